This is an optimization exercise on Yosys and OpenROAD, whose aim is small area, not a production implementation.
In this exercise RTL edits were held to simulation tests only and were not proved equivalent to the original.
The runs stand in the order in which they began. Some may have run side by side, so a run need not build on the results above it, and the first need not be the original design.
Some runs may be left out. An edit can pass the tests and still lose a function that they never use.
Power figures rest on the tool's default switching activity, not on a simulated workload.

$ cat config.mk
export PLATFORM = sky130hd
export DESIGN_NAME = ym2149_audio
export DESIGN_NICKNAME = ym2149_audio
export VERILOG_FILES = /design/flow/design.v
export SDC_FILE = /design/flow/constraint.sdc
export NUM_CORES = 8
export LEC_CHECK = 0
export CAP_MARGIN = 20
export CORE_MARGIN = 2
export CORE_UTILIZATION = 40
export SLEW_MARGIN = 20
$ cat constraint.sdc
create_clock -name core_clock -period 10.0 [get_ports {clk_i}]
set_input_delay 2.0000 -clock core_clock [delete_from_list [all_inputs] [get_ports {clk_i}]]
set_output_delay 2.0000 -clock core_clock [all_outputs]
set_load 0.01 [all_outputs]
$ cat design.v
module ym2149_audio
  (input  clk_i,
   input  en_clk_psg_i,
   input  sel_n_i,
   input  reset_n_i,
   input  bc_i,
   input  bdir_i,
   input  [7:0] data_i,
   output [7:0] data_r_o,
   output [11:0] ch_a_o,
   output [11:0] ch_b_o,
   output [11:0] ch_c_o,
   output [13:0] mix_audio_o,
   output [13:0] pcm14s_o);
  reg [3:0] reg_addr_r;
  wire [3:0] reg_addr_x;
  reg [7:0] data_i_r;
  reg [7:0] data_o_r;
  reg [1:0] busctl_r;
  reg sel_n_r;
  reg sel_ff_r;
  wire sel_ff_x;
  wire en_int_clk_psg_s;
  reg [127:0] reg_file_ar;
  wire en_data_rd_s;
  wire en_data_wr_s;
  reg [11:0] ch_a_level_r;
  wire [11:0] ch_a_level_x;
  reg [11:0] ch_b_level_r;
  wire [11:0] ch_b_level_x;
  reg [11:0] ch_c_level_r;
  wire [11:0] ch_c_level_x;
  reg [11:0] ch_a_period_s;
  wire ch_a_tone_en_n_s;
  wire ch_a_noise_en_n_s;
  wire ch_a_mode_s;
  reg [11:0] ch_b_period_s;
  wire ch_b_tone_en_n_s;
  wire ch_b_noise_en_n_s;
  wire ch_b_mode_s;
  reg [11:0] ch_c_period_s;
  wire ch_c_tone_en_n_s;
  wire ch_c_noise_en_n_s;
  wire ch_c_mode_s;
  reg [4:0] noise_period_s;
  wire [15:0] env_period_s;
  wire env_continue_s;
  wire env_attack_s;
  wire env_alternate_s;
  wire env_hold_s;
  reg [2:0] clk_div8_r;
  wire [2:0] clk_div8_x;
  reg en_cnt_r;
  wire en_cnt_x;
  reg [11:0] ch_a_cnt_r;
  wire [11:0] ch_a_cnt_x;
  wire flatline_a_s;
  reg tone_a_r;
  wire tone_a_x;
  reg [11:0] ch_b_cnt_r;
  wire [11:0] ch_b_cnt_x;
  wire flatline_b_s;
  reg tone_b_r;
  wire tone_b_x;
  reg [11:0] ch_c_cnt_r;
  wire [11:0] ch_c_cnt_x;
  wire flatline_c_s;
  reg tone_c_r;
  wire tone_c_x;
  reg [4:0] noise_cnt_r;
  wire [4:0] noise_cnt_x;
  wire flatline_n_s;
  reg noise_ff_r;
  wire noise_ff_x;
  reg [16:0] noise_lfsr_r;
  wire [16:0] noise_lfsr_x;
  wire noise_fb_s;
  wire noise_s;
  wire mix_a_s;
  wire mix_b_s;
  wire mix_c_s;
  reg env_shape_wr_r;
  wire env_shape_wr_x;
  wire env_rst_s;
  reg [15:0] env_cnt_r;
  wire [15:0] env_cnt_x;
  reg env_ff_r;
  wire env_ff_x;
  reg [4:0] shape_cnt_r;
  wire [4:0] shape_cnt_x;
  reg continue_ff_r;
  wire continue_ff_x;
  reg attack_ff_r;
  wire attack_ff_x;
  reg hold_ff_r;
  wire hold_ff_x;
  wire env_sel_s;
  reg [4:0] env_out_s;
  wire [11:0] level_a_s;
  wire [11:0] level_b_s;
  wire [11:0] level_c_s;
  reg [11:0] dac_a_r;
  reg [11:0] dac_b_r;
  reg [11:0] dac_c_r;
  reg [13:0] sum_audio_r;
  reg dac_reg_bit0_s;
  wire [11:0] dac_reg_level_s;
  wire [11:0] dac_env_level_s;
  reg [11:0] sign_a_r;
  wire [11:0] sign_a_x;
  wire [11:0] level_a_env_s;
  reg [11:0] sign_b_r;
  wire [11:0] sign_b_x;
  wire [11:0] level_b_env_s;
  reg [11:0] sign_c_r;
  wire [11:0] sign_c_x;
  wire [11:0] level_c_env_s;
  reg [13:0] pcm14s_r;
  wire [1:0] n52_o;
  wire n60_o;
  wire n62_o;
  wire n64_o;
  wire [3:0] n65_o;
  wire n67_o;
  wire [3:0] n68_o;
  wire [3:0] n69_o;
  wire [2:0] n70_o;
  reg [3:0] n71_o;
  reg n74_o;
  reg n78_o;
  wire n82_o;
  wire n83_o;
  wire [3:0] n86_o;
  wire n88_o;
  wire n89_o;
  wire [3:0] n91_o;
  wire [4:0] n92_o;
  wire [4:0] n95_o;
  wire n99_o;
  wire [11:0] n100_o;
  wire n102_o;
  wire [11:0] n103_o;
  wire n105_o;
  wire [11:0] n106_o;
  wire n110_o;
  wire [3:0] n129_o;
  wire [3:0] n134_o;
  wire [127:0] n137_o;
  wire [11:0] n138_o;
  wire [11:0] n139_o;
  wire [11:0] n140_o;
  wire [7:0] n141_o;
  wire [127:0] n142_o;
  wire [11:0] n143_o;
  wire [11:0] n144_o;
  wire [11:0] n145_o;
  wire [3:0] n146_o;
  wire n147_o;
  wire [127:0] n148_o;
  wire [11:0] n149_o;
  wire [11:0] n150_o;
  wire [11:0] n151_o;
  wire n152_o;
  wire [3:0] n154_o;
  wire [7:0] n156_o;
  wire [127:0] n157_o;
  wire [127:0] n158_o;
  wire [11:0] n160_o;
  wire [11:0] n162_o;
  wire [11:0] n164_o;
  wire n166_o;
  wire [3:0] n175_o;
  wire [7:0] n176_o;
  wire [11:0] n177_o;
  wire n178_o;
  wire n179_o;
  wire n180_o;
  wire [3:0] n181_o;
  wire [7:0] n182_o;
  wire [11:0] n183_o;
  wire n184_o;
  wire n185_o;
  wire n186_o;
  wire [3:0] n187_o;
  wire [7:0] n188_o;
  wire [11:0] n189_o;
  wire n190_o;
  wire n191_o;
  wire n192_o;
  wire [4:0] n193_o;
  wire [7:0] n194_o;
  wire [7:0] n195_o;
  wire [15:0] n196_o;
  wire n197_o;
  wire n198_o;
  wire n199_o;
  wire n200_o;
  wire n201_o;
  wire n202_o;
  wire n203_o;
  wire n204_o;
  wire [2:0] n212_o;
  wire n215_o;
  wire n216_o;
  wire n221_o;
  wire [2:0] n222_o;
  wire n223_o;
  wire [2:0] n225_o;
  wire n227_o;
  wire n232_o;
  wire n233_o;
  wire [11:0] n234_o;
  wire [11:0] n236_o;
  wire [11:0] n237_o;
  wire n240_o;
  wire n241_o;
  wire n244_o;
  wire n245_o;
  wire n246_o;
  wire n247_o;
  wire n248_o;
  wire n250_o;
  wire n251_o;
  wire [11:0] n252_o;
  wire [11:0] n254_o;
  wire [11:0] n255_o;
  wire n258_o;
  wire n259_o;
  wire n262_o;
  wire n263_o;
  wire n264_o;
  wire n265_o;
  wire n266_o;
  wire n268_o;
  wire n269_o;
  wire [11:0] n270_o;
  wire [11:0] n272_o;
  wire [11:0] n273_o;
  wire n276_o;
  wire n277_o;
  wire n280_o;
  wire n281_o;
  wire n282_o;
  wire n283_o;
  wire n284_o;
  wire n288_o;
  wire [11:0] n289_o;
  wire n290_o;
  wire [11:0] n291_o;
  wire n292_o;
  wire [11:0] n293_o;
  wire n294_o;
  wire [11:0] n296_o;
  wire n298_o;
  wire [11:0] n300_o;
  wire n302_o;
  wire [11:0] n304_o;
  wire n306_o;
  wire n315_o;
  wire n316_o;
  wire [4:0] n317_o;
  wire [4:0] n319_o;
  wire [4:0] n320_o;
  wire n323_o;
  wire n324_o;
  wire n327_o;
  wire n328_o;
  wire n329_o;
  wire n330_o;
  wire n331_o;
  wire n332_o;
  wire n333_o;
  wire n334_o;
  wire [15:0] n335_o;
  wire [16:0] n336_o;
  wire n337_o;
  wire n341_o;
  wire n342_o;
  wire n343_o;
  wire [16:0] n344_o;
  wire [4:0] n345_o;
  wire n346_o;
  wire n347_o;
  wire [4:0] n349_o;
  wire n351_o;
  wire [16:0] n353_o;
  wire n358_o;
  wire n359_o;
  wire n360_o;
  wire n361_o;
  wire n362_o;
  wire n363_o;
  wire n364_o;
  wire n365_o;
  wire n366_o;
  wire n368_o;
  wire n369_o;
  wire [15:0] n370_o;
  wire [15:0] n372_o;
  wire [15:0] n373_o;
  wire n374_o;
  wire n375_o;
  wire n376_o;
  wire n377_o;
  wire n378_o;
  wire n379_o;
  wire [4:0] n381_o;
  wire [4:0] n383_o;
  wire n387_o;
  wire n388_o;
  wire n389_o;
  wire [4:0] n390_o;
  wire [15:0] n391_o;
  wire n392_o;
  wire n393_o;
  wire [15:0] n395_o;
  wire n397_o;
  wire [4:0] n399_o;
  wire n405_o;
  wire n406_o;
  wire n407_o;
  wire n408_o;
  wire n409_o;
  wire n411_o;
  wire n412_o;
  wire n413_o;
  wire n415_o;
  wire n416_o;
  wire n418_o;
  wire [4:0] n419_o;
  wire [4:0] n420_o;
  wire n421_o;
  wire [4:0] n422_o;
  wire [4:0] n425_o;
  wire n431_o;
  wire n432_o;
  wire n433_o;
  wire n434_o;
  wire n435_o;
  wire n436_o;
  wire n437_o;
  wire n438_o;
  wire n439_o;
  wire n441_o;
  wire n443_o;
  wire n445_o;
  wire n451_o;
  wire [11:0] n452_o;
  wire n453_o;
  wire [11:0] n454_o;
  wire n456_o;
  wire [11:0] n457_o;
  wire n458_o;
  wire [11:0] n459_o;
  wire n461_o;
  wire [11:0] n462_o;
  wire n463_o;
  wire [11:0] n464_o;
  wire [13:0] n469_o;
  wire [13:0] n471_o;
  wire [13:0] n472_o;
  wire [13:0] n474_o;
  wire [13:0] n475_o;
  wire n485_o;
  wire [11:0] n486_o;
  wire n487_o;
  wire [11:0] n488_o;
  wire n489_o;
  wire [11:0] n490_o;
  wire [11:0] n492_o;
  wire n493_o;
  wire n494_o;
  wire n495_o;
  wire n496_o;
  wire n497_o;
  wire [11:0] n498_o;
  wire [10:0] n499_o;
  wire [10:0] n500_o;
  wire [11:0] n502_o;
  wire [11:0] n504_o;
  wire n505_o;
  wire [11:0] n506_o;
  wire [10:0] n507_o;
  wire [11:0] n509_o;
  wire [11:0] n511_o;
  wire n512_o;
  wire n513_o;
  wire n514_o;
  wire n515_o;
  wire n516_o;
  wire [11:0] n517_o;
  wire [10:0] n518_o;
  wire [10:0] n519_o;
  wire [11:0] n521_o;
  wire [11:0] n523_o;
  wire n524_o;
  wire [11:0] n525_o;
  wire [10:0] n526_o;
  wire [11:0] n528_o;
  wire [11:0] n530_o;
  wire n531_o;
  wire n532_o;
  wire n533_o;
  wire n534_o;
  wire n535_o;
  wire [11:0] n536_o;
  wire [10:0] n537_o;
  wire [10:0] n538_o;
  wire [11:0] n540_o;
  wire [11:0] n542_o;
  wire n543_o;
  wire [11:0] n544_o;
  wire [10:0] n545_o;
  wire [11:0] n547_o;
  wire n551_o;
  wire n552_o;
  wire [1:0] n553_o;
  wire [13:0] n554_o;
  wire n555_o;
  wire n556_o;
  wire [1:0] n557_o;
  wire [13:0] n558_o;
  wire [13:0] n559_o;
  wire n560_o;
  wire n561_o;
  wire [1:0] n562_o;
  wire [13:0] n563_o;
  wire [13:0] n564_o;
  reg [3:0] n574_q;
  reg [7:0] n575_q;
  reg [7:0] n576_q;
  reg [1:0] n577_q;
  reg n578_q;
  wire n579_o;
  reg n580_q;
  reg [127:0] n581_q;
  reg [11:0] n582_q;
  reg [11:0] n583_q;
  reg [11:0] n584_q;
  reg [2:0] n585_q;
  reg n586_q;
  reg [11:0] n587_q;
  reg n588_q;
  reg [11:0] n589_q;
  reg n590_q;
  reg [11:0] n591_q;
  reg n592_q;
  reg [4:0] n593_q;
  reg n594_q;
  reg [16:0] n595_q;
  reg n596_q;
  reg [15:0] n597_q;
  reg n598_q;
  reg [4:0] n599_q;
  reg n600_q;
  reg n601_q;
  reg n602_q;
  wire [11:0] n603_o;
  reg [11:0] n604_q;
  wire [11:0] n605_o;
  reg [11:0] n606_q;
  wire [11:0] n607_o;
  reg [11:0] n608_q;
  wire [13:0] n609_o;
  reg [13:0] n610_q;
  wire [11:0] n611_o;
  reg [11:0] n612_q;
  wire [11:0] n613_o;
  reg [11:0] n614_q;
  wire [11:0] n615_o;
  reg [11:0] n616_q;
  wire [13:0] n617_o;
  reg [13:0] n618_q;
  wire [11:0] n620_data;  
  wire [11:0] n621_data;  
  wire [7:0] n622_o;
  wire [7:0] n623_o;
  wire [7:0] n624_o;
  wire [7:0] n625_o;
  wire [7:0] n626_o;
  wire [7:0] n627_o;
  wire [7:0] n628_o;
  wire [7:0] n629_o;
  wire [7:0] n630_o;
  wire [7:0] n631_o;
  wire [7:0] n632_o;
  wire [7:0] n633_o;
  wire [7:0] n634_o;
  wire [7:0] n635_o;
  wire [7:0] n636_o;
  wire [7:0] n637_o;
  wire [1:0] n638_o;
  reg [7:0] n639_o;
  wire [1:0] n640_o;
  reg [7:0] n641_o;
  wire [1:0] n642_o;
  reg [7:0] n643_o;
  wire [1:0] n644_o;
  reg [7:0] n645_o;
  wire [1:0] n646_o;
  reg [7:0] n647_o;
  wire n648_o;
  wire n649_o;
  wire n650_o;
  wire n651_o;
  wire n652_o;
  wire n653_o;
  wire n654_o;
  wire n655_o;
  wire n656_o;
  wire n657_o;
  wire n658_o;
  wire n659_o;
  wire n660_o;
  wire n661_o;
  wire n662_o;
  wire n663_o;
  wire n664_o;
  wire n665_o;
  wire n666_o;
  wire n667_o;
  wire n668_o;
  wire n669_o;
  wire n670_o;
  wire n671_o;
  wire n672_o;
  wire n673_o;
  wire n674_o;
  wire n675_o;
  wire n676_o;
  wire n677_o;
  wire n678_o;
  wire n679_o;
  wire n680_o;
  wire n681_o;
  wire n682_o;
  wire n683_o;
  wire [7:0] n684_o;
  wire [7:0] n685_o;
  wire [7:0] n686_o;
  wire [7:0] n687_o;
  wire [7:0] n688_o;
  wire [7:0] n689_o;
  wire [7:0] n690_o;
  wire [7:0] n691_o;
  wire [7:0] n692_o;
  wire [7:0] n693_o;
  wire [7:0] n694_o;
  wire [7:0] n695_o;
  wire [7:0] n696_o;
  wire [7:0] n697_o;
  wire [7:0] n698_o;
  wire [7:0] n699_o;
  wire [7:0] n700_o;
  wire [7:0] n701_o;
  wire [7:0] n702_o;
  wire [7:0] n703_o;
  wire [7:0] n704_o;
  wire [7:0] n705_o;
  wire [7:0] n706_o;
  wire [7:0] n707_o;
  wire [7:0] n708_o;
  wire [7:0] n709_o;
  wire [7:0] n710_o;
  wire [7:0] n711_o;
  wire [7:0] n712_o;
  wire [7:0] n713_o;
  wire [7:0] n714_o;
  wire [7:0] n715_o;
  wire [127:0] n716_o;
  assign data_r_o = data_o_r;
  assign ch_a_o = dac_a_r;
  assign ch_b_o = dac_b_r;
  assign ch_c_o = dac_c_r;
  assign mix_audio_o = sum_audio_r;
  assign pcm14s_o = pcm14s_r;
  always @*
    reg_addr_r = n574_q;  
  assign reg_addr_x = n71_o;  
  always @*
    data_i_r = n575_q;  
  always @*
    data_o_r = n576_q;  
  always @*
    busctl_r = n577_q;  
  always @*
    sel_n_r = n578_q;  
  always @*
    sel_ff_r = n580_q;  
  assign sel_ff_x = n201_o;  
  assign en_int_clk_psg_s = n204_o;  
  always @*
    reg_file_ar = n581_q;  
  assign en_data_rd_s = n74_o;  
  assign en_data_wr_s = n78_o;  
  always @*
    ch_a_level_r = n582_q;  
  assign ch_a_level_x = n100_o;  
  always @*
    ch_b_level_r = n583_q;  
  assign ch_b_level_x = n103_o;  
  always @*
    ch_c_level_r = n584_q;  
  assign ch_c_level_x = n106_o;  
  always @*
    ch_a_period_s = n177_o;  
  assign ch_a_tone_en_n_s = n178_o;  
  assign ch_a_noise_en_n_s = n179_o;  
  assign ch_a_mode_s = n180_o;  
  always @*
    ch_b_period_s = n183_o;  
  assign ch_b_tone_en_n_s = n184_o;  
  assign ch_b_noise_en_n_s = n185_o;  
  assign ch_b_mode_s = n186_o;  
  always @*
    ch_c_period_s = n189_o;  
  assign ch_c_tone_en_n_s = n190_o;  
  assign ch_c_noise_en_n_s = n191_o;  
  assign ch_c_mode_s = n192_o;  
  always @*
    noise_period_s = n193_o;  
  assign env_period_s = n196_o;  
  assign env_continue_s = n197_o;  
  assign env_attack_s = n198_o;  
  assign env_alternate_s = n199_o;  
  assign env_hold_s = n200_o;  
  always @*
    clk_div8_r = n585_q;  
  assign clk_div8_x = n212_o;  
  always @*
    en_cnt_r = n586_q;  
  assign en_cnt_x = n216_o;  
  always @*
    ch_a_cnt_r = n587_q;  
  assign ch_a_cnt_x = n234_o;  
  assign flatline_a_s = n241_o;  
  always @*
    tone_a_r = n588_q;  
  assign tone_a_x = n244_o;  
  always @*
    ch_b_cnt_r = n589_q;  
  assign ch_b_cnt_x = n252_o;  
  assign flatline_b_s = n259_o;  
  always @*
    tone_b_r = n590_q;  
  assign tone_b_x = n262_o;  
  always @*
    ch_c_cnt_r = n591_q;  
  assign ch_c_cnt_x = n270_o;  
  assign flatline_c_s = n277_o;  
  always @*
    tone_c_r = n592_q;  
  assign tone_c_x = n280_o;  
  always @*
    noise_cnt_r = n593_q;  
  assign noise_cnt_x = n317_o;  
  assign flatline_n_s = n324_o;  
  always @*
    noise_ff_r = n594_q;  
  assign noise_ff_x = n327_o;  
  always @*
    noise_lfsr_r = n595_q;  
  assign noise_lfsr_x = n336_o;  
  assign noise_fb_s = n334_o;  
  assign noise_s = n337_o;  
  assign mix_a_s = n360_o;  
  assign mix_b_s = n363_o;  
  assign mix_c_s = n366_o;  
  always @*
    env_shape_wr_r = n596_q;  
  assign env_shape_wr_x = n83_o;  
  assign env_rst_s = n379_o;  
  always @*
    env_cnt_r = n597_q;  
  assign env_cnt_x = n370_o;  
  always @*
    env_ff_r = n598_q;  
  assign env_ff_x = n377_o;  
  always @*
    shape_cnt_r = n599_q;  
  assign shape_cnt_x = n381_o;  
  always @*
    continue_ff_r = n600_q;  
  assign continue_ff_x = n406_o;  
  always @*
    attack_ff_r = n601_q;  
  assign attack_ff_x = n413_o;  
  always @*
    hold_ff_r = n602_q;  
  assign hold_ff_x = n416_o;  
  assign env_sel_s = n408_o;  
  always @*
    env_out_s = n419_o;  
  assign level_a_s = n452_o;  
  assign level_b_s = n457_o;  
  assign level_c_s = n462_o;  
  always @*
    dac_a_r = n604_q;  
  always @*
    dac_b_r = n606_q;  
  always @*
    dac_c_r = n608_q;  
  always @*
    sum_audio_r = n610_q;  
  always @*
    dac_reg_bit0_s = n89_o;  
  assign dac_reg_level_s = n621_data;  
  assign dac_env_level_s = n620_data;  
  always @*
    sign_a_r = n612_q;  
  assign sign_a_x = n498_o;  
  assign level_a_env_s = n486_o;  
  always @*
    sign_b_r = n614_q;  
  assign sign_b_x = n517_o;  
  assign level_b_env_s = n488_o;  
  always @*
    sign_c_r = n616_q;  
  assign sign_c_x = n536_o;  
  assign level_c_env_s = n490_o;  
  always @*
    pcm14s_r = n618_q;  
  assign n52_o = {bdir_i, bc_i};
  assign n60_o = busctl_r == 2'b00;
  assign n62_o = busctl_r == 2'b01;
  assign n64_o = busctl_r == 2'b10;
  assign n65_o = data_i_r[7:4];
  assign n67_o = n65_o == 4'b0000;
  assign n68_o = data_i_r[3:0];
  assign n69_o = n67_o ? n68_o : reg_addr_r;
  assign n70_o = {n64_o, n62_o, n60_o};
  always @*
    case (n70_o)
      3'b100: n71_o = reg_addr_r;
      3'b010: n71_o = reg_addr_r;
      3'b001: n71_o = reg_addr_r;
      default: n71_o = n69_o;
    endcase
  always @*
    case (n70_o)
      3'b100: n74_o = 1'b0;
      3'b010: n74_o = 1'b1;
      3'b001: n74_o = 1'b0;
      default: n74_o = 1'b0;
    endcase
  always @*
    case (n70_o)
      3'b100: n78_o = 1'b1;
      3'b010: n78_o = 1'b0;
      3'b001: n78_o = 1'b0;
      default: n78_o = 1'b0;
    endcase
  assign n82_o = reg_addr_r == 4'b1101;
  assign n83_o = n82_o ? en_data_wr_s : 1'b0;
  assign n86_o = data_i_r[3:0];
  assign n88_o = n86_o == 4'b0000;
  assign n89_o = n88_o ? 1'b0 : 1'b1;
  assign n91_o = data_i_r[3:0];
  assign n92_o = {n91_o, dac_reg_bit0_s};
  assign n95_o = 5'b11111 - n92_o;
  assign n99_o = reg_addr_r == 4'b1000;
  assign n100_o = n99_o ? dac_reg_level_s : ch_a_level_r;
  assign n102_o = reg_addr_r == 4'b1001;
  assign n103_o = n102_o ? dac_reg_level_s : ch_b_level_r;
  assign n105_o = reg_addr_r == 4'b1010;
  assign n106_o = n105_o ? dac_reg_level_s : ch_c_level_r;
  assign n110_o = ~reset_n_i;
  assign n129_o = 4'b1111 - reg_addr_r;
  assign n134_o = 4'b1111 - reg_addr_r;
  assign n137_o = en_data_wr_s ? n716_o : reg_file_ar;
  assign n138_o = en_data_wr_s ? ch_a_level_x : ch_a_level_r;
  assign n139_o = en_data_wr_s ? ch_b_level_x : ch_b_level_r;
  assign n140_o = en_data_wr_s ? ch_c_level_x : ch_c_level_r;
  assign n141_o = n147_o ? n647_o : data_o_r;
  assign n142_o = en_data_rd_s ? reg_file_ar : n137_o;
  assign n143_o = en_data_rd_s ? ch_a_level_r : n138_o;
  assign n144_o = en_data_rd_s ? ch_b_level_r : n139_o;
  assign n145_o = en_data_rd_s ? ch_c_level_r : n140_o;
  assign n146_o = en_clk_psg_i ? reg_addr_x : reg_addr_r;
  assign n147_o = en_clk_psg_i & en_data_rd_s;
  assign n148_o = en_clk_psg_i ? n142_o : reg_file_ar;
  assign n149_o = en_clk_psg_i ? n143_o : ch_a_level_r;
  assign n150_o = en_clk_psg_i ? n144_o : ch_b_level_r;
  assign n151_o = en_clk_psg_i ? n145_o : ch_c_level_r;
  assign n152_o = en_clk_psg_i ? env_shape_wr_x : env_shape_wr_r;
  assign n154_o = n110_o ? 4'b0000 : n146_o;
  assign n156_o = n110_o ? 8'b00000000 : n141_o;
  assign n157_o = {8'b00000000, 8'b00000000, 8'b00000000, 8'b00000000, 8'b00000000, 8'b00000000, 8'b00000000, 8'b00000000, 8'b00000000, 8'b00000000, 8'b00000000, 8'b00000000, 8'b00000000, 8'b00000000, 8'b00000000, 8'b00000000};
  assign n158_o = n110_o ? n157_o : n148_o;
  assign n160_o = n110_o ? 12'b100000000000 : n149_o;
  assign n162_o = n110_o ? 12'b100000000000 : n150_o;
  assign n164_o = n110_o ? 12'b100000000000 : n151_o;
  assign n166_o = n110_o ? 1'b0 : n152_o;
  assign n175_o = reg_file_ar[115:112];
  assign n176_o = reg_file_ar[127:120];
  assign n177_o = {n175_o, n176_o};
  assign n178_o = reg_file_ar[64];
  assign n179_o = reg_file_ar[67];
  assign n180_o = reg_file_ar[60];
  assign n181_o = reg_file_ar[99:96];
  assign n182_o = reg_file_ar[111:104];
  assign n183_o = {n181_o, n182_o};
  assign n184_o = reg_file_ar[65];
  assign n185_o = reg_file_ar[68];
  assign n186_o = reg_file_ar[52];
  assign n187_o = reg_file_ar[83:80];
  assign n188_o = reg_file_ar[95:88];
  assign n189_o = {n187_o, n188_o};
  assign n190_o = reg_file_ar[66];
  assign n191_o = reg_file_ar[69];
  assign n192_o = reg_file_ar[44];
  assign n193_o = reg_file_ar[76:72];
  assign n194_o = reg_file_ar[31:24];
  assign n195_o = reg_file_ar[39:32];
  assign n196_o = {n194_o, n195_o};
  assign n197_o = reg_file_ar[19];
  assign n198_o = reg_file_ar[18];
  assign n199_o = reg_file_ar[17];
  assign n200_o = reg_file_ar[16];
  assign n201_o = ~sel_ff_r;
  assign n202_o = en_clk_psg_i & sel_ff_r;
  assign n203_o = ~sel_n_r;
  assign n204_o = n203_o ? n202_o : en_clk_psg_i;
  assign n212_o = clk_div8_r + 3'b001;
  assign n215_o = clk_div8_r == 3'b011;
  assign n216_o = n215_o ? 1'b1 : 1'b0;
  assign n221_o = ~reset_n_i;
  assign n222_o = en_int_clk_psg_s ? clk_div8_x : clk_div8_r;
  assign n223_o = en_int_clk_psg_s ? en_cnt_x : en_cnt_r;
  assign n225_o = n221_o ? 3'b000 : n222_o;
  assign n227_o = n221_o ? 1'b0 : n223_o;
  assign n232_o = $unsigned(ch_a_cnt_r) >= $unsigned(ch_a_period_s);
  assign n233_o = en_cnt_x & n232_o;
  assign n234_o = n233_o ? 12'b000000000000 : n237_o;
  assign n236_o = ch_a_cnt_r + 12'b000000000001;
  assign n237_o = en_cnt_r ? n236_o : ch_a_cnt_r;
  assign n240_o = $unsigned(ch_a_period_s) < $unsigned(12'b000000000110);
  assign n241_o = n240_o ? 1'b1 : 1'b0;
  assign n244_o = flatline_a_s ? 1'b1 : n248_o;
  assign n245_o = ~tone_a_r;
  assign n246_o = $unsigned(ch_a_cnt_r) >= $unsigned(ch_a_period_s);
  assign n247_o = en_cnt_x & n246_o;
  assign n248_o = n247_o ? n245_o : tone_a_r;
  assign n250_o = $unsigned(ch_b_cnt_r) >= $unsigned(ch_b_period_s);
  assign n251_o = en_cnt_x & n250_o;
  assign n252_o = n251_o ? 12'b000000000000 : n255_o;
  assign n254_o = ch_b_cnt_r + 12'b000000000001;
  assign n255_o = en_cnt_r ? n254_o : ch_b_cnt_r;
  assign n258_o = $unsigned(ch_b_period_s) < $unsigned(12'b000000000110);
  assign n259_o = n258_o ? 1'b1 : 1'b0;
  assign n262_o = flatline_b_s ? 1'b1 : n266_o;
  assign n263_o = ~tone_b_r;
  assign n264_o = $unsigned(ch_b_cnt_r) >= $unsigned(ch_b_period_s);
  assign n265_o = en_cnt_x & n264_o;
  assign n266_o = n265_o ? n263_o : tone_b_r;
  assign n268_o = $unsigned(ch_c_cnt_r) >= $unsigned(ch_c_period_s);
  assign n269_o = en_cnt_x & n268_o;
  assign n270_o = n269_o ? 12'b000000000000 : n273_o;
  assign n272_o = ch_c_cnt_r + 12'b000000000001;
  assign n273_o = en_cnt_r ? n272_o : ch_c_cnt_r;
  assign n276_o = $unsigned(ch_c_period_s) < $unsigned(12'b000000000110);
  assign n277_o = n276_o ? 1'b1 : 1'b0;
  assign n280_o = flatline_c_s ? 1'b1 : n284_o;
  assign n281_o = ~tone_c_r;
  assign n282_o = $unsigned(ch_c_cnt_r) >= $unsigned(ch_c_period_s);
  assign n283_o = en_cnt_x & n282_o;
  assign n284_o = n283_o ? n281_o : tone_c_r;
  assign n288_o = ~reset_n_i;
  assign n289_o = en_int_clk_psg_s ? ch_a_cnt_x : ch_a_cnt_r;
  assign n290_o = en_int_clk_psg_s ? tone_a_x : tone_a_r;
  assign n291_o = en_int_clk_psg_s ? ch_b_cnt_x : ch_b_cnt_r;
  assign n292_o = en_int_clk_psg_s ? tone_b_x : tone_b_r;
  assign n293_o = en_int_clk_psg_s ? ch_c_cnt_x : ch_c_cnt_r;
  assign n294_o = en_int_clk_psg_s ? tone_c_x : tone_c_r;
  assign n296_o = n288_o ? 12'b000000000000 : n289_o;
  assign n298_o = n288_o ? 1'b1 : n290_o;
  assign n300_o = n288_o ? 12'b000000000000 : n291_o;
  assign n302_o = n288_o ? 1'b1 : n292_o;
  assign n304_o = n288_o ? 12'b000000000000 : n293_o;
  assign n306_o = n288_o ? 1'b1 : n294_o;
  assign n315_o = $unsigned(noise_cnt_r) >= $unsigned(noise_period_s);
  assign n316_o = en_cnt_x & n315_o;
  assign n317_o = n316_o ? 5'b00000 : n320_o;
  assign n319_o = noise_cnt_r + 5'b00001;
  assign n320_o = en_cnt_r ? n319_o : noise_cnt_r;
  assign n323_o = $unsigned(noise_period_s) < $unsigned(5'b00101);
  assign n324_o = n323_o ? 1'b1 : 1'b0;
  assign n327_o = flatline_n_s ? 1'b1 : n331_o;
  assign n328_o = ~noise_ff_r;
  assign n329_o = $unsigned(noise_cnt_r) >= $unsigned(noise_period_s);
  assign n330_o = en_cnt_x & n329_o;
  assign n331_o = n330_o ? n328_o : noise_ff_r;
  assign n332_o = noise_lfsr_r[3];
  assign n333_o = noise_lfsr_r[0];
  assign n334_o = n332_o ^ n333_o;
  assign n335_o = noise_lfsr_r[16:1];
  assign n336_o = {noise_fb_s, n335_o};
  assign n337_o = noise_lfsr_r[0];
  assign n341_o = ~reset_n_i;
  assign n342_o = ~noise_ff_r;
  assign n343_o = n342_o & noise_ff_x;
  assign n344_o = n347_o ? noise_lfsr_x : noise_lfsr_r;
  assign n345_o = en_int_clk_psg_s ? noise_cnt_x : noise_cnt_r;
  assign n346_o = en_int_clk_psg_s ? noise_ff_x : noise_ff_r;
  assign n347_o = en_int_clk_psg_s & n343_o;
  assign n349_o = n341_o ? 5'b00000 : n345_o;
  assign n351_o = n341_o ? 1'b1 : n346_o;
  assign n353_o = n341_o ? 17'b10000000000000000 : n344_o;
  assign n358_o = ch_a_tone_en_n_s | tone_a_r;
  assign n359_o = ch_a_noise_en_n_s | noise_s;
  assign n360_o = n358_o & n359_o;
  assign n361_o = ch_b_tone_en_n_s | tone_b_r;
  assign n362_o = ch_b_noise_en_n_s | noise_s;
  assign n363_o = n361_o & n362_o;
  assign n364_o = ch_c_tone_en_n_s | tone_c_r;
  assign n365_o = ch_c_noise_en_n_s | noise_s;
  assign n366_o = n364_o & n365_o;
  assign n368_o = $unsigned(env_cnt_r) >= $unsigned(env_period_s);
  assign n369_o = en_cnt_x & n368_o;
  assign n370_o = n369_o ? 16'b0000000000000000 : n373_o;
  assign n372_o = env_cnt_r + 16'b0000000000000001;
  assign n373_o = en_cnt_r ? n372_o : env_cnt_r;
  assign n374_o = ~env_ff_r;
  assign n375_o = $unsigned(env_cnt_r) >= $unsigned(env_period_s);
  assign n376_o = en_cnt_x & n375_o;
  assign n377_o = n376_o ? n374_o : env_ff_r;
  assign n378_o = ~reset_n_i;
  assign n379_o = n378_o | env_shape_wr_r;
  assign n381_o = hold_ff_x ? 5'b11111 : n383_o;
  assign n383_o = shape_cnt_r + 5'b00001;
  assign n387_o = ~hold_ff_r;
  assign n388_o = env_ff_r != env_ff_x;
  assign n389_o = n387_o & n388_o;
  assign n390_o = n393_o ? shape_cnt_x : shape_cnt_r;
  assign n391_o = en_int_clk_psg_s ? env_cnt_x : env_cnt_r;
  assign n392_o = en_int_clk_psg_s ? env_ff_x : env_ff_r;
  assign n393_o = en_int_clk_psg_s & n389_o;
  assign n395_o = env_rst_s ? 16'b0000000000000000 : n391_o;
  assign n397_o = env_rst_s ? 1'b1 : n392_o;
  assign n399_o = env_rst_s ? 5'b00000 : n390_o;
  assign n405_o = shape_cnt_r == 5'b11111;
  assign n406_o = n405_o ? env_continue_s : continue_ff_r;
  assign n407_o = ~attack_ff_r;
  assign n408_o = env_attack_s ? n407_o : attack_ff_r;
  assign n409_o = ~attack_ff_r;
  assign n411_o = shape_cnt_r == 5'b11111;
  assign n412_o = n411_o & env_alternate_s;
  assign n413_o = n412_o ? n409_o : attack_ff_r;
  assign n415_o = shape_cnt_r == 5'b11111;
  assign n416_o = n415_o ? env_hold_s : hold_ff_r;
  assign n418_o = ~continue_ff_r;
  assign n419_o = n418_o ? 5'b00000 : n422_o;
  assign n420_o = ~shape_cnt_r;
  assign n421_o = ~env_sel_s;
  assign n422_o = n421_o ? n420_o : shape_cnt_r;
  assign n425_o = 5'b11111 - env_out_s;
  assign n431_o = ~hold_ff_r;
  assign n432_o = env_ff_r != env_ff_x;
  assign n433_o = n431_o & n432_o;
  assign n434_o = n437_o ? continue_ff_x : continue_ff_r;
  assign n435_o = n438_o ? attack_ff_x : attack_ff_r;
  assign n436_o = n439_o ? hold_ff_x : hold_ff_r;
  assign n437_o = en_int_clk_psg_s & n433_o;
  assign n438_o = en_int_clk_psg_s & n433_o;
  assign n439_o = en_int_clk_psg_s & n433_o;
  assign n441_o = env_rst_s ? 1'b1 : n434_o;
  assign n443_o = env_rst_s ? 1'b0 : n435_o;
  assign n445_o = env_rst_s ? 1'b0 : n436_o;
  assign n451_o = ~mix_a_s;
  assign n452_o = n451_o ? 12'b000000000000 : n454_o;
  assign n453_o = ~ch_a_mode_s;
  assign n454_o = n453_o ? ch_a_level_r : dac_env_level_s;
  assign n456_o = ~mix_b_s;
  assign n457_o = n456_o ? 12'b000000000000 : n459_o;
  assign n458_o = ~ch_b_mode_s;
  assign n459_o = n458_o ? ch_b_level_r : dac_env_level_s;
  assign n461_o = ~mix_c_s;
  assign n462_o = n461_o ? 12'b000000000000 : n464_o;
  assign n463_o = ~ch_c_mode_s;
  assign n464_o = n463_o ? ch_c_level_r : dac_env_level_s;
  assign n469_o = {2'b00, dac_a_r};
  assign n471_o = {2'b00, dac_b_r};
  assign n472_o = n469_o + n471_o;
  assign n474_o = {2'b00, dac_c_r};
  assign n475_o = n472_o + n474_o;
  assign n485_o = ~ch_a_mode_s;
  assign n486_o = n485_o ? ch_a_level_r : dac_env_level_s;
  assign n487_o = ~ch_b_mode_s;
  assign n488_o = n487_o ? ch_b_level_r : dac_env_level_s;
  assign n489_o = ~ch_c_mode_s;
  assign n490_o = n489_o ? ch_c_level_r : dac_env_level_s;
  assign n492_o = level_a_env_s - 12'b100000000000;
  assign n493_o = ch_a_tone_en_n_s & ch_a_noise_en_n_s;
  assign n494_o = n493_o | flatline_a_s;
  assign n495_o = ~ch_a_noise_en_n_s;
  assign n496_o = n495_o & flatline_n_s;
  assign n497_o = n494_o | n496_o;
  assign n498_o = n497_o ? n492_o : n506_o;
  assign n499_o = level_a_env_s[11:1];
  assign n500_o = ~n499_o;
  assign n502_o = {1'b1, n500_o};
  assign n504_o = n502_o + 12'b000000000001;
  assign n505_o = ~mix_a_s;
  assign n506_o = n505_o ? n504_o : n509_o;
  assign n507_o = level_a_env_s[11:1];
  assign n509_o = {1'b0, n507_o};
  assign n511_o = level_b_env_s - 12'b100000000000;
  assign n512_o = ch_b_tone_en_n_s & ch_b_noise_en_n_s;
  assign n513_o = n512_o | flatline_b_s;
  assign n514_o = ~ch_b_noise_en_n_s;
  assign n515_o = n514_o & flatline_n_s;
  assign n516_o = n513_o | n515_o;
  assign n517_o = n516_o ? n511_o : n525_o;
  assign n518_o = level_b_env_s[11:1];
  assign n519_o = ~n518_o;
  assign n521_o = {1'b1, n519_o};
  assign n523_o = n521_o + 12'b000000000001;
  assign n524_o = ~mix_b_s;
  assign n525_o = n524_o ? n523_o : n528_o;
  assign n526_o = level_b_env_s[11:1];
  assign n528_o = {1'b0, n526_o};
  assign n530_o = level_c_env_s - 12'b100000000000;
  assign n531_o = ch_c_tone_en_n_s & ch_c_noise_en_n_s;
  assign n532_o = n531_o | flatline_c_s;
  assign n533_o = ~ch_c_noise_en_n_s;
  assign n534_o = n533_o & flatline_n_s;
  assign n535_o = n532_o | n534_o;
  assign n536_o = n535_o ? n530_o : n544_o;
  assign n537_o = level_c_env_s[11:1];
  assign n538_o = ~n537_o;
  assign n540_o = {1'b1, n538_o};
  assign n542_o = n540_o + 12'b000000000001;
  assign n543_o = ~mix_c_s;
  assign n544_o = n543_o ? n542_o : n547_o;
  assign n545_o = level_c_env_s[11:1];
  assign n547_o = {1'b0, n545_o};
  assign n551_o = sign_a_r[11];
  assign n552_o = sign_a_r[11];
  assign n553_o = {n551_o, n552_o};
  assign n554_o = {n553_o, sign_a_r};
  assign n555_o = sign_b_r[11];
  assign n556_o = sign_b_r[11];
  assign n557_o = {n555_o, n556_o};
  assign n558_o = {n557_o, sign_b_r};
  assign n559_o = n554_o + n558_o;
  assign n560_o = sign_c_r[11];
  assign n561_o = sign_c_r[11];
  assign n562_o = {n560_o, n561_o};
  assign n563_o = {n562_o, sign_c_r};
  assign n564_o = n559_o + n563_o;
  always @(posedge clk_i)
    n574_q <= n154_o;
  always @(posedge clk_i)
    n575_q <= data_i;
  always @(posedge clk_i)
    n576_q <= n156_o;
  always @(posedge clk_i)
    n577_q <= n52_o;
  always @(posedge clk_i)
    n578_q <= sel_n_i;
  assign n579_o = en_clk_psg_i ? sel_ff_x : sel_ff_r;
  always @(posedge clk_i)
    n580_q <= reset_n_i ? n579_o : 1'b1;    
  always @(posedge clk_i)
    n581_q <= n158_o;
  always @(posedge clk_i)
    n582_q <= n160_o;
  always @(posedge clk_i)
    n583_q <= n162_o;
  always @(posedge clk_i)
    n584_q <= n164_o;
  always @(posedge clk_i)
    n585_q <= n225_o;
  always @(posedge clk_i)
    n586_q <= n227_o;
  always @(posedge clk_i)
    n587_q <= n296_o;
  always @(posedge clk_i)
    n588_q <= n298_o;
  always @(posedge clk_i)
    n589_q <= n300_o;
  always @(posedge clk_i)
    n590_q <= n302_o;
  always @(posedge clk_i)
    n591_q <= n304_o;
  always @(posedge clk_i)
    n592_q <= n306_o;
  always @(posedge clk_i)
    n593_q <= n349_o;
  always @(posedge clk_i)
    n594_q <= n351_o;
  always @(posedge clk_i)
    n595_q <= n353_o;
  always @(posedge clk_i)
    n596_q <= n166_o;
  always @(posedge clk_i)
    n597_q <= n395_o;
  always @(posedge clk_i)
    n598_q <= n397_o;
  always @(posedge clk_i)
    n599_q <= n399_o;
  always @(posedge clk_i)
    n600_q <= n441_o;
  always @(posedge clk_i)
    n601_q <= n443_o;
  always @(posedge clk_i)
    n602_q <= n445_o;
  assign n603_o = en_clk_psg_i ? level_a_s : dac_a_r;
  always @(posedge clk_i)
    n604_q <= n603_o;
  assign n605_o = en_clk_psg_i ? level_b_s : dac_b_r;
  always @(posedge clk_i)
    n606_q <= n605_o;
  assign n607_o = en_clk_psg_i ? level_c_s : dac_c_r;
  always @(posedge clk_i)
    n608_q <= n607_o;
  assign n609_o = en_clk_psg_i ? n475_o : sum_audio_r;
  always @(posedge clk_i)
    n610_q <= n609_o;
  assign n611_o = en_clk_psg_i ? sign_a_x : sign_a_r;
  always @(posedge clk_i)
    n612_q <= n611_o;
  assign n613_o = en_clk_psg_i ? sign_b_x : sign_b_r;
  always @(posedge clk_i)
    n614_q <= n613_o;
  assign n615_o = en_clk_psg_i ? sign_c_x : sign_c_r;
  always @(posedge clk_i)
    n616_q <= n615_o;
  assign n617_o = en_clk_psg_i ? n564_o : pcm14s_r;
  always @(posedge clk_i)
    n618_q <= n617_o;
  function [11:0] n619;
    input [4:0] idx;
    case (idx)
      5'd0: n619 = 12'b111111111111;
      5'd1: n619 = 12'b110101110110;
      5'd2: n619 = 12'b101101010011;
      5'd3: n619 = 12'b100110000111;
      5'd4: n619 = 12'b100000000100;
      5'd5: n619 = 12'b011010111111;
      5'd6: n619 = 12'b010110101101;
      5'd7: n619 = 12'b010011000111;
      5'd8: n619 = 12'b010000000101;
      5'd9: n619 = 12'b001101100001;
      5'd10: n619 = 12'b001011011000;
      5'd11: n619 = 12'b001001100101;
      5'd12: n619 = 12'b001000000100;
      5'd13: n619 = 12'b000110110010;
      5'd14: n619 = 12'b000101101101;
      5'd15: n619 = 12'b000100110011;
      5'd16: n619 = 12'b000100000010;
      5'd17: n619 = 12'b000011011001;
      5'd18: n619 = 12'b000010110111;
      5'd19: n619 = 12'b000010011010;
      5'd20: n619 = 12'b000010000001;
      5'd21: n619 = 12'b000001101101;
      5'd22: n619 = 12'b000001011100;
      5'd23: n619 = 12'b000001001101;
      5'd24: n619 = 12'b000001000001;
      5'd25: n619 = 12'b000000110111;
      5'd26: n619 = 12'b000000101110;
      5'd27: n619 = 12'b000000100111;
      5'd28: n619 = 12'b000000100001;
      5'd29: n619 = 12'b000000011011;
      5'd30: n619 = 12'b000000010111;
      5'd31: n619 = 12'b000000000000;
      default: n619 = 12'b000000000000;
    endcase
  endfunction
  assign n620_data = n619(n425_o);
  assign n621_data = n619(n95_o);
  assign n622_o = reg_file_ar[7:0];
  assign n623_o = reg_file_ar[15:8];
  assign n624_o = reg_file_ar[23:16];
  assign n625_o = reg_file_ar[31:24];
  assign n626_o = reg_file_ar[39:32];
  assign n627_o = reg_file_ar[47:40];
  assign n628_o = reg_file_ar[55:48];
  assign n629_o = reg_file_ar[63:56];
  assign n630_o = reg_file_ar[71:64];
  assign n631_o = reg_file_ar[79:72];
  assign n632_o = reg_file_ar[87:80];
  assign n633_o = reg_file_ar[95:88];
  assign n634_o = reg_file_ar[103:96];
  assign n635_o = reg_file_ar[111:104];
  assign n636_o = reg_file_ar[119:112];
  assign n637_o = reg_file_ar[127:120];
  assign n638_o = n129_o[1:0];
  always @*
    case (n638_o)
      2'b00: n639_o = n622_o;
      2'b01: n639_o = n623_o;
      2'b10: n639_o = n624_o;
      2'b11: n639_o = n625_o;
    endcase
  assign n640_o = n129_o[1:0];
  always @*
    case (n640_o)
      2'b00: n641_o = n626_o;
      2'b01: n641_o = n627_o;
      2'b10: n641_o = n628_o;
      2'b11: n641_o = n629_o;
    endcase
  assign n642_o = n129_o[1:0];
  always @*
    case (n642_o)
      2'b00: n643_o = n630_o;
      2'b01: n643_o = n631_o;
      2'b10: n643_o = n632_o;
      2'b11: n643_o = n633_o;
    endcase
  assign n644_o = n129_o[1:0];
  always @*
    case (n644_o)
      2'b00: n645_o = n634_o;
      2'b01: n645_o = n635_o;
      2'b10: n645_o = n636_o;
      2'b11: n645_o = n637_o;
    endcase
  assign n646_o = n129_o[3:2];
  always @*
    case (n646_o)
      2'b00: n647_o = n639_o;
      2'b01: n647_o = n641_o;
      2'b10: n647_o = n643_o;
      2'b11: n647_o = n645_o;
    endcase
  assign n648_o = n134_o[3];
  assign n649_o = ~n648_o;
  assign n650_o = n134_o[2];
  assign n651_o = ~n650_o;
  assign n652_o = n649_o & n651_o;
  assign n653_o = n649_o & n650_o;
  assign n654_o = n648_o & n651_o;
  assign n655_o = n648_o & n650_o;
  assign n656_o = n134_o[1];
  assign n657_o = ~n656_o;
  assign n658_o = n652_o & n657_o;
  assign n659_o = n652_o & n656_o;
  assign n660_o = n653_o & n657_o;
  assign n661_o = n653_o & n656_o;
  assign n662_o = n654_o & n657_o;
  assign n663_o = n654_o & n656_o;
  assign n664_o = n655_o & n657_o;
  assign n665_o = n655_o & n656_o;
  assign n666_o = n134_o[0];
  assign n667_o = ~n666_o;
  assign n668_o = n658_o & n667_o;
  assign n669_o = n658_o & n666_o;
  assign n670_o = n659_o & n667_o;
  assign n671_o = n659_o & n666_o;
  assign n672_o = n660_o & n667_o;
  assign n673_o = n660_o & n666_o;
  assign n674_o = n661_o & n667_o;
  assign n675_o = n661_o & n666_o;
  assign n676_o = n662_o & n667_o;
  assign n677_o = n662_o & n666_o;
  assign n678_o = n663_o & n667_o;
  assign n679_o = n663_o & n666_o;
  assign n680_o = n664_o & n667_o;
  assign n681_o = n664_o & n666_o;
  assign n682_o = n665_o & n667_o;
  assign n683_o = n665_o & n666_o;
  assign n684_o = reg_file_ar[7:0];
  assign n685_o = n668_o ? data_i_r : n684_o;
  assign n686_o = reg_file_ar[15:8];
  assign n687_o = n669_o ? data_i_r : n686_o;
  assign n688_o = reg_file_ar[23:16];
  assign n689_o = n670_o ? data_i_r : n688_o;
  assign n690_o = reg_file_ar[31:24];
  assign n691_o = n671_o ? data_i_r : n690_o;
  assign n692_o = reg_file_ar[39:32];
  assign n693_o = n672_o ? data_i_r : n692_o;
  assign n694_o = reg_file_ar[47:40];
  assign n695_o = n673_o ? data_i_r : n694_o;
  assign n696_o = reg_file_ar[55:48];
  assign n697_o = n674_o ? data_i_r : n696_o;
  assign n698_o = reg_file_ar[63:56];
  assign n699_o = n675_o ? data_i_r : n698_o;
  assign n700_o = reg_file_ar[71:64];
  assign n701_o = n676_o ? data_i_r : n700_o;
  assign n702_o = reg_file_ar[79:72];
  assign n703_o = n677_o ? data_i_r : n702_o;
  assign n704_o = reg_file_ar[87:80];
  assign n705_o = n678_o ? data_i_r : n704_o;
  assign n706_o = reg_file_ar[95:88];
  assign n707_o = n679_o ? data_i_r : n706_o;
  assign n708_o = reg_file_ar[103:96];
  assign n709_o = n680_o ? data_i_r : n708_o;
  assign n710_o = reg_file_ar[111:104];
  assign n711_o = n681_o ? data_i_r : n710_o;
  assign n712_o = reg_file_ar[119:112];
  assign n713_o = n682_o ? data_i_r : n712_o;
  assign n714_o = reg_file_ar[127:120];
  assign n715_o = n683_o ? data_i_r : n714_o;
  assign n716_o = {n715_o, n713_o, n711_o, n709_o, n707_o, n705_o, n703_o, n701_o, n699_o, n697_o, n695_o, n693_o, n691_o, n689_o, n687_o, n685_o};
endmodule
$ cat run.sh
#!/bin/bash
# synth_recipe.tcl (not shown) runs the flow's synth.tcl, then flattens the netlist and writes it again
# the make line also repeats each setting of config.mk as NAME=value (left out here)
make -C /OpenROAD-flow-scripts/flow DESIGN_CONFIG=/design/flow/config.mk WORK_HOME=/design/flow/orfs CLKGATE_MAP_FILE= SYNTH_SCRIPT=/design/flow/synth_recipe.tcl finish
==> results of run 1 <==
==> stage by stage <==
stage          instances  area, µm²  utilization, %  power (mW)
3_5_place_dp        2978      23000            42.9        1.91
3_3_place_gp        2978      23000            42.9        1.91
6_report            3057      24600            45.8        3.60
5_1_grt             3057      24600            45.8        3.73
4_1_cts             3057      24600            45.8        3.64
2_1_floorplan       2301      21600               -        1.81
==> routing by layer <==
metal	GRT usage, %	wire (µm)	vias to the layer above
met4	6.43	1400	0
met2	36.0	28500	462
met5	0	0	-
met3	2.63	2730	90
met1	28.1	26500	8218
li1	-	-	8210
==> power by group through the flow <==
stage                     logic, mW  registers, mW  clock network, mW
after global routing          0.274           1.63               1.82
after CTS                     0.250           1.63               1.76
after floorplan               0.138           1.67                  0
final                         0.248           1.63               1.72
after global placement        0.246           1.66                  0
after detailed placement      0.249           1.66                  0
==> cell usage after synthesis, drive strengths merged, types with 7 or more instances <==
cell and number:
a21oi 99, o211ai 20, o22ai 11, xnor2 45, o21ai 100, nand3 64
nor2 200, a21boi 60, nor2b 137, nand4 38, nand2 236, and3 18
a31oi 12, mux4 37, edfxtp 100, dfxtp 279, o211a 11, ha 112
inv 107, a211oi 29, clkbuf 109, nand3b 8, xor2 33, mux2i 130
nand2b 24, fa 26, o21a 9, or2 7, and2 31, a21o 23
buf 24, a22oi 11, o31ai 7, nor3b 7, nor4 17, or3 9
nor3 26
==> critical path, cell delays in order (launching register included) <==
cell	delay (ps)
dfxtp_1	510
xnor2_2	150
buf_4	320
nor2_1	60
o21ai_0	740
inv_1	230
ha_1	370
or2_2	300
mux4_2	470
o21ai_2	140
o22ai_1	240
mux2i_1	640
nand3_2	240
nor4_2	370
a311oi_1	160
a21o_1	200
==> final timing paths <==
check / from / to / slack, ps / cells past startpoint
min: n595_q[5] / n595_q[5] / 460 / 2
min reg2reg: n595_q[5] / n595_q[5] / 460 / 2
max: n581_q[18] / n612_q[11] / 4580 / 15
max reg2reg: n581_q[18] / n612_q[11] / 4580 / 15
==> state kept, by name, indices dropped and copies added, names as in the netlist, 8 cells and up <==
name	count
n612_q	12
n575_q	8
n584_q	12
n581_q	128
n606_q	12
n589_q	12
n616_q	12
n583_q	12
n576_q	8
n608_q	12
n604_q	12
n591_q	12
n614_q	12
n610_q	14
n587_q	12
n597_q	16
n582_q	12
n595_q	17
n618_q	14
==> final cells by class <==
cell class	instances	area, µm²
Timing Repair Buffer	114	1060
Clock inverter	21	307
Tap cell	696	871
Inverter	111	417
Clock buffer	58	1240
Multi-Input combinational cell	1678	12100
Sequential cell	379	8590
Fill cell	5105	29000
==> logic make-up (layout without fill, tap and decap cells) <==
group | Yosys count | count (layout) | share of synthesized area, %
AOI/OAI and AO/OA | 454 | 454 | 14.2
xor gates and xnor gates | 80 | 80 | 3.42
adders and majority gates | 138 | 138 | 8.91
buffers and inverters | 244 | 304 | 4.41
DFF | 379 | 379 | 39.8
muxes | 173 | 173 | 10.4
and+or+nand+nor | 833 | 833 | 18.9
==> qor.csv, run 1 <==
stage,metric,value,unit
synth,syn_nets,2453,
die,coreArea,53600,µm²
timing,max_freq,185,MHz
timing,max_slew_margin,34.4,%
synth,synth.area.top_cells,"dfxtp_1, edfxtp_1, ha_1",
global_route,grt_max_degree,93,
finish,final_common_cell,dfxtp_1,
min_path,hp-class,register to register,
timing,finalSetupViolCount,0,
die,rows,85,
pwr,pwr-share-seq,45.3,%
global_route,grt_pass1_wl,94300,µm
synth,yosysUniqueCellTypes,90,
timing,finalHoldViolCount,0,
timing,finalMaxSlewViolations,0,
detailed_routing,drt_wl_total,59100,µm
clock_tree,cts-hold-fix-buffers,0,
clock_tree,cts_setup_buffers,0,
synth,ys_async_sr_fraction,0,%
clock_tree,numCtsBuffers,44,
pwr,intPower,2.78,mW
timing,worst_pin_slew,971,ps
critical_path,crit_arrival,5740,ps
critical_path,cp_max_fo,26,
critical_path,endpoint_kind,register,
timing,hold_ws,461,ps
pwr,irDropWorstVdd,0.127,mV
synth,yosysWarnings,1,
die,die_w,236,µm
detailed_routing,num_vias,16980,
global_route,grt.overflow.total,0,
clock_tree,cts_resized,0,
global_route,grt_pass1_vias,16488,
clock_tree,insertion_delay,580,ps
finish,antenna_cells,0,
pwr,leakagePower,9.18,nW
synth,synth-seq-cells,379,
synth,synth_edf_count,100,
clock_tree,h-tree-depth,2,
pwr,comb_power_share,6.9,%
clock_tree,cts_sinks,379,
pwr,powerDensity,147,nW/µm²
die,dieArea,55800,µm²
clock_tree,cts_buffer_depth,3,
die,design.portCount,86,
timing,skew,19.9,ps
pwr,p_sw,0.826,mW
die,start_util,40.2,%
pwr,p_sw_share,22.9,%
placed_design,dpl.hpwl,42600,µm
timing,fin_setup_tns,0,ps
placed_design,portBuffers,85,
detailed_routing,drcViolationCount,0,
clock_tree,cts_tree,built,
finish,syn_to_final_growth,13.9,%
synth,avgSynthCellArea,9.38,µm²
run_status,outcome,finished clean,
detailed_routing,ant_nets,0,
synth,synth_top_area_share,25.9,%
pwr,p_clk_share,47.9,%
placed_design,gp_congestion,0.892,
clock_tree,clk_pin_slew_worst_paths,60,ps
detailed_routing,via_per_inst,5.55,
synth,synth_seq_area_share,39.8,%
flow_run,cap_violations,0,
finish,final_cell_mix,"dfxtp_1, nand2_1, nor2_1",
synth,syn-instance-count,2301,
placed_design,pre_cts_slack,4500,ps
detailed_routing,dr.pass1.iters,5,
timing,fin_ws,4580,ps
finish,drive_above_1_share,7.54,%
global_route,antenna_found_initial,0,
finish,finalNetCount,2480,
timing,period_share,54.2,%
die,die_y,236,µm
timing,grt_setup_unrepaired,false,
synth,yosysTopAreaCell,dfxtp_1,
critical_path,worstPathRequired,10320,ps
critical_path,worstSetupPathType,register to register,
synth,synth_flop_cell,dfxtp_1,
detailed_routing,wl_per_cell,19.3,µm
detailed_routing,drt_iter0_drc,1302,
clock_tree,cts-root-buf,clkbuf_16,
global_route,grt_use_total,21.2,%
critical_path,worst_setup_path_start_kind,register,
synth,syn_area,21600,µm²
timing,period_needed,5420,ps
==> run 2, diff against run 1 <==
==> design.v (replaced) <==
module ym2149_audio
  (input  clk_i,
   input  en_clk_psg_i,
   input  sel_n_i,
   input  reset_n_i,
   input  bc_i,
   input  bdir_i,
   input  [7:0] data_i,
   output [7:0] data_r_o,
   output [11:0] ch_a_o,
   output [11:0] ch_b_o,
   output [11:0] ch_c_o,
   output [13:0] mix_audio_o,
   output [13:0] pcm14s_o);
  localparam [31:0] DAC_B0  = 32'h7BB6CBED;
  localparam [31:0] DAC_B1  = 32'h6E0DA0AF;
  localparam [31:0] DAC_B2  = 32'h4EE459FB;
  localparam [31:0] DAC_B3  = 32'h24EA4461;
  localparam [31:0] DAC_B4  = 32'h624EA427;
  localparam [31:0] DAC_B5  = 32'h1E24EA63;
  localparam [31:0] DAC_B6  = 32'h01E24E87;
  localparam [31:0] DAC_B7  = 32'h001E24E9;
  localparam [31:0] DAC_B8  = 32'h0001E24F;
  localparam [31:0] DAC_B9  = 32'h00001E25;
  localparam [31:0] DAC_B10 = 32'h000001E3;
  localparam [31:0] DAC_B11 = 32'h0000001F;
  function [11:0] dac_rom;
    input [4:0] idx;
    dac_rom = {DAC_B11[idx], DAC_B10[idx], DAC_B9[idx], DAC_B8[idx],
               DAC_B7[idx],  DAC_B6[idx],  DAC_B5[idx], DAC_B4[idx],
               DAC_B3[idx],  DAC_B2[idx],  DAC_B1[idx], DAC_B0[idx]};
  endfunction
  function ge16;
    input [15:0] a, b;
    integer k;
    reg c;
    begin
      c = 1'b1;
      for (k = 0; k < 16; k = k + 1)
        c = (a[k] & ~b[k]) | (a[k] & c) | (~b[k] & c);
      ge16 = c;
    end
  endfunction
  function [15:0] cnt_next;
    input [15:0] a;
    input ci, clr;
    integer k;
    reg c;
    begin
      c = ci;
      for (k = 0; k < 16; k = k + 1) begin
        cnt_next[k] = ~clr & (a[k] ^ c);
        c = c & a[k];
      end
    end
  endfunction
  function [13:0] add3;
    input [11:0] a, b, c;
    input ci0, ci1;
    reg [12:0] s, k;
    reg cy;
    integer i;
    begin
      k[0] = ci0;
      for (i = 0; i < 12; i = i + 1) begin
        s[i] = a[i] ^ b[i] ^ c[i];
        k[i+1] = (a[i] & b[i]) | (a[i] & c[i]) | (b[i] & c[i]);
      end
      s[12] = 1'b0;
      cy = ci1;
      for (i = 0; i < 13; i = i + 1) begin
        add3[i] = s[i] ^ k[i] ^ cy;
        cy = (s[i] & k[i]) | (s[i] & cy) | (k[i] & cy);
      end
      add3[13] = cy;
    end
  endfunction
  reg [7:0] data_i_r;
  reg [1:0] busctl_r;
  reg sel_n_r;
  reg sel_ff_r;
  reg [3:0] reg_addr_r;
  reg [7:0] data_o_r;
  reg [127:0] rf;    
  reg [2:0] written_r;
  reg env_shape_wr_r;
  always @(posedge clk_i) begin
    data_i_r <= data_i;
    busctl_r <= {bdir_i, bc_i};
    sel_n_r  <= sel_n_i;
  end
  always @(posedge clk_i)
    if (!reset_n_i)
      sel_ff_r <= 1'b1;
    else if (en_clk_psg_i)
      sel_ff_r <= ~sel_ff_r;
  wire en_int = sel_n_r ? en_clk_psg_i : (en_clk_psg_i & sel_ff_r);
  wire rd_s = (busctl_r == 2'b01);
  wire wr_s = (busctl_r == 2'b10);
  wire la_s = (busctl_r == 2'b11);
  wire [7:0] wdata = data_i_r & {8{reset_n_i}};
  wire wr_e = en_clk_psg_i & wr_s;
  integer r;
  always @(posedge clk_i)
    for (r = 0; r < 16; r = r + 1)
      if (!reset_n_i || (wr_e && reg_addr_r == r))
        rf[8*r +: 8] <= wdata;
  always @(posedge clk_i)
    if (!reset_n_i) begin
      reg_addr_r <= 4'd0;
      data_o_r <= 8'd0;
      written_r <= 3'b000;
      env_shape_wr_r <= 1'b0;
    end else if (en_clk_psg_i) begin
      if (la_s && data_i_r[7:4] == 4'd0)
        reg_addr_r <= data_i_r[3:0];
      if (rd_s)
        data_o_r <= rf[8*reg_addr_r +: 8];
      if (wr_s) begin
        if (reg_addr_r == 4'd8)  written_r[0] <= 1'b1;
        if (reg_addr_r == 4'd9)  written_r[1] <= 1'b1;
        if (reg_addr_r == 4'd10) written_r[2] <= 1'b1;
      end
      env_shape_wr_r <= wr_s && (reg_addr_r == 4'd13);
    end
  assign data_r_o = data_o_r;
  wire [11:0] per_a = rf[11:0];
  wire [11:0] per_b = rf[27:16];
  wire [11:0] per_c = rf[43:32];
  wire [4:0]  per_n = rf[52:48];
  wire [2:0]  tone_en_n  = rf[58:56];
  wire [2:0]  noise_en_n = rf[61:59];
  wire [15:0] per_e = rf[103:88];
  wire env_continue = rf[107];
  wire env_attack   = rf[106];
  wire env_alt      = rf[105];
  wire env_hold     = rf[104];
  reg [2:0] div_r;
  always @(posedge clk_i)
    div_r <= cnt_next({13'd0, div_r}, en_int, !reset_n_i);
  wire cmp_e = en_int & (div_r == 3'd3);
  wire inc_e = en_int & (div_r == 3'd4);
  reg [11:0] cnt_a, cnt_b, cnt_c;
  reg [2:0]  tone_r;
  wire ge_a = ge16({4'd0, cnt_a}, {4'd0, per_a});
  wire ge_b = ge16({4'd0, cnt_b}, {4'd0, per_b});
  wire ge_c = ge16({4'd0, cnt_c}, {4'd0, per_c});
  wire flat_a = (per_a[11:3] == 9'd0) & ~(per_a[2] & per_a[1]);
  wire flat_b = (per_b[11:3] == 9'd0) & ~(per_b[2] & per_b[1]);
  wire flat_c = (per_c[11:3] == 9'd0) & ~(per_c[2] & per_c[1]);
  always @(posedge clk_i) begin
    cnt_a <= cnt_next({4'd0, cnt_a}, inc_e, !reset_n_i || (cmp_e && ge_a));
    cnt_b <= cnt_next({4'd0, cnt_b}, inc_e, !reset_n_i || (cmp_e && ge_b));
    cnt_c <= cnt_next({4'd0, cnt_c}, inc_e, !reset_n_i || (cmp_e && ge_c));
  end
  always @(posedge clk_i)
    if (!reset_n_i)
      tone_r <= 3'b111;
    else if (en_int) begin
      if (flat_a) tone_r[0] <= 1'b1; else if (cmp_e && ge_a) tone_r[0] <= ~tone_r[0];
      if (flat_b) tone_r[1] <= 1'b1; else if (cmp_e && ge_b) tone_r[1] <= ~tone_r[1];
      if (flat_c) tone_r[2] <= 1'b1; else if (cmp_e && ge_c) tone_r[2] <= ~tone_r[2];
    end
  reg [4:0]  cnt_n;
  reg        noise_ff_r;
  reg [16:0] lfsr_r;
  wire ge_n = ge16({11'd0, cnt_n}, {11'd0, per_n});
  wire flat_n = (per_n[4:3] == 2'd0) & ~(per_n[2] & (per_n[1] | per_n[0]));
  wire noise_ff_x = flat_n | (noise_ff_r ^ (cmp_e & ge_n));
  always @(posedge clk_i)
    cnt_n <= cnt_next({11'd0, cnt_n}, inc_e, !reset_n_i || (cmp_e && ge_n));
  always @(posedge clk_i)
    if (!reset_n_i) begin
      noise_ff_r <= 1'b1;
      lfsr_r <= 17'h10000;
    end else if (en_int) begin
      noise_ff_r <= noise_ff_x;
      if (!noise_ff_r && noise_ff_x)
        lfsr_r <= {lfsr_r[3] ^ lfsr_r[0], lfsr_r[16:1]};
    end
  wire noise_s = lfsr_r[0];
  wire [2:0] mix_s = (tone_en_n | tone_r) & (noise_en_n | {3{noise_s}});
  reg [15:0] cnt_e;
  reg        env_ff_r;
  reg [4:0]  shape_r;
  reg        cont_r, att_r, hold_r;
  wire ge_e = ge16(cnt_e, per_e);
  wire env_tgl = cmp_e & ge_e;
  wire shape_end = (shape_r == 5'd31);
  wire hold_x = shape_end ? env_hold : hold_r;
  wire env_step = ~hold_r & env_tgl;
  always @(posedge clk_i)
    cnt_e <= cnt_next(cnt_e, inc_e, !reset_n_i || env_shape_wr_r || env_tgl);
  always @(posedge clk_i)
    if (!reset_n_i || env_shape_wr_r) begin
      env_ff_r <= 1'b1;
      shape_r <= 5'd0;
      cont_r <= 1'b1;
      att_r <= 1'b0;
      hold_r <= 1'b0;
    end else begin
      if (env_tgl) env_ff_r <= ~env_ff_r;
      if (env_step) begin
        shape_r <= hold_x ? 5'd31 : cnt_next({11'd0, shape_r}, 1'b1, 1'b0);
        if (shape_end) begin
          cont_r <= env_continue;
          hold_r <= env_hold;
          if (env_alt) att_r <= ~att_r;
        end
      end
    end
  wire env_sel = env_attack ^ att_r;
  wire [4:0] env_idx = ~cont_r ? 5'd31 : (env_sel ? ~shape_r : shape_r);
  wire [2:0] mode_s = {rf[84], rf[76], rf[68]};
  wire [2:0] flat_s = {flat_c, flat_b, flat_a};
  wire [2:0] cond_s = (tone_en_n & noise_en_n) | flat_s | (~noise_en_n & {3{flat_n}});
  function [4:0] reg_idx;
    input [3:0] v;
    reg_idx = ~{v, |v};
  endfunction
  reg [4:0] idx_a, idx_b, idx_c;
  reg [2:0] mid_r, mix_r, cond_r;
  always @(posedge clk_i)
    if (en_clk_psg_i) begin
      idx_a <= mode_s[0] ? env_idx : reg_idx(rf[67:64]);
      idx_b <= mode_s[1] ? env_idx : reg_idx(rf[75:72]);
      idx_c <= mode_s[2] ? env_idx : reg_idx(rf[83:80]);
      mid_r <= ~mode_s & ~written_r;
      mix_r <= mix_s;
      cond_r <= cond_s;
    end
  wire [11:0] lvl_a = mid_r[0] ? 12'h800 : dac_rom(idx_a);
  wire [11:0] lvl_b = mid_r[1] ? 12'h800 : dac_rom(idx_b);
  wire [11:0] lvl_c = mid_r[2] ? 12'h800 : dac_rom(idx_c);
  wire [11:0] dac_a = lvl_a & {12{mix_r[0]}};
  wire [11:0] dac_b = lvl_b & {12{mix_r[1]}};
  wire [11:0] dac_c = lvl_c & {12{mix_r[2]}};
  assign ch_a_o = dac_a;
  assign ch_b_o = dac_b;
  assign ch_c_o = dac_c;
  function [10:0] sign_op;
    input [11:0] l;
    input cond, mix;
    sign_op = cond ? l[10:0] : (l[11:1] ^ {11{~mix}});
  endfunction
  wire [10:0] op_a = sign_op(lvl_a, cond_r[0], mix_r[0]);
  wire [10:0] op_b = sign_op(lvl_b, cond_r[1], mix_r[1]);
  wire [10:0] op_c = sign_op(lvl_c, cond_r[2], mix_r[2]);
  wire [2:0] neg_s = ~cond_r & ~mix_r;
  wire [2:0] lvl_hi = {lvl_c[11], lvl_b[11], lvl_a[11]};
  wire [2:0] t_s = (cond_r & ~lvl_hi) | neg_s;
  wire [13:0] s_lo = add3({1'b0, op_a}, {1'b0, op_b}, {1'b0, op_c}, neg_s[0], neg_s[1]);
  wire [15:0] s_lo1 = cnt_next({2'b00, s_lo}, neg_s[2], 1'b0);
  wire [1:0] n_t = {(t_s[0] & t_s[1]) | (t_s[0] & t_s[2]) | (t_s[1] & t_s[2]),
                    t_s[0] ^ t_s[1] ^ t_s[2]};
  wire [2:0] pcm_hi = {1'b0, s_lo1[12:11]} - {1'b0, n_t};
  reg [13:0] sum_r, pcm_r;
  always @(posedge clk_i)
    if (en_clk_psg_i) begin
      sum_r <= add3(dac_a, dac_b, dac_c, 1'b0, 1'b0);
      pcm_r <= {pcm_hi, s_lo1[10:0]};
    end
  assign mix_audio_o = sum_r;
  assign pcm14s_o = pcm_r;
endmodule
==> qor.csv, run 2 <==
stage,metric,value,unit
global_route,grt_max_degree,55,
finish,finish.utilization,47.1,%
finish,largest_reg_flops,128,
critical_path,endpoint_kind,register,
timing,hold_ws,446,ps
timing,finalSetupViolCount,0,
clock_tree,cts_resized,0,
finish,multi_input_area,7840,µm²
synth,syn-instance-count,1401,
clock_tree,cts-hold-fix-buffers,0,
critical_path,path_delay_family,adder cells,
pwr,leakagePower,7.65,nW
finish,largest_register,rf,
synth,yosysWarnings,1,
clock_tree,cts-root-buf,clkbuf_16,
critical_path,worst-path-buf-inv,7,
critical_path,cp_max_fo,12,
finish,finalNetCount,1660,
timing,finalHoldViolCount,0,
synth,synth_flop_cell,edfxtp_1,
detailed_routing,via_per_inst,5.39,
synth,synth_edf_count,180,
timing,max_slew_margin,27.1,%
die,design.portCount,86,
detailed_routing,wl_per_cell,19.3,µm
run_status,outcome,finished clean,
clock_tree,insertion_delay,550,ps
clock_tree,h-tree-depth,2,
synth,avgSynthCellArea,11.6,µm²
synth,synth_seq_area_share,47.6,%
critical_path,critPathMostFrequentCell,fa_1,
detailed_routing,drt_wl_total,39100,µm
finish,final_cell_mix,"edfxtp_1, ha_1, dfxtp_1",
clock_tree,cts_sinks,297,
critical_path,crit_slowest_cell,edfxtp_1,
timing,finalMaxSlewViolations,0,
detailed_routing,num_vias,10917,
detailed_routing,drt_iter0_drc,661,
global_route,grt.overflow.total,0,
global_route,grt_pass1_vias,10724,
pwr,powerDensity,172,nW/µm²
placed_design,portBuffers,85,
min_path,hp-class,register to register,
timing,skew,31.9,ps
global_route,grt_pass1_wl,61100,µm
synth,yosysTopAreaCell,edfxtp_1,
finish,final_common_cell,edfxtp_1,
synth,synth-seq-cells,297,
clock_tree,cts_tree,built,
die,die_w,206,µm
synth,ys_async_sr_fraction,0,%
placed_design,dpl.hpwl,29000,µm
timing,fin_setup_tns,0,ps
clock_tree,cts_setup_buffers,0,
clock_tree,cts_buffer_depth,3,
global_route,grt_use_total,19.0,%
synth,syn_area,16300,µm²
finish,antenna_cells,0,
flow_run,cap_violations,0,
finish,postLayoutCellArea,18800,µm²
finish,fill_cells,3619,
finish,top_regs,"rf (128), lfsr_r (17), cnt_e (16)",
clock_tree,clk_pin_slew_worst_paths,60,ps
synth,synth_top_area_share,33.2,%
timing,grt_setup_unrepaired,false,
timing,worst_pin_slew,1080,ps
die,die_y,206,µm
critical_path,worstPathRequired,10280,ps
synth,synth_most_common_cell,edfxtp_1,
finish,syn_to_final_growth,15.5,%
timing,max_freq,112,MHz
synth,yosysUniqueCellTypes,67,
die,start_util,40.8,%
synth,syn_nets,1587,
detailed_routing,ant_nets,0,
clock_tree,numCtsBuffers,34,
pwr,irDropWorstVdd,0.115,mV
die,rows,73,
placed_design,placed_area,17700,µm²
detailed_routing,drcViolationCount,0,
timing,period_share,89.3,%
critical_path,crit_arrival,9210,ps
die,dieArea,42300,µm²
critical_path,cpPeakStageDelay,600,ps
timing,period_needed,8930,ps
global_route,antenna_found_initial,0,
synth,synth.area.top_cells,"edfxtp_1, dfxtp_1, ha_1",
detailed_routing,dr.pass1.iters,5,
critical_path,worstSetupPathType,register to register,
placed_design,gp_congestion,0.901,
synth,yosys-top-cells-count,"edfxtp_1, ha_1, dfxtp_1",
critical_path,worst_setup_path_start_kind,register,
die,coreArea,39900,µm²
finish,drive_above_1_share,9.27,%
finish,seqCellArea,7750,µm²
==> run 2: changes by cell type after synthesis, sizes merged, moves of 36 or more <==
cell / before / now
a21boi: 60 / 4
clkbuf: 109 / 52
dfxtp: 279 / 117
edfxtp: 100 / 180
mux2i: 130 / 49
nand2: 236 / 77
nand3: 64 / 12
nand4: 38 / 1
nor2: 200 / 111
nor2b: 137 / 27
o21ai: 100 / 46
xnor2: 45 / 9
==> run 2: area by class of cell <==
cell class	count	area share [%]
inverter	108	2.16
clock inverter	17	0.985
timing repair buffer	105	5.30
tap	525	3.50
multi-input combinational	928	41.7
clock buffer	44	5.10
sequential	297	41.2
==> run 2: cell families after synthesis <==
group,synth area share [%]
AOI/OAI and AO/OA,10.1
DFF,47.6
buffers and inverters,4.18
xor gates and xnor gates,0.915
adders and majority gates,16.3
and+or+nand+nor,11.6
muxes,9.25
==> run 2: final timing paths <==
path                                 from         to  slack, ps  depth (start not counted)
worst max-delay path             idx_c[0]  pcm_r[12]       1070                         29
worst min-delay path            lfsr_r[6]  lfsr_r[5]        450                          2
worst max register to register   idx_c[0]  pcm_r[12]       1070                         29
worst min register to register  lfsr_r[6]  lfsr_r[5]        450                          2
==> run 2: power by group <==
part / internal [mW] / switching, mW
logic: 0.237 / 0.275
registers: 1.40 / 0.0632
clock network: 0.758 / 0.505
==> run 2: routing by layer <==
layer | vias to the layer above | global-route usage [%] | wire (µm)
met1 | 5302 | 24.0 | 16400
met5 | - | 0 | 0
li1 | 5226 | - | -
met3 | 69 | 3.67 | 2290
met2 | 320 | 32.8 | 19400
met4 | 0 | 5.60 | 950
==> run 2: per-stage QoR <==
step	setup WS, ps	total power [mW]	instances
6_report	1070	3.24	2024
5_1_grt	583	3.41	2024
4_1_cts	1060	3.29	2024
3_5_place_dp	1060	2.01	1963
3_3_place_gp	1170	2.00	1963
2_1_floorplan	1530	1.79	1401
==> run 2: worst min-delay path, delay by kind of cell, from the launching register on <==
family / cells / cell delay [ps]
and+or+nand+nor: 1 / 60
DFF: 1 / 290
muxes: 1 / 60
==> run 3, diff against run 2 <==
--- a/config.mk
+++ b/config.mk
@@ -10,2 +10,3 @@
 export CORE_UTILIZATION = 40
+export CTS_BUF_LIST = sky130_fd_sc_hd__clkbuf_1 sky130_fd_sc_hd__clkbuf_2 sky130_fd_sc_hd__clkbuf_4
 export SLEW_MARGIN = 20
==> qor.csv, run 3 <==
stage,metric,value,unit
timing,period_share,89.3,%
finish,final_cell_mix,"edfxtp_1, ha_1, dfxtp_1",
critical_path,crit_slowest_cell,edfxtp_1,
finish,finish.utilization,46.6,%
finish,syn_to_final_growth,14.3,%
clock_tree,h-tree-depth,3,
timing,max_freq,112,MHz
finish,postLayoutCellArea,18600,µm²
critical_path,critPathMostFrequentCell,fa_1,
die,coreArea,39900,µm²
synth,syn_nets,1587,
timing,skew,61.0,ps
synth,synth_flop_cell,edfxtp_1,
finish,fill_cells,3684,
finish,largest_register,rf,
timing,worst_pin_slew,1090,ps
finish,multi_input_area,7840,µm²
clock_tree,cts_setup_buffers,0,
synth,yosysTopAreaCell,edfxtp_1,
finish,top_regs,"rf (128), lfsr_r (17), cnt_e (16)",
detailed_routing,via_per_inst,5.30,
critical_path,worstSetupPathType,register to register,
timing,fin_setup_tns,0,ps
global_route,antenna_found_initial,2,
min_path,hp-class,register to register,
placed_design,placed_area,17700,µm²
critical_path,worst_setup_path_start_kind,register,
critical_path,cp_max_fo,12,
run_status,outcome,finished clean,
clock_tree,numCtsBuffers,81,
global_route,grt.overflow.total,0,
critical_path,crit_arrival,9400,ps
synth,yosysWarnings,1,
die,start_util,40.8,%
clock_tree,clk_pin_slew_worst_paths,60,ps
die,die_y,206,µm
synth,synth_most_common_cell,edfxtp_1,
pwr,power.total,3.00,mW
detailed_routing,drt_iter0_drc,708,
finish,finalNetCount,1707,
clock_tree,cts_resized,0,
timing,hold_ws,427,ps
finish,final_common_cell,edfxtp_1,
detailed_routing,ant_nets,0,
clock_tree,cts-hold-fix-buffers,0,
global_route,grt_pass1_wl,61900,µm
placed_design,portBuffers,85,
pwr,leakagePower,7.59,nW
timing,finalMaxSlewViolations,0,
die,die_w,206,µm
global_route,grt_use_total,19.2,%
synth,ys_async_sr_fraction,0,%
finish,drive_above_1_share,11.0,%
critical_path,cpPeakStageDelay,610,ps
pwr,powerDensity,161,nW/µm²
clock_tree,insertion_delay,750,ps
finish,seqCellArea,7750,µm²
synth,synth_seq_area_share,47.6,%
clock_tree,cts_buffer_depth,3,
synth,synth.area.top_cells,"edfxtp_1, dfxtp_1, ha_1",
synth,syn-instance-count,1401,
placed_design,dpl.hpwl,29000,µm
clock_tree,cts-root-buf,clkbuf_4,
global_route,grt_max_degree,55,
pwr,irDropWorstVdd,0.0889,mV
synth,yosys-top-cells-count,"edfxtp_1, ha_1, dfxtp_1",
detailed_routing,num_vias,11198,
detailed_routing,drcViolationCount,0,
critical_path,endpoint_kind,register,
placed_design,gp_congestion,0.901,
synth,yosysUniqueCellTypes,67,
synth,synth-seq-cells,297,
clock_tree,cts_sinks,297,
timing,grt_setup_unrepaired,false,
critical_path,worstPathRequired,10470,ps
finish,largest_reg_flops,128,
synth,synth_edf_count,180,
clock_tree,cts_tree,built,
timing,finalSetupViolCount,0,
timing,finalHoldViolCount,0,
global_route,grt_pass1_vias,11123,
die,dieArea,42300,µm²
die,rows,73,
flow_run,cap_violations,0,
synth,syn_area,16300,µm²
timing,max_slew_margin,26.8,%
synth,avgSynthCellArea,11.6,µm²
detailed_routing,dr.pass1.iters,5,
detailed_routing,wl_per_cell,18.8,µm
die,design.portCount,86,
detailed_routing,drt_wl_total,39600,µm
timing,period_needed,8930,ps
synth,synth_top_area_share,33.2,%
## run 3: cell counts after synthesis
No cell type changed its count.
## run 3: worst max-delay path, delay by kind of cell (launching register included)
| kind | cells | cell delay, ps |
|---|---|---|
| AND/OR/NAND/NOR | 1 | 150 |
| flip-flops | 1 | 610 |
| AO/OA/AOI/OAI | 1 | 200 |
| multiplexers | 2 | 740 |
| adder cells (fa/ha/maj) | 18 | 6380 |
| buffers and inverters | 7 | 640 |
## run 3: path summary, 6_finish.rpt
check / startpoint / to / slack (ps) / depth (start not counted)
worst max-delay path: idx_c[0] / pcm_r[12] / 1070 / 29
worst max register to register: idx_c[0] / pcm_r[12] / 1070 / 29
worst min-delay path: lfsr_r[6] / lfsr_r[5] / 430 / 2
worst min register to register: lfsr_r[6] / lfsr_r[5] / 430 / 2
## run 3: metal layers
metal,part of all wire [%],vias to the layer above,global-route usage (%)
met5,0,-,0
met4,2.6,0,7.48
met3,6.3,61,3.86
met2,49,371,32.8
met1,42,5395,23.8
li1,-,5371,-
## run 3: stage by stage
| step | worst slack, ps | instances |
|---|---|---|
| finish | 1070 | 2112 |
| global route | 578 | 2112 |
| CTS | 1080 | 2111 |
| detailed placement | 1060 | 1963 |
| global placement | 1170 | 1963 |
| floorplan | 1530 | 1401 |
## run 3: power breakdown
group	internal, mW	switching, mW
Clock	0.506	0.513
Sequential	1.40	0.0634
Combinational	0.237	0.275
Total	2.15	0.852
## run 3: final cells by class
type                       instances  area share [%]
multi-input combinational        928            42.2
clock buffer                     124            4.18
timing repair buffer             105            5.36
clock inverter                    24           0.835
antenna                            1          0.0135
sequential                       297            41.7
inverter                         108            2.18
tap                              525            3.53
## run 3: cells by family (layout without fill, tap and decap cells)
logic type / after synthesis / after routing / share of synthesized area (%)
AO/OA/AOI/OAI: 249 / 249 / 10.1
XOR/XNOR: 17 / 17 / 0.915
adder cells (fa/ha/maj): 187 / 187 / 16.3
buffers and inverters: 176 / 361 / 4.18
flip-flops: 297 / 297 / 47.6
multiplexers: 95 / 95 / 9.25
other: 0 / 1 / 0
AND/OR/NAND/NOR: 380 / 380 / 11.6
==> run 4, diff against run 3 <==
--- a/config.mk
+++ b/config.mk
@@ -10,3 +10,5 @@
 export CORE_UTILIZATION = 40
-export CTS_BUF_LIST = sky130_fd_sc_hd__clkbuf_1 sky130_fd_sc_hd__clkbuf_2 sky130_fd_sc_hd__clkbuf_4
+export CTS_BUF_LIST = sky130_fd_sc_hd__clkbuf_8
+export CTS_CLUSTER_DIAMETER = 50
+export CTS_CLUSTER_SIZE = 16
 export SLEW_MARGIN = 20
==> qor.csv, run 4 <==
stage,metric,value,unit
placed_design,placed_cells,1963,
timing,hold_ws,459,ps
critical_path,crit_arrival,9300,ps
timing,grt_setup_unrepaired,false,
die,die_w,206,µm
critical_path,crit_slowest_cell,edfxtp_1,
timing,period_share,89.3,%
global_route,grt.overflow.total,0,
synth,yosysUniqueCellTypes,67,
critical_path,worst_setup_path_start_kind,register,
clock_tree,cts_setup_buffers,0,
clock_tree,cts_buffer_depth,3,
finish,final_common_cell,edfxtp_1,
critical_path,r2r-start,idx_c[0],
placed_design,dpl.hpwl,29000,µm
die,coreArea,39900,µm²
synth,synth-simple-area-share,11.6,%
critical_path,worstPathRequired,10360,ps
run_status,outcome,finished clean,
pwr,leakagePower,7.50,nW
finish,multi_input_area,7840,µm²
finish,finish.utilization,46.3,%
critical_path,worstSetupPathType,register to register,
synth,synth-adder-area-share,16.3,%
finish,syn_to_final_growth,13.5,%
detailed_routing,wl_per_cell,19.2,µm
clock_tree,cts_tree,built,
clock_tree,h-tree-depth,2,
detailed_routing,via_per_inst,5.35,
synth,synth_edf_count,180,
timing,worst_pin_slew,1130,ps
timing,finalMaxSlewViolations,0,
die,start_util,40.8,%
placed_design,placed_area,17700,µm²
placed_design,gp_congestion,0.901,
timing,fin_ws,1070,ps
clock_tree,cts-hold-fix-buffers,0,
clock_tree,cts_resized,0,
detailed_routing,drt_wl_total,38900,µm
synth,synth-seq-cells,297,
clock_tree,clk_pin_slew_worst_paths,90,ps
detailed_routing,num_vias,10859,
clock_tree,cts-root-buf,clkbuf_8,
synth,synth_top_family_by_area,adder cells,
clock_tree,insertion_delay,620,ps
placed_design,portBuffers,85,
finish,antenna_cells,0,
synth,synth-compound-area-share,10.1,%
synth,synth_flop_cell,edfxtp_1,
min_path,holdCritStartpoint,data_o_r[5],
synth,synth_top_area_share,33.2,%
finish,instances_no_fill,2028,
timing,max_slew_margin,23.9,%
die,rows,73,
die,design.portCount,86,
critical_path,rr_endpoint,pcm_r[12],
min_path,whs_path_depth,2,
synth,synth_seq_area_share,47.6,%
global_route,grt_use_total,18.9,%
finish,finalNetCount,1662,
flow_run,cap_violations,0,
finish,fill_cells,3663,
detailed_routing,dr.pass1.iters,5,
synth,synth.area.top_cells,"edfxtp_1, dfxtp_1, ha_1",
finish,drive_above_1_share,9.65,%
finish,largest_register,rf,
pwr,irDropWorstVdd,0.0932,mV
synth,syn-instance-count,1401,
die,die_y,206,µm
detailed_routing,ant_nets,0,
critical_path,cpPeakStageDelay,610,ps
critical_path,endpoint_kind,register,
timing,fin_setup_tns,0,ps
finish,top_regs,"rf (128), lfsr_r (17), cnt_e (16)",
clock_tree,numCtsBuffers,36,
synth,synth_most_common_cell,edfxtp_1,
min_path,min_to,data_o_r[5],
finish,postLayoutCellArea,18500,µm²
pwr,power.total,2.93,mW
finish,largest_reg_flops,128,
synth,syn_area,16300,µm²
synth,yosys-top-cells-count,"edfxtp_1, ha_1, dfxtp_1",
synth,synthMuxAreaShare,9.25,%
synth,ys_async_sr_fraction,0,%
finish,final_cell_mix,"edfxtp_1, ha_1, dfxtp_1",
detailed_routing,drcViolationCount,0,
min_path,hp-class,register to register,
critical_path,r2r_slack,1070,ps
global_route,grt_pass1_vias,10722,
critical_path,critPathMostFrequentCell,fa_1,
synth,syn_nets,1587,
timing,finalHoldViolCount,0,
detailed_routing,drt_iter0_drc,649,
clock_tree,cts_sinks,297,
global_route,grt_pass1_wl,60900,µm
pwr,powerDensity,159,nW/µm²
synth,avgSynthCellArea,11.6,µm²
timing,period_needed,8930,ps
critical_path,ff2ff_path_depth,29,
placed_design,pre_cts_slack,1060,ps
timing,max_freq,112,MHz
timing,skew,35.3,ps
synth,synthXorXnorAreaFrac,0.915,%
synth,yosysTopAreaCell,edfxtp_1,
timing,finalSetupViolCount,0,
synth,yosysWarnings,1,
critical_path,cp_max_fo,12,
die,dieArea,42300,µm²
global_route,grt_max_degree,55,
finish,seqCellArea,7750,µm²
global_route,antenna_found_initial,0,
## run 4: changes by cell type in the layout (fill, tap and decap cells not counted), moves of 2 or more
| cell | before | now |
|---|---|---|
| inv_1 | 108 | 110 |
| clkinv_4 | 0 | 3 |
| inv_8 | 0 | 3 |
| inv_6 | 0 | 5 |
| clkbuf_4 | 83 | 0 |
| clkbuf_8 | 0 | 37 |
| clkbuf_1 | 41 | 0 |
| clkinv_8 | 0 | 7 |
| clkinv_2 | 4 | 1 |
| clkinv_1 | 16 | 1 |
## run 4: worst max-delay path, delay by kind of cell (launching register included)
| kind | cells | cell delay (ps) |
|---|---|---|
| compound gates | 1 | 200 |
| fa+ha+maj | 18 | 6370 |
| buf+inv | 7 | 640 |
| flops | 1 | 610 |
| mux | 2 | 740 |
| simple gates | 1 | 150 |
## run 4: kinds of logic after synthesis
family	count (synthesis)
adder cells (fa/ha/maj)	187
flip-flops	297
XOR/XNOR	17
AND/OR/NAND/NOR	380
AO/OA/AOI/OAI	249
buffers and inverters	176
multiplexers	95
## run 4: worst max path at each step
stage          cells past startpoint   endpoint  startpoint  slack, ps
6_report                          29  pcm_r[12]    idx_c[0]       1070
5_1_grt                           29  pcm_r[12]    idx_c[0]        590
4_1_cts                           29  pcm_r[12]    idx_c[0]       1080
3_5_place_dp                      29  pcm_r[12]    idx_c[0]       1060
3_3_place_gp                      29  pcm_r[12]    idx_c[0]       1170
2_1_floorplan                     30  pcm_r[12]    idx_c[0]       1530
## run 4: cell type report
cell class / instances / share of cell area [%]
Tap cell: 525 / 3.56
Clock inverter: 28 / 1.67
Timing Repair Buffer: 105 / 5.39
Multi-Input combinational cell: 928 / 42.5
Sequential cell: 297 / 42.0
Clock buffer: 37 / 2.76
Inverter: 108 / 2.19
## run 4: routing by layer
metal | GRT usage, % | up-vias | wire length, µm
met5 | 0 | - | 0
met2 | 32.1 | 296 | 18900
met4 | 7.50 | 0 | 1280
li1 | - | 5226 | -
met3 | 3.36 | 75 | 2260
met1 | 23.9 | 5262 | 16400
## run 4: power by group
part | total [mW] | leakage (nW) | internal [mW] | switching (mW)
registers | 1.46 | 2.78 | 1.40 | 0.0629
logic | 0.513 | 4.30 | 0.238 | 0.275
clock network | 0.956 | 0.410 | 0.417 | 0.539
total | 2.93 | 7.50 | 2.06 | 0.877
==> run 5, diff against run 4 <==
--- a/config.mk
+++ b/config.mk
@@ -10,5 +10,5 @@
 export CORE_UTILIZATION = 40
-export CTS_BUF_LIST = sky130_fd_sc_hd__clkbuf_8
-export CTS_CLUSTER_DIAMETER = 50
-export CTS_CLUSTER_SIZE = 16
+export CTS_BUF_LIST = sky130_fd_sc_hd__clkbuf_4 sky130_fd_sc_hd__clkbuf_8
+export CTS_CLUSTER_DIAMETER = 40
+export CTS_CLUSTER_SIZE = 12
 export SLEW_MARGIN = 20
==> qor.csv, run 5 <==
stage,metric,value,unit
run_status,outcome,finished clean,
placed_design,portBuffers,85,
pwr,leakagePower,7.60,nW
detailed_routing,wl_per_cell,19.1,µm
timing,finalHoldViolCount,0,
finish,finalNetCount,1670,
detailed_routing,dr.pass1.iters,5,
placed_design,dpl.hpwl,29000,µm
synth,syn_nets,1587,
critical_path,cpPeakStageDelay,610,ps
global_route,grt_pass1_wl,61000,µm
clock_tree,insertion_delay,630,ps
critical_path,worstSetupPathType,register to register,
min_path,hp-class,register to register,
detailed_routing,drt_iter0_drc,649,
timing,grt_setup_unrepaired,false,
clock_tree,cts_sinks,297,
placed_design,gp_congestion,0.901,
detailed_routing,drt_wl_total,39100,µm
flow_run,cap_violations,0,
timing,hold_ws,458,ps
clock_tree,cts_resized,0,
clock_tree,cts_setup_buffers,0,
critical_path,cp_max_fo,12,
critical_path,crit_slowest_cell,edfxtp_1,
clock_tree,cts_buffer_depth,3,
synth,synth_most_common_cell,edfxtp_1,
detailed_routing,ant_nets,0,
global_route,grt_use_total,18.9,%
die,die_y,206,µm
global_route,grt_pass1_vias,10756,
clock_tree,h-tree-depth,2,
timing,max_freq,112,MHz
die,dieArea,42300,µm²
synth,synth_flop_cell,edfxtp_1,
synth,synth_edf_count,180,
detailed_routing,drcViolationCount,0,
synth,synth_top_area_share,33.2,%
timing,max_slew_margin,27.9,%
synth,syn_area,16300,µm²
pwr,powerDensity,167,nW/µm²
finish,instances_no_fill,2045,
pwr,irDropWorstVdd,0.204,mV
global_route,grt.overflow.total,0,
finish,antenna_cells,0,
finish,final_cell_mix,"edfxtp_1, ha_1, dfxtp_1",
clock_tree,cts_tree,built,
synth,syn-instance-count,1401,
finish,final_common_cell,edfxtp_1,
timing,period_needed,8960,ps
detailed_routing,num_vias,10958,
clock_tree,numCtsBuffers,44,
clock_tree,cts-hold-fix-buffers,0,
timing,period_share,89.6,%
clock_tree,clk_pin_slew_worst_paths,80,ps
placed_design,placed_cells,1963,
die,die_w,206,µm
finish,top_regs,"rf (128), lfsr_r (17), cnt_e (16)",
finish,syn_to_final_growth,14.9,%
die,coreArea,39900,µm²
synth,yosysUniqueCellTypes,67,
critical_path,critPathMostFrequentCell,fa_1,
timing,finalMaxSlewViolations,0,
die,start_util,40.8,%
synth,avgSynthCellArea,11.6,µm²
detailed_routing,via_per_inst,5.36,
finish,largest_register,rf,
die,rows,73,
finish,drive_above_1_share,10.8,%
synth,synth_seq_area_share,47.6,%
synth,synth-seq-cells,297,
die,design.portCount,86,
clock_tree,cts-root-buf,clkbuf_8,
synth,synth.area.top_cells,"edfxtp_1, dfxtp_1, ha_1",
critical_path,worst_setup_path_start_kind,register,
critical_path,worstPathRequired,10340,ps
timing,worst_pin_slew,1070,ps
timing,fin_setup_tns,0,ps
critical_path,crit_arrival,9310,ps
global_route,grt_max_degree,55,
synth,yosysWarnings,1,
global_route,antenna_found_initial,0,
finish,largest_reg_flops,128,
synth,yosysTopAreaCell,edfxtp_1,
synth,yosys-top-cells-count,"edfxtp_1, ha_1, dfxtp_1",
timing,finalSetupViolCount,0,
timing,skew,42.8,ps
synth,ys_async_sr_fraction,0,%
critical_path,endpoint_kind,register,
[run 5: layer usage]
layer  vias to the layer above  global-route usage, %  share of wire (%)
met3                        63                   3.52                5.9
met1                      5325                   23.8                 42
met5                         -                      0                  0
li1                       5255                      -                  -
met4                         0                   6.04                2.5
met2                       315                   32.7                 50
[run 5: path summary, 6_finish.rpt]
kind                      end  slack (ps)   startpoint  cells past startpoint
hold reg to reg   data_o_r[3]         460  data_o_r[3]                      2
setup reg to reg    pcm_r[12]        1040     idx_c[0]                     29
hold / removal    data_o_r[3]         460  data_o_r[3]                      2
setup / recovery    pcm_r[12]        1040     idx_c[0]                     29
[run 5: cell type report]
cell class                      count  area [µm²]
Clock inverter                     34         384
Multi-Input combinational cell    928        7840
Fill cell                        3632       21200
Inverter                          108         405
Sequential cell                   297        7750
Tap cell                          525         657
Timing Repair Buffer              105         996
Clock buffer                       48         648
[run 5: power by group]
group,internal (mW),switching [mW]
Clock,0.597,0.543
Sequential,1.40,0.0627
Combinational,0.237,0.274
Total,2.24,0.880
[run 5: metrics by stage]
stage | cell area, µm² | power, mW | util, % | setup WS [ps]
final | 18700 | 3.12 | 46.8 | 1040
after CTS | 18700 | 3.16 | 46.8 | 1050
after detailed placement | 17700 | 2.01 | 44.2 | 1060
after global routing | 18700 | 3.28 | 46.8 | 547
after global placement | 17700 | 2.00 | 44.2 | 1170
after floorplan | 16300 | 1.79 | - | 1530
[run 5: critical path, delay by kind of cell, from the launching register on]
family | cells | cell delay, ps
compound gates | 1 | 200
fa+ha+maj | 18 | 6400
buf+inv | 7 | 640
flops | 1 | 610
mux | 2 | 740
simple gates | 1 | 150
[run 5: cell families (layout without fill, tap and decap cells)]
logic type	count (synthesis)	in the layout	share of synthesized area (%)
mux	95	95	9.25
xor+xnor	17	17	0.915
simple gates	380	380	11.6
flops	297	297	47.6
buf+inv	176	295	4.18
compound gates	249	249	10.1
fa+ha+maj	187	187	16.3

## afterwards: timing with drivers on the ports
In the flow no input, the clock included, has a driving cell. The finished layouts below were timed again as built, in two steps. Step 1 assumes that a clkbuf_16 drives the clock port and a buf_2 every other input. Step 2 also shifts input and output timing later by t, the mid clock arrival at the registers, as if the neighbouring blocks saw the same clock. a / b / c = ideal / step 1 / step 2; a / b = the first two.
run	t, ns	setup WS [ns]	worst hold slack (ns)	latest minus earliest clock arrival (ns)	cell pins on the clock port's net
run 1	0.625	4.583 / 4.583 / 4.510	0.461 / 0.461 / 0.461	0.021 / 0.021	1
run 2	0.589	1.070 / 1.070 / 1.070	0.446 / 0.446 / 0.446	0.033 / 0.033	1
run 3	0.768	1.067 / 1.067 / 1.067	0.427 / 0.427 / 0.427	0.066 / 0.066	1
run 4	0.651	1.066 / 1.066 / 1.066	0.459 / 0.459 / 0.459	0.039 / 0.040	1
run 5	0.658	1.035 / 1.035 / 1.035	0.458 / 0.458 / 0.458	0.044 / 0.044	1
After both steps setup and hold are still met in every run listed. The setup slack of run 1, which loses most, moves by 0.000 ns with the drivers and by -0.073 ns with both steps.
